Source: an optimization exercise on an open RTL-to-GDS flow (aim: small area and a short achievable clock period). Production flows keep margins and buffers that such runs may drop.
At most, simulation tests tie the RTL to the original design; equivalence was not proved.
Runs are listed by start time; runs that overlapped did not see each other's results, and the first one shown may already differ from the original design.
The series may have gaps, and a smaller design here may also do less where the tests do not look.
No functional check of the RTL was part of run 1.
Power is estimated from default activity; no workload was simulated.

==> flow/design.v <==
module fetch_unit_with_btb (
    input clk,
    input reset,
    input stall,
    input flush,
    input branch_taken_execute,         
    input [31:0] pc_execute,            
    input [31:0] target_pc_execute,     
    output reg [31:0] pc_out,           
    output reg btb_hit,                 
    output reg [31:0] predicted_pc      
);
    localparam NUM_SETS = 16;           
    localparam NUM_WAYS = 4;            
    localparam STRONGLY_NOT_TAKEN = 2'b00;
    localparam WEAKLY_NOT_TAKEN   = 2'b01;
    localparam WEAKLY_TAKEN       = 2'b10;
    localparam STRONGLY_TAKEN     = 2'b11;
    reg [25:0] btb_tag [NUM_SETS*NUM_WAYS-1:0];              
    reg [31:0] btb_target_pc [NUM_SETS*NUM_WAYS-1:0];        
    reg [1:0] btb_predictor [NUM_SETS*NUM_WAYS-1:0];         
    reg [NUM_SETS*NUM_WAYS-1:0] btb_valid;                    
    reg [2*NUM_SETS-1:0] fifo_pointer;                        
    reg [31:0] current_pc;
    wire [3:0] set_index;               
    wire [25:0] tag_bits;               
    wire [3:0] set_index_execute;
    wire [25:0] tag_bits_execute;
    assign set_index_execute = pc_execute[5:2];  
    assign tag_bits_execute = pc_execute[31:6];  
    wire [1:0] fifo_pointer_execute = fifo_pointer[{set_index_execute, 1'b0} +: 2];
    assign set_index = current_pc[5:2];
    assign tag_bits = current_pc[31:6];
    always @(*) begin
        btb_hit = 0;
        predicted_pc = current_pc + 32'd4;  
        for (integer i = 0; i < NUM_WAYS; i = i + 1) begin
            if (btb_valid[{set_index, i[1:0]}] && btb_tag[{set_index, i[1:0]}] == tag_bits) begin
                btb_hit = 1;
                if (btb_predictor[{set_index, i[1:0]}][1])  
                    predicted_pc = btb_target_pc[{set_index, i[1:0]}];
            end
        end
    end
    always @(posedge clk or posedge reset) begin
        if (reset)
            current_pc <= 32'b0;
        else if (!stall)
            current_pc <= flush ? pc_execute : predicted_pc;
    end
    always @(*) begin
        pc_out = current_pc;
    end
    reg found_execute;
    reg [1:0] hit_way_execute;
    always @(*) begin
        found_execute = 0;
        hit_way_execute = 0;
        for (integer i = 0; i < NUM_WAYS; i = i + 1) begin
            if (btb_valid[{set_index_execute, i[1:0]}] && btb_tag[{set_index_execute, i[1:0]}] == tag_bits_execute) begin
                found_execute = 1;
                hit_way_execute = i[1:0];
            end
        end
    end
    always @(posedge clk or posedge reset) begin
        if (reset) begin
            btb_valid <= 0;
            fifo_pointer <= 0;
        end else if (branch_taken_execute || flush) begin   
            if (!found_execute) begin
                btb_valid[{set_index_execute, fifo_pointer_execute}] <= 1;
                fifo_pointer[{set_index_execute, 1'b0} +: 2] <= fifo_pointer_execute + 2'd1;
            end
        end
    end
    always @(posedge clk) begin
        if (!reset && (branch_taken_execute || flush)) begin
            if (found_execute) begin
                if ((btb_predictor[{set_index_execute, hit_way_execute}] == WEAKLY_TAKEN && !branch_taken_execute) ||
                    (btb_predictor[{set_index_execute, hit_way_execute}] == WEAKLY_NOT_TAKEN && branch_taken_execute)) begin
                    btb_target_pc[{set_index_execute, hit_way_execute}] <= target_pc_execute;
                end
                if (branch_taken_execute) begin
                    btb_predictor[{set_index_execute, hit_way_execute}] <= (btb_predictor[{set_index_execute, hit_way_execute}] == STRONGLY_TAKEN) ? STRONGLY_TAKEN :
                                                   (btb_predictor[{set_index_execute, hit_way_execute}] + 2'd1);
                end else begin
                    btb_predictor[{set_index_execute, hit_way_execute}] <= (btb_predictor[{set_index_execute, hit_way_execute}] == STRONGLY_NOT_TAKEN) ? STRONGLY_NOT_TAKEN :
                                                   (btb_predictor[{set_index_execute, hit_way_execute}] - 2'd1);
                end
            end else begin
                btb_tag[{set_index_execute, fifo_pointer_execute}] <= tag_bits_execute;
                btb_target_pc[{set_index_execute, fifo_pointer_execute}] <= target_pc_execute;
                btb_predictor[{set_index_execute, fifo_pointer_execute}] <= branch_taken_execute ? WEAKLY_TAKEN : WEAKLY_NOT_TAKEN;
            end
        end
    end
endmodule
==> flow/run.sh <==
#!/bin/bash
# synth_recipe.tcl (not shown) runs the flow's synth.tcl, then flattens the netlist and writes it again
# the make line also repeats each setting of config.mk as NAME=value (left out here)
make -C /OpenROAD-flow-scripts/flow DESIGN_CONFIG=/design/flow/config.mk WORK_HOME=/design/flow/orfs CLKGATE_MAP_FILE= SYNTH_SCRIPT=/design/flow/synth_recipe.tcl finish
==> flow/config.mk <==
export PLATFORM = sky130hd
export DESIGN_NAME = fetch_unit_with_btb
export DESIGN_NICKNAME = fetch_unit_with_btb
export VERILOG_FILES = /design/flow/design.v
export SDC_FILE = /design/flow/constraint.sdc
export NUM_CORES = 8
export LEC_CHECK = 0
export CAP_MARGIN = 20
export CORE_MARGIN = 2
export CORE_UTILIZATION = 40
export SETUP_SLACK_MARGIN = 2.0
export SLEW_MARGIN = 20
==> flow/constraint.sdc <==
create_clock -name core_clock -period 9.5 [get_ports {clk}]
set_input_delay 1.9000 -clock core_clock [delete_from_list [all_inputs] [get_ports {clk}]]
set_output_delay 1.9000 -clock core_clock [all_outputs]
set_load 0.01 [all_outputs]
==> results of run 1 <==
[worst max path at each step]
stage	to	depth (start not counted)
6_report	predicted_pc[27]	21
5_1_grt	predicted_pc[30]	21
4_1_cts	predicted_pc[27]	19
3_5_place_dp	btb_target_pc[33][11]	22
3_3_place_gp	btb_target_pc[3][7]	19
2_1_floorplan	btb_target_pc[3][0]	22
[worst max-delay path, cell delays in order (launching register included)]
cell and delay (ns):
dfrtp_4 0.57, buf_12 0.17, buf_16 0.14, buf_12 0.14
buf_6 0.11, mux4_2 0.41, mux4_2 0.56, xnor2_4 0.26
nand4_1 0.15, nor3_2 0.25, buf_4 0.22, and3_4 0.28
buf_8 0.15, buf_16 0.13, buf_4 0.12, buf_12 0.09
mux2i_4 0.26, nor2_1 0.08, a21oi_2 0.19, a21oi_4 0.12
mux2_4 0.36, buf_6 0.15
[what timing repair did]
item                                    4_1_cts  5_1_grt
gates resized for setup                     438      103
endpoints found under the setup margin     1275     1119
pin swaps                                    52       49
hold buffers                                  0        0
buffers inserted                            134       44
endpoints found under the hold margin         0        0
cloned                                       26        7
[layout by cell type (no fill, tap or decap), types with 65 or more instances in the layout]
master	count
buf_12	117
buf_4	560
clkbuf_1	92
clkbuf_16	421
clkinv_1	84
clkinv_2	79
dfrtp_1	122
edfxtp_1	3840
mux2i_1	572
mux4_2	1405
nand2_1	145
nor2_1	182
nor2_4	76
nor3_4	65
o21bai_1	67
o22ai_1	237
xnor2_1	141
[flip-flops by register name, summed over array words and instances (netlist names)]
register / count
fifo_pointer: 32
btb_tag: 1664
current_pc: 32
btb_predictor: 128
btb_target_pc: 2048
btb_valid: 64
[layer usage]
metal  GRT usage, %  part of all wire, %  up-vias
met4           10.8                  4.9        8
met3           3.87                  9.0      947
met5              0                0.015        -
met2           41.0                   49     5430
li1               -                    -    36528
met1           33.4                   37    50415
[through the flow]
step           cells  util, %  hold WS [ns]  power, uW
2_1_floorplan   8275        -         0.453      24000
3_3_place_gp   14005     42.9         0.470      26900
3_5_place_dp   14022     43.0         0.483      27000
4_1_cts        14929     46.9         0.495      43200
5_1_grt        14984     47.1         0.517      44200
6_report       14995     47.1         0.495      43200
[kinds of logic (layout without fill, tap and decap cells)]
family / after synthesis / count (layout) / synth area share, %
simple gates: 795 / 803 / 2.34
mux: 2081 / 2081 / 22.7
xor+xnor: 220 / 220 / 1.13
buf+inv: 617 / 1650 / 1.77
flops: 3968 / 3968 / 69.8
fa+ha+maj: 4 / 4 / 0.0295
other cells: 0 / 15 / 0
compound gates: 590 / 591 / 2.27
[final cells by class]
type | instances | share of cell area [%]
flip-flops and latches | 3968 | 59.4
multi-input cells | 3699 | 25.7
clock buffers | 515 | 5.44
repair buffers | 875 | 4.63
well taps | 5663 | 3.55
clock inverters | 232 | 1.14
inverters | 27 | 0.0665
diodes | 15 | 0.0188
repair inverters | 1 | 0.00439
[power breakdown]
part / switching [uW] / leakage [uW] / total [uW] / internal, uW
registers: 274 / 0.0361 / 19800 / 19600
logic: 4290 / 0.0216 / 7360 / 3070
clock network: 6870 / 0.00641 / 16000 / 9100
==> results_dict.tcl, run 1 <==
set metrics [dict create \
    outcome "timing/DRC/antenna clean" \
    drive_above_1_share_pct 35.1 \
    clkSinkCount 3968 \
    antenna_found_initial 33 \
    cp-end-kind "output port" \
    core_sq_um 423000 \
    nets 9051 \
    finalClockSkew_ns 0.0780 \
    grt.overflow.total 0 \
    fin_setup_tns_ns 0 \
    wire_per_inst_um 36.7 \
    cts-root-buf "clkbuf_16" \
    synth_area_leaders "edfxtp_1, mux4_2, mux2i_1" \
    cp-startpoint "current_pc[2]" \
    final_area_sq_um 199000 \
    die_w_um 656 \
    gp_congestion 0.897 \
    r2r_setup_slack_ns 3.05 \
    dieArea_sq_um 430000 \
    worstHoldPathCells 1 \
    synthFlopType "edfxtp_1" \
    p_per_area_nw_per_um2 217 \
    crit_fanout 8 \
    grt_use_total_pct 25.1 \
    holdCritStartpoint "btb_valid[58]" \
    clock_latency_ns 1.02 \
    worstRegToRegCells 20 \
    finalSetupViolCount 0 \
    synth_commonest_cells "edfxtp_1, mux4_2, mux2i_1" \
    wirelength_mm 550 \
    slew_viol_final 0 \
    min_period_over_period_pct 82.6 \
    tightest_slew_ns 1.14 \
    synth_most_common_cell "edfxtp_1" \
    synth_seq_area_share_pct 69.8 \
    cts_tree "built" \
    synth.distinct_cells 76 \
    regArea_sq_um 119000 \
    viasPerCell 6.22 \
    synth_area_sq_um 170000 \
    die_h_um 656 \
    setup_ws_ns 1.65 \
    relSlewSlack_pct 23.8 \
    hpwl_mm 340 \
    multi_input_area_sq_um 51300 \
    place_area_sq_um 182000 \
    vdd_drop_max_uv 191 \
    avgSynthCellArea_sq_um 20.5 \
    startpoint_type "register" \
    areaGrowthSynthToFinish_pct 17.4 \
    num_vias 93328 \
    drc 0 \
    worstSetupPathType "register to output port" \
    antenna_left 0 \
    cp.arrival_ns 5.95 \
    drtIter0Drc 13007 \
    synth-seq-cells 3968 \
    yosysWarnings 1 \
    grt_pass1_vias 93401 \
    syn-instance-count 8275 \
    hold_viol 0 \
    max_freq_mhz 127 \
    cts_made_buffers 406 \
    timing.rr.end "btb_target_pc[63][4]" \
    place_ws_ns 0.489 \
    num_rows 239 \
    grt_max_degree 121 \
    io_buffers 133 \
    clkSlewWorstSetupHoldPaths_ns 0.06 \
    initial_core_util_pct 40.1 \
    synth_top_cell_by_area "edfxtp_1" \
    whs_endpoint "btb_valid[58]" \
    period_minus_slack_ns 7.85 \
    r2r_start "btb_tag[46][23]" \
    nFillCells 34563 \
    synth_edf_count 3840 \
    cp_data_required_time_ns 7.60 \
    rsz0062_at_grt "yes" \
    synth_top_area_share_pct 67.9 \
    io_pins 134 \
    htree_levels 5 \
    grt_pass1_wl_mm 760 \
    synth_fp_nets 8348 \
    async_reset_ff_share_pct 3.23 \
    leakagePower_uw 0.0641 \
    hold_path.class "register to register" \
    dr.pass1.iters 7 \
    cts_max_path_buffers 4 \
    drv_cap 0 \
]
==> inputs of run 2 (changes only) <==
==> flow/design.v (replaced) <==
module fetch_unit_with_btb (
    input clk,
    input reset,
    input stall,
    input flush,
    input branch_taken_execute,
    input [31:0] pc_execute,
    input [31:0] target_pc_execute,
    output [31:0] pc_out,
    output btb_hit,
    output [31:0] predicted_pc
);
    reg [64*26-1:0] tag_q;
    reg [64*32-1:0] tgt_q;
    reg [64*2-1:0]  prd_q;
    reg [2*16-1:0]  ptr_q;
    reg [15:0]      full_q;
    reg [31:0] pc_q;
    reg        hit_q;       
    reg [31:0] pred_q;      
    reg [1:0]  hway_q;      
    reg [15:0] dsa;         
    assign pc_out = pc_q;
    assign btb_hit = hit_q;
    assign predicted_pc = pred_q;
    function [29:0] inc30(input [29:0] v);
        integer i;
        begin
            for (i = 0; i < 30; i = i + 1)
                inc30[i] = v[i] ^ ((v & ((30'd1 << i) - 30'd1)) == ((30'd1 << i) - 30'd1));
        end
    endfunction
    wire        T  = branch_taken_execute;
    wire        en = branch_taken_execute | flush;
    wire [3:0]  sx = pc_execute[5:2];
    wire [25:0] tx = pc_execute[31:6];
    wire [3:0]  sa = pred_q[5:2];
    wire [25:0] ta = pred_q[31:6];
    wire [15:0] dsx, dst;
    genvar g, h;
    generate
        for (g = 0; g < 16; g = g + 1) begin : dec
            assign dsx[g] = (sx == g);
            assign dst[g] = flush ? dsx[g] : dsa[g];
        end
    endgenerate
    wire [103:0] xtag, atag;
    wire [7:0]   xprd;
    wire [3:0]   aprd1;
    wire [1:0]   xptr, aptr;
    wire         xfull, afull;
    wire [127:0] trow;
    generate
        for (g = 0; g < 104; g = g + 1) begin : rtag
            wire [15:0] col;
            for (h = 0; h < 16; h = h + 1) begin : c
                assign col[h] = tag_q[h*104 + g];
            end
            btb_sel16 ux (.s(dsx), .d(col), .y(xtag[g]));
            btb_sel16 ua (.s(dsa), .d(col), .y(atag[g]));
        end
        for (g = 0; g < 8; g = g + 1) begin : rprd
            wire [15:0] col;
            for (h = 0; h < 16; h = h + 1) begin : c
                assign col[h] = prd_q[h*8 + g];
            end
            btb_sel16 ux (.s(dsx), .d(col), .y(xprd[g]));
            if (g % 2 == 1) begin : a
                btb_sel16 ua (.s(dsa), .d(col), .y(aprd1[g/2]));
            end
        end
        for (g = 0; g < 3; g = g + 1) begin : rptr
            wire [15:0] col;
            for (h = 0; h < 16; h = h + 1) begin : c
                assign col[h] = (g == 2) ? full_q[h] : ptr_q[h*2 + g];
            end
            wire yx, ya;
            btb_sel16 ux (.s(dsx), .d(col), .y(yx));
            btb_sel16 ua (.s(dsa), .d(col), .y(ya));
            if (g == 2) begin : f
                assign xfull = yx;
                assign afull = ya;
            end else begin : p
                assign xptr[g] = yx;
                assign aptr[g] = ya;
            end
        end
        for (g = 0; g < 128; g = g + 1) begin : rtgt
            wire [15:0] col;
            for (h = 0; h < 16; h = h + 1) begin : c
                assign col[h] = tgt_q[h*128 + g];
            end
            btb_sel16 ut (.s(dst), .d(col), .y(trow[g]));
        end
    endgenerate
    wire [3:0] xv = {xfull, xfull | (xptr == 2'd3), xfull | xptr[1], xfull | (xptr != 2'd0)};
    wire [3:0] av = {afull, afull | (aptr == 2'd3), afull | aptr[1], afull | (aptr != 2'd0)};
    wire [3:0] em;
    wire [3:0] am;
    generate
        for (g = 0; g < 4; g = g + 1) begin : cmp
            btb_cmp26 ux (.a(xtag[g*26 +: 26]), .b(tx), .v(xv[g]), .y(em[g]));
            btb_cmp26 ua (.a(atag[g*26 +: 26]), .b(ta), .v(av[g]), .y(am[g]));
        end
    endgenerate
    wire       found = |em;
    wire [1:0] hw = {em[3] | em[2], em[3] | em[1]};
    wire [1:0] op = ({2{em[0]}} & xprd[1:0]) | ({2{em[1]}} & xprd[3:2]) |
                    ({2{em[2]}} & xprd[5:4]) | ({2{em[3]}} & xprd[7:6]);
    wire cond = (op == 2'b10 & ~T) | (op == 2'b01 & T);    
    wire np1  = found ? (T ? (op != 2'b00) : (op == 2'b11)) : T;
    wire keep_t = found & ~cond;                            
    wire [3:0] fpdec = {xptr == 2'd3, xptr == 2'd2, xptr == 2'd1, xptr == 2'd0};
    wire [3:0] wsel = found ? em : fpdec;      
    wire [3:0] wtag = found ? 4'd0 : fpdec;    
    wire [3:0] wtgt = found ? (em & {4{cond}}) : fpdec;    
    wire [1:0] p_new = ~found ? {T, ~T} :
                       T ? ((op == 2'b11) ? 2'b11 : op + 2'd1)
                         : ((op == 2'b00) ? 2'b00 : op - 2'd1);
    wire [1:0] uway = found ? hw : xptr;
    wire [1:0] aw = {am[3] | am[2], am[3] | am[1]};
    wire [29:0] x_inc = inc30(pc_execute[31:2]);
    wire [29:0] q_inc = inc30(stall ? pc_q[31:2] : pred_q[31:2]);    
    wire sameN = en & (pred_q[31:2] == pc_execute[31:2]);
    wire sameS = en & (pc_q[31:2] == pc_execute[31:2]);
    wire uX = flush | sameN;    
    wire [3:0] np1w, condw;
    generate
        for (g = 0; g < 4; g = g + 1) begin : pw
            wire [1:0] o = xprd[g*2 +: 2];
            assign condw[g] = (o == 2'b10 & ~T) | (o == 2'b01 & T);
            assign np1w[g] = T ? (o != 2'b00) : (o == 2'b11);
        end
    endgenerate
    wire [3:0] evA = {4{en & (sa == sx)}} & fpdec;
    wire [3:0] cX = {4{uX}} & np1w & ~condw;         
    wire [3:0] cA = {4{~uX}} & aprd1 & ~evA;         
    wire [3:0] cF = {4{~uX}} & aprd1;
    wire [3:0] st = (cX & em) | (am & (cA | (cF & {4{found}})));    
    wire [3:0] amk = am & ~(evA & {4{~found}});
    wire anyT = |st;
    wire anyI = (|(em & {4{uX}} & np1w & condw)) | (uX & T & ~found);
    wire kS = |(em & np1w & ~condw);                  
    wire iS = (|(em & np1w & condw)) | (~found & T);   
    wire evictS = en & ~found & (pc_q[5:2] == sx) & hit_q & (hway_q == xptr);
    wire [3:0] selT = st & {4{~stall}};
    wire selI = stall ? (sameS & ~kS & iS) : (~anyT & anyI);
    wire selX = stall ? (sameS & ~kS & ~iS) : (~anyT & ~anyI & uX);
    wire selQ = stall ? (~sameS & evictS) : (~anyT & ~anyI & ~uX);
    wire selP = stall & (sameS ? kS : ~evictS);
    wire [1:0] lo_q = stall ? pc_q[1:0] : pred_q[1:0];
    wire [31:0] d_x = {x_inc, flush & ~stall ? pc_execute[1:0] : lo_q};
    wire [31:0] d_q = {q_inc, lo_q};
    wire [31:0] pred_n;
    generate
        for (g = 0; g < 32; g = g + 1) begin : pk
            btb_pick8 u (.s({selP, selQ, selX, selI, selT}),
                         .d({pred_q[g], d_q[g], d_x[g], target_pc_execute[g],
                             trow[96+g], trow[64+g], trow[32+g], trow[g]}),
                         .y(pred_n[g]));
        end
    endgenerate
    wire [31:0] pc_n = stall ? pc_q : flush ? pc_execute : pred_q;
    wire        hit_n = stall ? (sameS | (hit_q & ~evictS)) : (uX | (|amk));
    wire [1:0]  hway_n = stall ? (sameS ? uway : hway_q) : (uX ? uway : aw);
    wire [15:0] dsa_n;
    generate
        for (g = 0; g < 16; g = g + 1) begin : dn
            assign dsa_n[g] = (pred_n[5:2] == g);
        end
    endgenerate
    always @(posedge clk or posedge reset) begin
        if (reset) begin
            pc_q <= 32'd0;
            hit_q <= 1'b0;
            pred_q <= 32'd4;
            dsa <= 16'd2;
        end else begin
            pc_q <= pc_n;
            hit_q <= hit_n;
            pred_q <= pred_n;
            dsa <= dsa_n;
        end
    end
    always @(posedge clk)
        hway_q <= hway_n;
    wire [64*26-1:0] tag_d;
    wire [64*32-1:0] tgt_d;
    wire [64*2-1:0]  prd_d;
    generate
        for (g = 0; g < 16; g = g + 1) begin : set
            wire upd = en & dsx[g];
            always @(posedge clk or posedge reset) begin
                if (reset) begin
                    ptr_q[g*2 +: 2] <= 2'd0;
                    full_q[g] <= 1'b0;
                end else if (upd & ~found) begin
                    ptr_q[g*2 +: 2] <= ptr_q[g*2 +: 2] + 2'd1;
                    full_q[g] <= full_q[g] | (ptr_q[g*2 +: 2] == 2'd3);
                end
            end
            for (h = 0; h < 4; h = h + 1) begin : way
                localparam integer E = g*4 + h;
                wire we_tag = upd & wtag[h];
                wire we_tgt = upd & wtgt[h];
                wire we_prd = upd & wsel[h];
                genvar b;
                for (b = 0; b < 26; b = b + 1) begin : tb
                    btb_hold u (.q(tag_q[E*26 + b]), .wd(tx[b]), .we(we_tag), .hold(~we_tag),
                                .d(tag_d[E*26 + b]));
                end
                for (b = 0; b < 32; b = b + 1) begin : gb
                    btb_hold u (.q(tgt_q[E*32 + b]), .wd(target_pc_execute[b]), .we(we_tgt),
                                .hold(~we_tgt), .d(tgt_d[E*32 + b]));
                end
                for (b = 0; b < 2; b = b + 1) begin : pb
                    btb_hold u (.q(prd_q[E*2 + b]), .wd(p_new[b]), .we(we_prd), .hold(~we_prd),
                                .d(prd_d[E*2 + b]));
                end
            end
        end
    endgenerate
    always @(posedge clk) begin
        tag_q <= tag_d;
        tgt_q <= tgt_d;
        prd_q <= prd_d;
    end
endmodule
module btb_aoi222 (
    input a0, input b0, input a1, input b1, input a2, input b2,
    output y
);
    assign y = ~((a0 & b0) | (a1 & b1) | (a2 & b2));
endmodule
module btb_sel16 (
    input [15:0] s,
    input [15:0] d,
    output y
);
    wire [5:0] n;
    genvar k;
    generate
        for (k = 0; k < 5; k = k + 1) begin : g
            btb_aoi222 u (.a0(s[3*k]), .b0(d[3*k]), .a1(s[3*k+1]), .b1(d[3*k+1]),
                          .a2(s[3*k+2]), .b2(d[3*k+2]), .y(n[k]));
        end
    endgenerate
    assign n[5] = ~(s[15] & d[15]);
    assign y = ~(n[0] & n[1] & n[2]) | ~(n[3] & n[4] & n[5]);
endmodule
module btb_hold (
    input q, input wd, input we, input hold,
    output d
);
    assign d = (q & hold) | (wd & we);
endmodule
module btb_cmp26 (
    input [25:0] a,
    input [25:0] b,
    input v,
    output y
);
    wire [26:0] x = {1'b0, a ^ b};            
    wire [8:0] n;                             
    wire [2:0] m;                             
    genvar k;
    generate
        for (k = 0; k < 9; k = k + 1) begin : g3
            btb_nor3 u (.a(x[3*k]), .b(x[3*k+1]), .c(x[3*k+2]), .y(n[k]));
        end
        for (k = 0; k < 3; k = k + 1) begin : g9
            btb_nand3 u (.a(n[3*k]), .b(n[3*k+1]), .c(n[3*k+2]), .y(m[k]));
        end
    endgenerate
    btb_nor4 u (.a(m[0]), .b(m[1]), .c(m[2]), .d(~v), .y(y));
endmodule
module btb_nor3 (input a, input b, input c, output y);
    assign y = ~(a | b | c);
endmodule
module btb_nand3 (input a, input b, input c, output y);
    assign y = ~(a & b & c);
endmodule
module btb_nor4 (input a, input b, input c, input d, output y);
    assign y = ~(a | b | c | d);
endmodule
module btb_aoi22 (
    input a0, input b0, input a1, input b1,
    output y
);
    assign y = ~((a0 & b0) | (a1 & b1));
endmodule
module btb_pick8 (
    input [7:0] s,
    input [7:0] d,
    output y
);
    wire [2:0] n;
    btb_aoi222 u0 (.a0(s[0]), .b0(d[0]), .a1(s[1]), .b1(d[1]), .a2(s[2]), .b2(d[2]), .y(n[0]));
    btb_aoi222 u1 (.a0(s[3]), .b0(d[3]), .a1(s[4]), .b1(d[4]), .a2(s[5]), .b2(d[5]), .y(n[1]));
    btb_aoi22  u2 (.a0(s[6]), .b0(d[6]), .a1(s[7]), .b1(d[7]), .y(n[2]));
    btb_nand3  u3 (.a(n[0]), .b(n[1]), .c(n[2]), .y(y));
endmodule
==> flow/flow/run.sh (new file) <==
#!/bin/bash
set -o pipefail
bash standard.sh \
    MATCH_CELL_FOOTPRINT=0 \
    "BUFFER_PORTS_ARGS=-buffer_cell sky130_fd_sc_hd__buf_4" \
    "CTS_ARGS=-sink_clustering_enable -repair_clock_nets -dont_use_dummy_load" \
    finish > flow.log 2>&1
==> flow/standard.sh (new file) <==
#!/bin/bash
# synth_recipe.tcl (not shown) runs the flow's synth.tcl, then flattens the netlist and writes it again
# the make line also repeats each setting of config.mk as NAME=value (left out here)
make -C /OpenROAD-flow-scripts/flow DESIGN_CONFIG=/design/flow/config.mk WORK_HOME=/design/flow/orfs CLKGATE_MAP_FILE= SYNTH_SCRIPT=/design/flow/synth_recipe.tcl "${@:-finish}"
--- a/flow/config.mk
+++ b/flow/config.mk
@@ -7,6 +7,8 @@
 export LEC_CHECK = 0
 export CAP_MARGIN = 20
 export CORE_MARGIN = 2
-export CORE_UTILIZATION = 40
-export SETUP_SLACK_MARGIN = 2.0
+export CORE_UTILIZATION = 55
+export SETUP_SLACK_MARGIN = 5.0
 export SLEW_MARGIN = 20
+export SYNTH_HIERARCHICAL = 1
+export TNS_END_PERCENT = 0
removed: flow/run.sh
==> results_dict.tcl, run 2 <==
set metrics [dict create \
    outcome "timing/DRC/antenna clean" \
    viasPerCell 8.43 \
    synth_seq_area_share_pct 54.2 \
    cp_cell_sequence "buf_12 -> clkinvlp_4 -> ha_4 -> and3_4 -> buf_8 -> a222oi_1 -> and3_1 -> nand4_1 -> buf_4 -> inv_1 -> nor4_4 -> buf_6 -> nor3_4 -> and3_4 -> a21oi_2 -> mux2i_4 -> nor2_4 -> a222oi_1 -> nand3_2 -> nand2b_4 -> nor2_1" \
    tightest_slew_ns 1.31 \
    synth_area_sq_um 148000 \
    die_h_um 523 \
    drv_cap 0 \
    synth-seq-cells 3971 \
    synth_edf_count 2 \
    drc 0 \
    io_pins 134 \
    gp_congestion 0.954 \
    num_vias 143297 \
    grt_max_degree 110 \
    dr.pass1.iters 20 \
    cts_max_path_buffers 4 \
    cp-end-kind "register" \
    cp.arrival_ns 7.48 \
    areaGrowthSynthToFinish_pct 15.8 \
    htree_levels 5 \
    hold_viol 0 \
    clkSlewWorstSetupHoldPaths_ns 0.06 \
    hold_buffers 0 \
    antenna_left 0 \
    synth_top_area_share_pct 52.0 \
    synth_area_leaders "dfxtp_1, a22o_1, a222oi_1" \
    synth.distinct_cells 67 \
    yosys-mux-area-fraction_pct 0.518 \
    leakagePower_uw 0.0651 \
    initial_core_util_pct 55.3 \
    io_buffers 133 \
    slowest_delay_ns 0.97 \
    cts_tree "built" \
    p_per_area_nw_per_um2 328 \
    holdWs_ns 0.481 \
    wire_per_inst_um 42.0 \
    clkSinkCount 3971 \
    die_w_um 523 \
    synth-xor-area-share_pct 2.02 \
    grt_pass1_wl_mm 991 \
    cp_data_required_time_ns 10.36 \
    core_sq_um 268000 \
    cts_made_buffers 406 \
    clock_latency_ns 0.99 \
    nets 13523 \
    hpwl_mm 399 \
    synth_commonest_cells "a22o_1, dfxtp_1, a222oi_1" \
    drive_above_1_share_pct 12.0 \
    top_register "tgt_q" \
    finalSetupViolCount 0 \
    largest_registers "tgt_q x2048, tag_q x1664, prd_q x128" \
    crit_slowest_cell "a222oi_1" \
    fin_setup_tns_ns 0 \
    synth_top_family_by_area "compound AO/OA/AOI/OAI gates" \
    startpoint_type "primary input" \
    hold_path.class "register to register" \
    syn-instance-count 12281 \
    num_rows 190 \
    rsz0062_at_grt "yes" \
    dieArea_sq_um 273000 \
    wirelength_mm 715 \
    avgSynthCellArea_sq_um 12.0 \
    final_common_cell "a22o_1" \
    synthFlopType "dfxtp_1" \
    drtIter0Drc 34908 \
    fin_util_pct 64.0 \
    synth_top_cell_by_area "dfxtp_1" \
    slew_viol_final 0 \
    finalClockSkew_ns 0.0954 \
    grt_use_total_pct 49.3 \
    antenna_found_initial 36 \
    period_minus_slack_ns 6.62 \
    relSlewSlack_pct 12.3 \
    vdd_drop_max_uv 214 \
    min_period_over_period_pct 69.7 \
    max_freq_mhz 151 \
    grt_pass1_vias 134948 \
    synth_most_common_cell "a22o_1" \
    async_reset_ff_share_pct 3.25 \
    worstSetupPathType "primary input to register" \
    grt.overflow.total 0 \
    synth_fp_nets 12379 \
    cts-root-buf "clkbuf_16" \
    synth-simple-area-share_pct 6.42 \
    synthAdderAreaFrac_pct 0.245 \
    final_cell_mix "a22o_1, dfxtp_1, a222oi_1" \
    largest_reg_flops 2048 \
    crit_fanout 7 \
    synth_compound_area_share_pct 35.9 \
    yosysWarnings 7 \
]
run 2: changes by cell type after synthesis, moves of 235 or more:
cell / previous run / this run
and3_1: 20 / 383
o22ai_1: 237 / 2
a22o_1: 8 / 3842
nand2_1: 146 / 658
mux2i_1: 598 / 45
nand4_1: 64 / 379
mux4_2: 1405 / 0
dfxtp_1: 0 / 3840
edfxtp_1: 3840 / 2
a222oi_1: 0 / 1834
run 2: area by class of cell:
class	instances	area, sq um
inverters	156	632
clock buffers	406	10200
multi-input cells	8110	68600
well taps	3552	4440
repair buffers	776	7210
repair inverters	4	30.0
flip-flops and latches	3971	80200
fillers	20849	96300
diodes	30	75.1
run 2: final timing paths:
kind	cells after the start	slack, ns	start	endpoint
worst max-delay path	21	2.88	pc_execute[2]	dsa[13]
worst min-delay path	1	0.48	full_q[7]	full_q[7]
worst max register to register	18	3.23	dsa[11]	dsa[13]
worst min register to register	1	0.48	full_q[7]	full_q[7]
max in group asynchronous	3	6.95	reset	dsa[12]
min in group asynchronous	2	1.06	reset	pc_q[10]
run 2: kinds of logic after synthesis:
kind of cell             Yosys count
XOR/XNOR                         342
AND/OR/NAND/NOR                 1784
adder cells (fa/ha/maj)           29
other                              8
flip-flops                      3971
multiplexers                      73
buffers and inverters            252
AO/OA/AOI/OAI                   5822
run 2: power breakdown:
| part | internal (uW) | switching [uW] | total, uW | leakage (uW) |
|---|---|---|---|---|
| registers | 23800 | 4930 | 28700 | 0.0333 |
| logic | 7480 | 6210 | 13700 | 0.0268 |
| clock network | 7440 | 6290 | 13700 | 0.00500 |
| total | 38700 | 17400 | 56200 | 0.0651 |
run 2: metal layers:
layer  vias up  GRT usage, %  wire length, um
met5         -         0.140               70
met4        10          42.8            72800
met3      3213          16.6           106000
met2     13559          68.8           289000
met1     70436          60.5           247000
li1      56079             -                -
run 2: repair_timing:
action                     in CTS  in global routing
resized for setup             213                 14
cloned                         62                  4
setup buffers                 113                 10
hold endpoints to repair        0                  0
setup endpoints to repair    3939               3939
pin swaps                     138                 17
run 2: stage by stage:
| step | cells | total power, uW | worst slack, ns | cell area, sq um |
|---|---|---|---|---|
| after floorplan | 12281 | 36600 | 2.95 | 148000 |
| after global placement | 16367 | 40600 | 0.921 | 158000 |
| after detailed placement | 16378 | 41500 | 0.923 | 158000 |
| after CTS | 16959 | 55100 | 3.35 | 171000 |
| after global routing | 16982 | 57700 | 3.06 | 171000 |
| final | 17005 | 56200 | 2.88 | 171000 |
run 2: Yosys stat by module, one instance, submodules excluded, excerpt:
module,cells,flops+latches,cell area (sq um)
btb_nand3,1,0,5.00
btb_hold,1,0,8.76
btb_cmp26,28,0,235
btb_aoi22,1,0,12.5
btb_nor4,1,0,12.5
btb_nor3,1,0,10.0
btb_sel16,3,0,16.3
run 2: worst max-delay path: cells and delay by family:
kind | cells | cell delay [ns]
adder cells (fa/ha/maj) | 1 | 0.26
buffers and inverters | 6 | 1.16
AND/OR/NAND/NOR | 10 | 2.34
AO/OA/AOI/OAI | 3 | 1.52
multiplexers | 1 | 0.24
==> inputs of run 3 (changes only) <==
--- a/flow/design.v
+++ b/flow/design.v
@@ -19,7 +19,14 @@
     reg        hit_q;       
     reg [31:0] pred_q;      
     reg [1:0]  hway_q;      
-    reg [15:0] dsa;         
+    reg [15:0] dsa, dsa1, dsa2, dsa3;
+    reg [15:0] p_dec;       
+    reg [15:0] p_set;       
+    reg [3:0]  p_wtag, p_wtgt, p_wprd;
+    reg [3:0]  p_mt, p_mp, p_mg;    
+    reg [25:0] p_tag;
+    reg [31:0] p_tgt;
+    reg [1:0]  p_prd;
     assign pc_out = pc_q;
     assign btb_hit = hit_q;
     assign predicted_pc = pred_q;
@@ -36,14 +43,25 @@
     wire [25:0] tx = pc_execute[31:6];
     wire [3:0]  sa = pred_q[5:2];
     wire [25:0] ta = pred_q[31:6];
-    wire [15:0] dsx, dst;
+    wire [15:0] dsx, dst, dsu;
     genvar g, h;
     generate
         for (g = 0; g < 16; g = g + 1) begin : dec
             assign dsx[g] = (sx == g);
-            assign dst[g] = flush ? dsx[g] : dsa[g];
+            assign dst[g] = flush ? dsx[g] : dsa2[g];
+            assign dsu[g] = flush ? dsx[g] : dsa3[g];
         end
     endgenerate
+    wire [3:0] mt = p_mt;
+    wire [3:0] mp = p_mp;
+    wire [3:0] mg = p_mg;
+    wire bx = |(dsx & p_dec);
+    wire pm_x = (p_tag == tx);           
+    wire pm_a = (p_tag == ta);           
+    wire ba = |(dsa & p_dec);
+    wire ba1 = |(dsa1 & p_dec);
+    wire bt = |(dst & p_dec);
+    wire bu = |(dsu & p_dec);
     wire [103:0] xtag, atag;
     wire [7:0]   xprd;
     wire [3:0]   aprd1;
@@ -57,16 +75,24 @@
                 assign col[h] = tag_q[h*104 + g];
             end
             btb_sel16 ux (.s(dsx), .d(col), .y(xtag[g]));
-            btb_sel16 ua (.s(dsa), .d(col), .y(atag[g]));
+            if (g < 52) begin : lo
+                btb_sel16 ua (.s(dsa), .d(col), .y(atag[g]));
+            end else begin : hi
+                btb_sel16 ua (.s(dsa1), .d(col), .y(atag[g]));
+            end
         end
         for (g = 0; g < 8; g = g + 1) begin : rprd
             wire [15:0] col;
             for (h = 0; h < 16; h = h + 1) begin : c
                 assign col[h] = prd_q[h*8 + g];
             end
-            btb_sel16 ux (.s(dsx), .d(col), .y(xprd[g]));
+            wire rx;
+            btb_sel16 ux (.s(dsx), .d(col), .y(rx));
+            assign xprd[g] = (bx & mp[g/2]) ? p_prd[g % 2] : rx;
             if (g % 2 == 1) begin : a
-                btb_sel16 ua (.s(dsa), .d(col), .y(aprd1[g/2]));
+                wire r;
+                btb_sel16 ua (.s(dsa1), .d(col), .y(r));
+                assign aprd1[g/2] = (ba1 & mp[g/2]) ? p_prd[1] : r;
             end
         end
         for (g = 0; g < 3; g = g + 1) begin : rptr
@@ -76,7 +102,7 @@
             end
             wire yx, ya;
             btb_sel16 ux (.s(dsx), .d(col), .y(yx));
-            btb_sel16 ua (.s(dsa), .d(col), .y(ya));
+            btb_sel16 ua (.s(dsa1), .d(col), .y(ya));
             if (g == 2) begin : f
                 assign xfull = yx;
                 assign afull = ya;
@@ -90,7 +116,15 @@
             for (h = 0; h < 16; h = h + 1) begin : c
                 assign col[h] = tgt_q[h*128 + g];
             end
-            btb_sel16 ut (.s(dst), .d(col), .y(trow[g]));
+            if (g % 32 < 16) begin : lo
+                wire r;
+                btb_sel16 ut (.s(dst), .d(col), .y(r));
+                assign trow[g] = (bt & mg[g/32]) ? p_tgt[g % 32] : r;
+            end else begin : hi
+                wire r;
+                btb_sel16 ut (.s(dsu), .d(col), .y(r));
+                assign trow[g] = (bu & mg[g/32]) ? p_tgt[g % 32] : r;
+            end
         end
     endgenerate
     wire [3:0] xv = {xfull, xfull | (xptr == 2'd3), xfull | xptr[1], xfull | (xptr != 2'd0)};
@@ -99,8 +133,11 @@
     wire [3:0] am;
     generate
         for (g = 0; g < 4; g = g + 1) begin : cmp
-            btb_cmp26 ux (.a(xtag[g*26 +: 26]), .b(tx), .v(xv[g]), .y(em[g]));
-            btb_cmp26 ua (.a(atag[g*26 +: 26]), .b(ta), .v(av[g]), .y(am[g]));
+            wire ex, ea;
+            btb_cmp26 ux (.a(xtag[g*26 +: 26]), .b(tx), .v(xv[g]), .y(ex));
+            btb_cmp26 ua (.a(atag[g*26 +: 26]), .b(ta), .v(av[g]), .y(ea));
+            assign em[g] = (bx & mt[g]) ? (xv[g] & pm_x) : ex;
+            assign am[g] = ((g < 2 ? ba : ba1) & mt[g]) ? (av[g] & pm_a) : ea;
         end
     endgenerate
     wire       found = |em;
@@ -136,18 +173,13 @@
     wire [3:0] cX = {4{uX}} & np1w & ~condw;         
     wire [3:0] cA = {4{~uX}} & aprd1 & ~evA;         
     wire [3:0] cF = {4{~uX}} & aprd1;
-    wire [3:0] st = (cX & em) | (am & (cA | (cF & {4{found}})));    
-    wire [3:0] amk = am & ~(evA & {4{~found}});
-    wire anyT = |st;
-    wire anyI = (|(em & {4{uX}} & np1w & condw)) | (uX & T & ~found);
-    wire kS = |(em & np1w & ~condw);                  
-    wire iS = (|(em & np1w & condw)) | (~found & T);   
-    wire evictS = en & ~found & (pc_q[5:2] == sx) & hit_q & (hway_q == xptr);
-    wire [3:0] selT = st & {4{~stall}};
-    wire selI = stall ? (sameS & ~kS & iS) : (~anyT & anyI);
-    wire selX = stall ? (sameS & ~kS & ~iS) : (~anyT & ~anyI & uX);
-    wire selQ = stall ? (~sameS & evictS) : (~anyT & ~anyI & ~uX);
-    wire selP = stall & (sameS ? kS : ~evictS);
+    wire [3:0] selT;
+    wire selI, selX, selQ, selP, hit_n;
+    btb_ctl uctl (.em(em), .am(am), .cX(cX), .cA(cA), .cF(cF), .cI({4{uX}} & np1w & condw),
+                  .kw(np1w & ~condw), .iw(np1w & condw), .evA(evA), .uX(uX), .uXT(uX & T), .T(T),
+                  .stall(stall), .sameS(sameS),
+                  .evS(en & (pc_q[5:2] == sx) & hit_q & (hway_q == xptr)), .hit_q(hit_q),
+                  .selT(selT), .selI(selI), .selX(selX), .selQ(selQ), .selP(selP), .hit_n(hit_n));
     wire [1:0] lo_q = stall ? pc_q[1:0] : pred_q[1:0];
     wire [31:0] d_x = {x_inc, flush & ~stall ? pc_execute[1:0] : lo_q};
     wire [31:0] d_q = {q_inc, lo_q};
@@ -161,12 +193,16 @@
         end
     endgenerate
     wire [31:0] pc_n = stall ? pc_q : flush ? pc_execute : pred_q;
-    wire        hit_n = stall ? (sameS | (hit_q & ~evictS)) : (uX | (|amk));
     wire [1:0]  hway_n = stall ? (sameS ? uway : hway_q) : (uX ? uway : aw);
-    wire [15:0] dsa_n;
+    wire [15:0] dsa_n, dsa1_n, dsa2_n, dsa3_n;
     generate
         for (g = 0; g < 16; g = g + 1) begin : dn
-            assign dsa_n[g] = (pred_n[5:2] == g);
+            wire [6:0] d = {d_q[5:2] == g, d_x[5:2] == g, target_pc_execute[5:2] == g,
+                            trow[101:98] == g, trow[69:66] == g, trow[37:34] == g, trow[5:2] == g};
+            btb_pick8 u0 (.s({selP, selQ, selX, selI, selT}), .d({dsa[g], d}), .y(dsa_n[g]));
+            btb_pick8 u1 (.s({selP, selQ, selX, selI, selT}), .d({dsa1[g], d}), .y(dsa1_n[g]));
+            btb_pick8 u2 (.s({selP, selQ, selX, selI, selT}), .d({dsa2[g], d}), .y(dsa2_n[g]));
+            btb_pick8 u3 (.s({selP, selQ, selX, selI, selT}), .d({dsa3[g], d}), .y(dsa3_n[g]));
         end
     endgenerate
     always @(posedge clk or posedge reset) begin
@@ -175,15 +211,42 @@
             hit_q <= 1'b0;
             pred_q <= 32'd4;
             dsa <= 16'd2;
+            dsa1 <= 16'd2;
+            dsa2 <= 16'd2;
+            dsa3 <= 16'd2;
         end else begin
             pc_q <= pc_n;
             hit_q <= hit_n;
             pred_q <= pred_n;
             dsa <= dsa_n;
+            dsa1 <= dsa1_n;
+            dsa2 <= dsa2_n;
+            dsa3 <= dsa3_n;
         end
     end
     always @(posedge clk)
         hway_q <= hway_n;
+    always @(posedge clk or posedge reset) begin
+        if (reset) begin
+            p_mt <= 4'd0;
+            p_mg <= 4'd0;
+            p_mp <= 4'd0;
+        end else begin
+            p_mt <= wtag & {4{en}};
+            p_mg <= wtgt & {4{en}};
+            p_mp <= wsel & {4{en}};
+        end
+    end
+    always @(posedge clk) begin
+        p_dec <= dsx;
+        p_set <= dsx & {16{en}};
+        p_wtag <= wtag;
+        p_wtgt <= wtgt;
+        p_wprd <= wsel;
+        p_tag <= tx;
+        p_tgt <= target_pc_execute;
+        p_prd <= p_new;
+    end
     wire [64*26-1:0] tag_d;
     wire [64*32-1:0] tgt_d;
     wire [64*2-1:0]  prd_d;
@@ -201,20 +264,21 @@
             end
             for (h = 0; h < 4; h = h + 1) begin : way
                 localparam integer E = g*4 + h;
-                wire we_tag = upd & wtag[h];
-                wire we_tgt = upd & wtgt[h];
-                wire we_prd = upd & wsel[h];
+                wire pv = p_set[g];
+                wire we_tag = pv & p_wtag[h];
+                wire we_tgt = pv & p_wtgt[h];
+                wire we_prd = pv & p_wprd[h];
                 genvar b;
                 for (b = 0; b < 26; b = b + 1) begin : tb
-                    btb_hold u (.q(tag_q[E*26 + b]), .wd(tx[b]), .we(we_tag), .hold(~we_tag),
+                    btb_hold u (.q(tag_q[E*26 + b]), .wd(p_tag[b]), .we(we_tag), .hold(~we_tag),
                                 .d(tag_d[E*26 + b]));
                 end
                 for (b = 0; b < 32; b = b + 1) begin : gb
-                    btb_hold u (.q(tgt_q[E*32 + b]), .wd(target_pc_execute[b]), .we(we_tgt),
+                    btb_hold u (.q(tgt_q[E*32 + b]), .wd(p_tgt[b]), .we(we_tgt),
                                 .hold(~we_tgt), .d(tgt_d[E*32 + b]));
                 end
                 for (b = 0; b < 2; b = b + 1) begin : pb
-                    btb_hold u (.q(prd_q[E*2 + b]), .wd(p_new[b]), .we(we_prd), .hold(~we_prd),
+                    btb_hold u (.q(prd_q[E*2 + b]), .wd(p_prd[b]), .we(we_prd), .hold(~we_prd),
                                 .d(prd_d[E*2 + b]));
                 end
             end
@@ -283,20 +347,49 @@
 module btb_nor4 (input a, input b, input c, input d, output y);
     assign y = ~(a | b | c | d);
 endmodule
-module btb_aoi22 (
-    input a0, input b0, input a1, input b1,
-    output y
-);
-    assign y = ~((a0 & b0) | (a1 & b1));
-endmodule
 module btb_pick8 (
     input [7:0] s,
     input [7:0] d,
     output y
 );
-    wire [2:0] n;
-    btb_aoi222 u0 (.a0(s[0]), .b0(d[0]), .a1(s[1]), .b1(d[1]), .a2(s[2]), .b2(d[2]), .y(n[0]));
-    btb_aoi222 u1 (.a0(s[3]), .b0(d[3]), .a1(s[4]), .b1(d[4]), .a2(s[5]), .b2(d[5]), .y(n[1]));
-    btb_aoi22  u2 (.a0(s[6]), .b0(d[6]), .a1(s[7]), .b1(d[7]), .y(n[2]));
-    btb_nand3  u3 (.a(n[0]), .b(n[1]), .c(n[2]), .y(y));
+    assign y = |(s & d);
+endmodule
+module btb_ctl (
+    input [3:0] em,
+    input [3:0] am,
+    input [3:0] cX,
+    input [3:0] cA,
+    input [3:0] cF,
+    input [3:0] cI,
+    input [3:0] kw,
+    input [3:0] iw,
+    input [3:0] evA,
+    input uX,
+    input uXT,
+    input T,
+    input stall,
+    input sameS,
+    input evS,
+    input hit_q,
+    output [3:0] selT,
+    output selI,
+    output selX,
+    output selQ,
+    output selP,
+    output hit_n
+);
+    wire found = |em;
+    wire [3:0] st = (cX & em) | (am & (cA | (cF & {4{found}})));    
+    wire anyT = |st;
+    wire anyI = (|(em & cI)) | (uXT & ~found);
+    wire kS = |(em & kw);                     
+    wire iS = (|(em & iw)) | (~found & T);    
+    wire evictS = evS & ~found;
+    wire [3:0] amk = am & ~(evA & {4{~found}});
+    assign selT = st & {4{~stall}};
+    assign selI = stall ? (sameS & ~kS & iS) : (~anyT & anyI);
+    assign selX = stall ? (sameS & ~kS & ~iS) : (~anyT & ~anyI & uX);
+    assign selQ = stall ? (~sameS & evictS) : (~anyT & ~anyI & ~uX);
+    assign selP = stall & (sameS ? kS : ~evictS);
+    assign hit_n = stall ? (sameS | (hit_q & ~evictS)) : (uX | (|amk));
 endmodule
==> flow/flow/run.sh (replaced) <==
#!/bin/bash
set -o pipefail
bash standard.sh \
    MATCH_CELL_FOOTPRINT=0 \
    "BUFFER_PORTS_ARGS=-buffer_cell sky130_fd_sc_hd__buf_4" \
    "CTS_ARGS=-sink_clustering_enable -repair_clock_nets -dont_use_dummy_load -sink_clustering_size 24 -sink_clustering_max_diameter 80" \
    finish > flow.log 2>&1
==> results_dict.tcl, run 3 <==
set metrics [dict create \
    leakagePower_uw 0.0665 \
    num_vias 155774 \
    crit_fanout 19 \
    drive_above_1_share_pct 10.4 \
    die_w_um 540 \
    cts_made_buffers 209 \
    outcome "timing/DRC/antenna clean" \
    fin_setup_tns_ns 0 \
    synth_top_area_share_pct 50.0 \
    relSlewSlack_pct 13.8 \
    synth-seq-cells 4135 \
    crit_buf_inv 7 \
    die_h_um 540 \
    final_cell_mix "dfxtp_1, a22o_1, a222oi_1" \
    synthAdderAreaFrac_pct 0.253 \
    synth_compound_area_share_pct 35.3 \
    num_rows 196 \
    synth-xor-area-share_pct 2.16 \
    core_sq_um 285000 \
    hold_viol 0 \
    synth_top_cell_by_area "dfxtp_1" \
    synth_area_sq_um 158000 \
    grt.overflow.total 0 \
    synth_commonest_cells "dfxtp_1, a22o_1, a222oi_1" \
    top_register "tgt_q" \
    hpwl_mm 458 \
    drv_cap 0 \
    grt_pass1_vias 144516 \
    synth_top_family_by_area "compound AO/OA/AOI/OAI gates" \
    hold_path.class "register to register" \
    viasPerCell 8.66 \
    cts-root-buf "clkbuf_16" \
    timing.rr.end "pred_q[10]" \
    r2r_start "dsa[1]" \
    io_buffers 133 \
    worstRegToRegCells 19 \
    htree_levels 4 \
    clock_latency_ns 0.97 \
    initial_core_util_pct 55.4 \
    io_pins 134 \
    grt_use_total_pct 50.7 \
    antenna_left 0 \
    dr.pass1.iters 22 \
    period_minus_slack_ns 6.31 \
    dp.cells 17630 \
    antenna_found_initial 63 \
    grt_pass1_wl_mm 1090 \
    p_per_area_nw_per_um2 304 \
    yosysWarnings 7 \
    synth_seq_area_share_pct 53.0 \
    synth_fp_nets 13454 \
    cp-startpoint "pc_execute[2]" \
    worstHoldPathCells 1 \
    wirelength_mm 790 \
    max_freq_mhz 158 \
    areaGrowthSynthToFinish_pct 11.5 \
    largest_reg_flops 2048 \
    r2r_setup_slack_ns 3.36 \
    finalSetupViolCount 0 \
    grt_max_degree 121 \
    cts_max_path_buffers 4 \
    slew_viol_final 0 \
    critPathTopFamily "simple AND/OR/NAND/NOR gates" \
    synth.distinct_cells 81 \
    avgSynthCellArea_sq_um 11.8 \
    nets 14283 \
    crit_slowest_cell "nor4_4" \
    min_period_over_period_pct 66.5 \
    synth_most_common_cell "dfxtp_1" \
    clkSlewWorstSetupHoldPaths_ns 0.07 \
    startpoint_type "primary input" \
    drc 0 \
    cp-end-kind "register" \
    drtIter0Drc 41515 \
    tightest_slew_ns 1.29 \
    synth_edf_count 2 \
    vdd_drop_max_uv 236 \
    async_reset_ff_share_pct 4.57 \
    worstSetupPathType "primary input to register" \
    stdcell_count 17996 \
    synth_area_leaders "dfxtp_1, a22o_1, a222oi_1" \
    rsz0062_at_grt "yes" \
    wire_per_inst_um 43.9 \
    final_common_cell "dfxtp_1" \
    yosys-mux-area-fraction_pct 1.44 \
    gp_congestion 1.03 \
    slowest_delay_ns 0.45 \
    clkSinkCount 4135 \
    largest_registers "tgt_q x2048, tag_q x1664, prd_q x128" \
    finalClockSkew_ns 0.0871 \
    whs_endpoint "prd_q[120]" \
    cp.arrival_ns 7.13 \
    cts_tree "built" \
    holdCritStartpoint "prd_q[120]" \
    syn-instance-count 13353 \
    synth-simple-area-share_pct 6.77 \
    dieArea_sq_um 292000 \
    cp_data_required_time_ns 10.32 \
    synthFlopType "dfxtp_1" \
    cp_cell_sequence "buf_12 -> inv_6 -> ha_4 -> nand3_4 -> clkinv_8 -> buf_16 -> a222oi_1 -> and3_4 -> nand4_1 -> xor2_1 -> nor3_2 -> nand3_2 -> nor4_4 -> o21ai_2 -> and2_4 -> inv_6 -> or4_4 -> o211ai_4 -> or3_4 -> o22ai_4 -> clkbuf_16 -> clkbuf_16 -> a22oi_1 -> nand4_1" \
]
run 3: cell count changes after synthesis, sizes merged, moves of 61 or more:
| cell | previous run | this run |
|---|---|---|
| a22oi | 33 | 416 |
| mux2 | 28 | 146 |
| nand4 | 380 | 484 |
| nor4 | 15 | 88 |
| inv | 156 | 289 |
| a222oi | 1834 | 1773 |
| dfxtp | 3840 | 3944 |
run 3: how the worst max path moves through the flow:
stage | to | slack, ns | cells past startpoint
final | dsa2[3] | 3.19 | 24
after global routing | pred_q[9] | 3.30 | 24
after CTS | dsa2[3] | 3.58 | 24
after detailed placement | dsa2[2] | 1.20 | 21
after global placement | dsa[2] | 1.34 | 21
after floorplan | dsa1[1] | 1.23 | 20
run 3: area by class of cell:
cell class	count	area, sq um
Inverter	295	1390
Multi-Input combinational cell	8788	73700
Timing Repair Buffer	739	6870
Timing Repair inverter	14	140
Sequential cell	4135	84000
Antenna cell	54	135
Fill cell	22927	109000
Clock buffer	209	5230
Tap cell	3762	4710
run 3: logic make-up after synthesis:
family	after synthesis
AO/OA/AOI/OAI	6219
flip-flops	4135
AND/OR/NAND/NOR	1931
buffers and inverters	430
XOR/XNOR	389
multiplexers	209
adder cells (fa/ha/maj)	32
other	8
run 3: worst register-to-register path: stages, from the launching register on:
cell       delay [ns]
dfstp_2          0.55
buf_4            0.55
buf_4            0.64
a222oi_1         0.18
and3_1           0.25
nand4_1          0.22
xor2_1           0.12
nor3_2           0.43
nand3_1          0.34
nor4_4           0.70
o21ai_0          0.17
o21ai_0          0.28
a22oi_1          0.27
nand4_1          0.17
or2_4            0.19
o22ai_4          0.13
buf_12           0.19
clkbuf_16        0.22
a22oi_1          0.25
nand4_1          0.12
run 3: Yosys stat by module (local to each module, per instance):
module	cells	cell area [sq um]	times used
btb_aoi222	1	10.0	1770
btb_cmp26	28	235	8
btb_ctl	52	327	1
btb_hold	1	8.76	3840
btb_nand3	1	5.00	24
btb_nor3	1	10.0	72
btb_nor4	1	12.5	8
btb_pick8	5	36.3	96
btb_sel16	3	16.3	354
fetch_unit_with_btb	5821	94300	1
run 3: metrics by stage:
stage               power (uW)  hold slack [ns]  setup WS (ns)  util, %  cell area [sq um]
floorplan                37600            0.447           1.23        -             158000
global placement         42000            0.464           1.34     58.9             168000
detailed placement       42800            0.469           1.20     59.0             168000
CTS                      52200            0.485           3.58     61.5             175000
global route             54900            0.499           3.30     61.7             176000
finish                   53600            0.489           3.19     61.7             176000
run 3: power by group:
group | switching, uW | total (uW) | internal [uW] | leakage [uW]
logic | 6600 | 14100 | 7510 | 0.0290
clock network | 5770 | 9690 | 3920 | 0.00258
registers | 5470 | 29800 | 24300 | 0.0350
total | 17800 | 53600 | 35800 | 0.0665
run 3: per-layer routing:
metal	track usage, %	wire, um	up-vias
met1	64.6	281000	76205
met4	36.1	65900	38
met5	2.55	861	-
met2	67.4	305000	16163
met3	22.5	138000	3773
li1	-	-	59595
run 3: timing repair:
| item | 4_1_cts | 5_1_grt |
|---|---|---|
| hold endpoints to repair | 0 | 0 |
| gates cloned | 38 | 5 |
| setup endpoints to repair | 173 | 173 |
| pin swaps | 62 | 36 |
| hold buffers | 0 | 0 |
| resized for setup | 201 | 51 |
| setup buffers | 42 | 11 |
==> inputs of run 4 (changes only) <==
--- a/flow/design.v
+++ b/flow/design.v
@@ -44,10 +44,10 @@
     wire [3:0]  sa = pred_q[5:2];
     wire [25:0] ta = pred_q[31:6];
     wire [15:0] dsx, dst, dsu;
+    btb_dec16 udx (.a(sx), .y(dsx));
     genvar g, h;
     generate
         for (g = 0; g < 16; g = g + 1) begin : dec
-            assign dsx[g] = (sx == g);
             assign dst[g] = flush ? dsx[g] : dsa2[g];
             assign dsu[g] = flush ? dsx[g] : dsa3[g];
         end
@@ -324,7 +324,7 @@
     input v,
     output y
 );
-    wire [26:0] x = {1'b0, a ^ b};            
+    wire [26:0] x = {~v, a ^ b};              
     wire [8:0] n;                             
     wire [2:0] m;                             
     genvar k;
@@ -336,7 +336,7 @@
             btb_nand3 u (.a(n[3*k]), .b(n[3*k+1]), .c(n[3*k+2]), .y(m[k]));
         end
     endgenerate
-    btb_nor4 u (.a(m[0]), .b(m[1]), .c(m[2]), .d(~v), .y(y));
+    btb_nor3 u (.a(m[0]), .b(m[1]), .c(m[2]), .y(y));
 endmodule
 module btb_nor3 (input a, input b, input c, output y);
     assign y = ~(a | b | c);
@@ -344,9 +344,6 @@
 module btb_nand3 (input a, input b, input c, output y);
     assign y = ~(a & b & c);
 endmodule
-module btb_nor4 (input a, input b, input c, input d, output y);
-    assign y = ~(a | b | c | d);
-endmodule
 module btb_pick8 (
     input [7:0] s,
     input [7:0] d,
@@ -393,3 +390,14 @@
     assign selP = stall & (sameS ? kS : ~evictS);
     assign hit_n = stall ? (sameS | (hit_q & ~evictS)) : (uX | (|amk));
 endmodule
+module btb_dec16 (
+    input [3:0] a,
+    output [15:0] y
+);
+    genvar k;
+    generate
+        for (k = 0; k < 16; k = k + 1) begin : d
+            assign y[k] = (a == k);
+        end
+    endgenerate
+endmodule
==> results_dict.tcl, run 4 <==
set metrics [dict create \
    drc 0 \
    drive_above_1_share_pct 10.7 \
    place_ws_ns 1.50 \
    grt_pass1_wl_mm 1090 \
    gp_congestion 1.00 \
    wl_met2_mm 305 \
    synth_top_area_share_pct 50.0 \
    cts_made_buffers 205 \
    wire_per_inst_um 44.5 \
    synth_commonest_cells "dfxtp_1, a22o_1, a222oi_1" \
    crit_fanout 38 \
    num_vias 156819 \
    avgSynthCellArea_sq_um 11.9 \
    yosysWarnings 7 \
    drv_cap 0 \
    syn-instance-count 13298 \
    outcome "timing/DRC/antenna clean" \
    synth_area_leaders "dfxtp_1, a22o_1, a222oi_1" \
    drtIter0Drc 43196 \
    cp-end-kind "register" \
    top_register "tgt_q" \
    synth_edf_count 2 \
    synth.distinct_cells 82 \
    dr.pass1.iters 15 \
    largest_reg_flops 2048 \
    dieArea_sq_um 292000 \
    dp.cells 17585 \
    synthFlopType "dfxtp_1" \
    vdd_drop_max_uv 209 \
    regArea_sq_um 84000 \
    grt.overflow.total 0 \
    stdcell_count 18034 \
    period_minus_slack_ns 6.14 \
    wirelength_mm 803 \
    io_buffers 133 \
    initial_core_util_pct 55.4 \
    synth_top_cell_by_area "dfxtp_1" \
    finalClockSkew_ns 0.126 \
    clkSinkCount 4135 \
    p_total_uw 53600 \
    cts_max_path_buffers 4 \
    relSlewSlack_pct 11.0 \
    die_h_um 540 \
    clkSlewWorstSetupHoldPaths_ns 0.10 \
    synth_fp_nets 13399 \
    grt_use_total_pct 51.2 \
    core_sq_um 285000 \
    synth_seq_area_share_pct 53.0 \
    nFillCells 22825 \
    io_pins 134 \
    worstSetupPathType "primary input to register" \
    async_reset_ff_share_pct 4.57 \
    cp_data_required_time_ns 10.35 \
    nets 14291 \
    top_layer "met5" \
    final_cell_mix "dfxtp_1, a22o_1, a222oi_1" \
    fin_setup_tns_ns 0 \
    slew_viol_final 0 \
    setup_ws_ns 3.36 \
    hold_path.class "register to register" \
    hold_viol 0 \
    cts_tree "built" \
    fin_util_pct 61.7 \
    max_freq_mhz 163 \
    num_rows 196 \
    synth_most_common_cell "dfxtp_1" \
    viasPerCell 8.70 \
    synth_area_sq_um 158000 \
    multi_input_area_sq_um 73600 \
    grt_pass1_vias 144731 \
    p_per_area_nw_per_um2 305 \
    antenna_left 0 \
    largest_registers "tgt_q x2048, tag_q x1664, prd_q x128" \
    areaGrowthSynthToFinish_pct 11.4 \
    rsz0062_at_grt "yes" \
    htree_levels 4 \
    final_common_cell "dfxtp_1" \
    synth-seq-cells 4135 \
    wl_met3_mm 148 \
    hpwl_mm 462 \
    cp.arrival_ns 7.00 \
    finalSetupViolCount 0 \
    drt-met1-wl_mm 282 \
    tightest_slew_ns 1.34 \
    startpoint_type "primary input" \
    grt_max_degree 121 \
    cts-root-buf "clkbuf_16" \
    leakagePower_uw 0.0669 \
    die_w_um 540 \
    min_period_over_period_pct 64.7 \
    clock_latency_ns 1.00 \
    antenna_found_initial 83 \
]
-- run 4: cell families (layout without fill, tap and decap cells) --
kind of cell / count (synthesis) / after routing / synth area share [%]
AOI/OAI and AO/OA: 6202 / 6202 / 35.2
xor gates and xnor gates: 383 / 383 / 2.13
adders and majority gates: 32 / 32 / 0.253
buffers and inverters: 364 / 1242 / 0.957
DFF: 4135 / 4135 / 53.0
muxes: 234 / 234 / 1.62
other: 0 / 84 / 0
and+or+nand+nor: 1948 / 1960 / 6.82
-- run 4: worst max-delay path, stage by stage --
cell and delay (ns):
clkbuf_16 0.17, and4bb_4 0.84, mux2_4 0.83, buf_4 0.72, a222oi_1 0.25, and3_1 0.37, nand4_1 0.36, mux2_2 0.43
nand2_1 0.31, nor2_1 0.42, a22oi_1 0.16, nand4_1 0.15
-- run 4: final timing paths --
path,from,end,slack (ns),depth (start not counted)
max,pc_execute[2],dsa1[7],3.36,12
min,p_tgt[19],tgt_q[1939],0.47,1
max reg2reg,dsa1[2],pred_q[12],3.59,20
min reg2reg,p_tgt[19],tgt_q[1939],0.47,1
max in group asynchronous,reset,dsa1[13],7.02,3
min in group asynchronous,reset,p_mt[1],1.06,2
-- run 4: layer usage --
metal	global-route usage [%]	vias to the layer above
li1	-	59634
met1	63.9	76846
met2	66.7	16385
met3	26.2	3888
met4	37.1	66
met5	2.32	-
-- run 4: final cells by class --
| class | count | area share, % |
|---|---|---|
| timing repair buffer | 792 | 4.23 |
| multi-input combinational | 8811 | 41.8 |
| sequential | 4135 | 47.7 |
| inverter | 244 | 0.541 |
| tap | 3762 | 2.67 |
| antenna | 84 | 0.119 |
| timing repair inverter | 1 | 0.00284 |
| clock buffer | 205 | 2.91 |
-- run 4: modules after synthesis, one instance, submodules excluded, a selection --
| module | cell area, sq um | cells inside |
|---|---|---|
| fetch_unit_with_btb | 94100 | 5754 |
| btb_ctl | 327 | 52 |
| btb_dec16 | 277 | 20 |
| btb_cmp26 | 231 | 27 |
| btb_pick8 | 36.3 | 5 |
| btb_aoi222 | 10.0 | 1 |
| btb_hold | 8.76 | 1 |
-- run 4: metrics by stage --
step / instance area, sq um / hold WS (ns)
2_1_floorplan: 158000 / 0.455
3_3_place_gp: 168000 / 0.459
3_5_place_dp: 168000 / 0.467
4_1_cts: 174000 / 0.462
5_1_grt: 176000 / 0.477
6_report: 176000 / 0.467
-- run 4: timing repair --
action | in CTS | in global routing
cloned | 22 | 23
gates resized for setup | 84 | 106
hold buffers | 0 | 0
endpoints found under the setup margin | 174 | 174
buffers inserted | 53 | 61
pin swaps | 36 | 70
-- run 4: power breakdown --
part | internal, uW | switching, uW
combinational | 7530 | 6740
clock | 3850 | 5780
sequential | 24300 | 5400
==> inputs of run 5 (changes only) <==
--- a/flow/design.v
+++ b/flow/design.v
@@ -19,7 +19,9 @@
     reg        hit_q;       
     reg [31:0] pred_q;      
     reg [1:0]  hway_q;      
-    reg [15:0] dsa, dsa1, dsa2, dsa3;
+    reg [15:0] dsa, dsa1n, dsa2, dsa3n;
+    wire [15:0] dsa1 = ~dsa1n;
+    wire [15:0] dsa3 = ~dsa3n;
     reg [15:0] p_dec;       
     reg [15:0] p_set;       
     reg [3:0]  p_wtag, p_wtgt, p_wprd;
@@ -194,15 +196,13 @@
     endgenerate
     wire [31:0] pc_n = stall ? pc_q : flush ? pc_execute : pred_q;
     wire [1:0]  hway_n = stall ? (sameS ? uway : hway_q) : (uX ? uway : aw);
-    wire [15:0] dsa_n, dsa1_n, dsa2_n, dsa3_n;
+    wire [15:0] dsa_n, dsa2_n;
     generate
         for (g = 0; g < 16; g = g + 1) begin : dn
             wire [6:0] d = {d_q[5:2] == g, d_x[5:2] == g, target_pc_execute[5:2] == g,
                             trow[101:98] == g, trow[69:66] == g, trow[37:34] == g, trow[5:2] == g};
             btb_pick8 u0 (.s({selP, selQ, selX, selI, selT}), .d({dsa[g], d}), .y(dsa_n[g]));
-            btb_pick8 u1 (.s({selP, selQ, selX, selI, selT}), .d({dsa1[g], d}), .y(dsa1_n[g]));
             btb_pick8 u2 (.s({selP, selQ, selX, selI, selT}), .d({dsa2[g], d}), .y(dsa2_n[g]));
-            btb_pick8 u3 (.s({selP, selQ, selX, selI, selT}), .d({dsa3[g], d}), .y(dsa3_n[g]));
         end
     endgenerate
     always @(posedge clk or posedge reset) begin
@@ -211,17 +211,17 @@
             hit_q <= 1'b0;
             pred_q <= 32'd4;
             dsa <= 16'd2;
-            dsa1 <= 16'd2;
+            dsa1n <= ~16'd2;
             dsa2 <= 16'd2;
-            dsa3 <= 16'd2;
+            dsa3n <= ~16'd2;
         end else begin
             pc_q <= pc_n;
             hit_q <= hit_n;
             pred_q <= pred_n;
             dsa <= dsa_n;
-            dsa1 <= dsa1_n;
+            dsa1n <= ~dsa_n;
             dsa2 <= dsa2_n;
-            dsa3 <= dsa3_n;
+            dsa3n <= ~dsa2_n;
         end
     end
     always @(posedge clk)
@@ -394,10 +394,15 @@
     input [3:0] a,
     output [15:0] y
 );
+    wire [3:0] lo = {a[1] & a[0], a[1] & ~a[0], ~a[1] & a[0], ~a[1] & ~a[0]};
+    wire [3:0] hi = {a[3] & a[2], a[3] & ~a[2], ~a[3] & a[2], ~a[3] & ~a[2]};
     genvar k;
     generate
         for (k = 0; k < 16; k = k + 1) begin : d
-            assign y[k] = (a == k);
+            btb_and2 u (.a(lo[k % 4]), .b(hi[k / 4]), .y(y[k]));
         end
     endgenerate
 endmodule
+module btb_and2 (input a, input b, output y);
+    assign y = a & b;
+endmodule
==> results_dict.tcl, run 5 <==
set metrics [dict create \
    worstSetupPathType "primary input to register" \
    initial_core_util_pct 55.2 \
    synth_commonest_cells "dfxtp_1, a22o_1, a222oi_1" \
    tightest_slew_ns 1.32 \
    slowest_delay_ns 0.51 \
    gp_congestion 1.01 \
    grt.overflow.total 0 \
    wirelength_mm 799 \
    htree_levels 4 \
    holdWs_ns 0.490 \
    cp_common_cell "buf_12" \
    cts_max_path_buffers 4 \
    p_per_area_nw_per_um2 307 \
    r2r_start "dsa1n[1]" \
    power_frac_clock_pct 18.0 \
    drtIter0Drc 42062 \
    synth_area_leaders "dfxtp_1, a22o_1, a222oi_1" \
    hpwl_mm 456 \
    dieArea_sq_um 290000 \
    outcome "timing/DRC/antenna clean" \
    antenna_left 0 \
    worstHoldPathCells 1 \
    timing.rr.end "dsa[6]" \
    finalClockSkew_ns 0.114 \
    viasPerCell 8.61 \
    drv_cap 0 \
    largest_reg_flops 2048 \
    critPathTopFamily "simple AND/OR/NAND/NOR gates" \
    drc 0 \
    grt_use_total_pct 51.8 \
    synth_area_sq_um 157000 \
    fin_setup_tns_ns 0 \
    synth_top_area_share_pct 50.3 \
    synth_most_common_cell "dfxtp_1" \
    hold_path.class "register to register" \
    crit_buf_inv 7 \
    cts-root-buf "clkbuf_16" \
    max_freq_mhz 165 \
    final_area_sq_um 175000 \
    num_rows 196 \
    yosysWarnings 7 \
    slew_viol_final 0 \
    p_int_uw 35800 \
    vdd_drop_max_uv 247 \
    rsz0062_at_grt "yes" \
    synthFlopType "dfxtp_1" \
    crit_slowest_cell "and2_4" \
    drive_above_1_share_pct 11.1 \
    async_reset_ff_share_pct 4.57 \
    num_vias 154069 \
    synth_top_cell_by_area "dfxtp_1" \
    final_cell_mix "dfxtp_1, a22o_1, a222oi_1" \
    startpoint_type "primary input" \
    p_sw_uw 17900 \
    cp_cell_sequence "buf_12 -> nor2_4 -> and2_4 -> buf_12 -> a222oi_1 -> nand4_1 -> xor2_1 -> nor3_2 -> nand3_2 -> nor3_4 -> a21boi_4 -> nor2_4 -> inv_2 -> buf_6 -> buf_4 -> a222oi_1 -> and3_4 -> nand3_1 -> o21ai_4 -> buf_12 -> clkbuf_16 -> a22oi_1 -> nand4_1" \
    synth-seq-cells 4135 \
    syn-instance-count 13214 \
    place_area_sq_um 167000 \
    areaGrowthSynthToFinish_pct 11.4 \
    core_sq_um 285000 \
    holdCritStartpoint "tgt_q[1772]" \
    io_buffers 133 \
    antenna_found_initial 77 \
    clock_latency_ns 0.99 \
    grt_max_degree 123 \
    relSlewSlack_pct 12.0 \
    p_sw_share_pct 33.4 \
    synth.distinct_cells 81 \
    grt_pass1_vias 143132 \
    power_frac_seq_pct 55.6 \
    top_register "tgt_q" \
    synth_fp_nets 13315 \
    final_common_cell "dfxtp_1" \
    cp_data_required_time_ns 10.26 \
    cp.arrival_ns 6.81 \
    min_period_over_period_pct 63.7 \
    hold_viol 0 \
    cts_made_buffers 207 \
    dp.cells 17478 \
    stdcell_count 17893 \
    worstRegToRegCells 22 \
    whs_endpoint "tgt_q[1772]" \
    leakagePower_uw 0.0666 \
    synth_seq_area_share_pct 53.4 \
    crit_fanout 62 \
    synth_edf_count 2 \
    clkSlewWorstSetupHoldPaths_ns 0.06 \
    clkSinkCount 4135 \
    io_pins 134 \
    dr.pass1.iters 17 \
    die_w_um 538 \
    die_h_um 538 \
    nets 14199 \
    period_minus_slack_ns 6.05 \
    cp-end-kind "register" \
    r2r_setup_slack_ns 3.46 \
    grt_pass1_wl_mm 1100 \
    pwr-share-comb_pct 26.4 \
    cts_tree "built" \
    wire_per_inst_um 44.7 \
    largest_registers "tgt_q x2048, tag_q x1664, prd_q x128" \
    avgSynthCellArea_sq_um 11.9 \
    finalSetupViolCount 0 \
]
## run 5: cells by family after synthesis
kind of cell	count (synthesis)	synth area share, %
XOR/XNOR	386	2.16
AO/OA/AOI/OAI	6074	34.9
AND/OR/NAND/NOR	1922	6.66
multiplexers	230	1.59
flip-flops	4135	53.4
buffers and inverters	435	1.12
adder cells (fa/ha/maj)	32	0.255
## run 5: final cells by class
type | instances | area (sq um)
inverters | 308 | 1170
multi-input cells | 8670 | 72500
well taps | 3762 | 4710
fillers | 22908 | 110000
flip-flops and latches | 4135 | 84000
clock buffers | 207 | 5180
repair buffers | 776 | 7260
diodes | 35 | 87.6
## run 5: worst max-delay path by stage
stage                             start        to  cells past startpoint
final                     pc_execute[2]    dsa[6]                     23
after global routing      pc_execute[2]    dsa[6]                     25
after CTS                 pc_execute[4]  dsa1n[1]                     25
after detailed placement  pc_execute[5]  dsa1n[1]                     22
after global placement    pc_execute[3]  dsa1n[1]                     22
after floorplan           pc_execute[2]  dsa1n[1]                     22
## run 5: stage by stage
stage / total power, uW / utilization (%) / setup slack, ns
after detailed placement: 42900 / 58.6 / 1.42
after global routing: 54900 / 61.4 / 3.53
after CTS: 52300 / 61.2 / 3.81
final: 53700 / 61.4 / 3.45
after floorplan: 37500 / - / 2.53
after global placement: 42200 / 58.6 / 1.54
## run 5: power groups by stage
stage / sequential (uW) / combinational, uW / clock, uW
2_1_floorplan: 28100 / 9430 / 0
3_3_place_gp: 29400 / 12800 / 0
3_5_place_dp: 29700 / 13200 / 0
4_1_cts: 29400 / 13300 / 9530
5_1_grt: 30300 / 14500 / 10100
6_report: 29800 / 14200 / 9640
## run 5: what timing repair did
action                     4_1_cts  5_1_grt
buffers inserted               113        7
hold buffers                     0        0
resized for setup              172       46
cloned                          40        4
setup endpoints to repair      176      175
pin swaps                       92       56
## run 5: metal layers
metal | GRT usage (%) | routed length [um] | vias to the layer above
met5 | 0.493 | 609 | -
met4 | 37.1 | 70100 | 52
met3 | 25.5 | 147000 | 3786
met2 | 68.5 | 305000 | 15996
met1 | 64.6 | 277000 | 75374
li1 | - | - | 58861
## run 5: per-module statistics from Yosys (local to each module, per instance), a selection
module,flops+latches,cells inside
btb_nand3,0,1
fetch_unit_with_btb,4135,5826
btb_pick8,0,5
btb_sel16,0,3
btb_ctl,0,52
btb_cmp26,0,27
btb_nor3,0,1
btb_and2,0,1
btb_dec16,0,8
btb_hold,0,1
==> inputs of run 6 (changes only) <==
--- a/flow/design.v
+++ b/flow/design.v
@@ -76,11 +76,11 @@
             for (h = 0; h < 16; h = h + 1) begin : c
                 assign col[h] = tag_q[h*104 + g];
             end
-            btb_sel16 ux (.s(dsx), .d(col), .y(xtag[g]));
+            btb_sel16f ux (.s(dsx), .d(col), .y(xtag[g]));
             if (g < 52) begin : lo
-                btb_sel16 ua (.s(dsa), .d(col), .y(atag[g]));
+                btb_sel16f ua (.s(dsa), .d(col), .y(atag[g]));
             end else begin : hi
-                btb_sel16 ua (.s(dsa1), .d(col), .y(atag[g]));
+                btb_sel16f ua (.s(dsa1), .d(col), .y(atag[g]));
             end
         end
         for (g = 0; g < 8; g = g + 1) begin : rprd
@@ -406,3 +406,33 @@
 module btb_and2 (input a, input b, output y);
     assign y = a & b;
 endmodule
+module btb_sel16f (
+    input [15:0] s,
+    input [15:0] d,
+    output y
+);
+    wire [3:0] q;
+    genvar k;
+    generate
+        for (k = 0; k < 4; k = k + 1) begin : g
+            btb_sel4 u (.s(s[4*k +: 4]), .d(d[4*k +: 4]), .y(q[k]));
+        end
+    endgenerate
+    wire n0, n1;
+    btb_nor2 u0 (.a(q[0]), .b(q[1]), .y(n0));
+    btb_nor2 u1 (.a(q[2]), .b(q[3]), .y(n1));
+    btb_nand2 u2 (.a(n0), .b(n1), .y(y));
+endmodule
+module btb_nor2 (input a, input b, output y);
+    assign y = ~(a | b);
+endmodule
+module btb_nand2 (input a, input b, output y);
+    assign y = ~(a & b);
+endmodule
+module btb_sel4 (
+    input [3:0] s,
+    input [3:0] d,
+    output y
+);
+    assign y = |(s & d);
+endmodule
==> results_dict.tcl, run 6 <==
set metrics [dict create \
    outcome "timing/DRC/antenna clean" \
    worstSetupPathType "primary input to register" \
    vdd_drop_max_uv 227 \
    htree_levels 4 \
    gp_congestion 1.03 \
    finalSetupViolCount 0 \
    critPathTopFamily "simple AND/OR/NAND/NOR gates" \
    finalClockSkew_ns 0.0895 \
    tightest_slew_ns 1.32 \
    grt_max_degree 76 \
    top_register "tgt_q" \
    dr.pass1.iters 12 \
    crit_slowest_cell "mux2_4" \
    largest_registers "tgt_q x2048, tag_q x1664, prd_q x128" \
    final_common_cell "dfxtp_1" \
    holdWs_ns 0.491 \
    cts_max_path_buffers 4 \
    areaGrowthSynthToFinish_pct 11.7 \
    relSlewSlack_pct 11.2 \
    grt.overflow.total 0 \
    num_vias 156204 \
    synth_area_leaders "dfxtp_1, a22o_1, a22oi_1" \
    synth_most_common_cell "dfxtp_1" \
    synth-seq-cells 4135 \
    hpwl_mm 449 \
    synth_top_area_share_pct 49.0 \
    cts_made_buffers 206 \
    die_h_um 545 \
    worstHoldPathCells 1 \
    crit_buf_inv 5 \
    cp_cell_sequence "buf_12 -> nor2_4 -> buf_4 -> and2_4 -> clkbuf_16 -> mux2_4 -> buf_4 -> a222oi_1 -> and3_1 -> nand4_1 -> mux2_2 -> nand2b_1 -> nor2_1 -> a22oi_1 -> nand4_1 -> inv_1" \
    synthFlopType "dfxtp_1" \
    clkSlewWorstSetupHoldPaths_ns 0.09 \
    drc 0 \
    cp_num_cells 16 \
    die_w_um 545 \
    cp.arrival_ns 6.68 \
    fin_setup_tns_ns 0 \
    drtIter0Drc 31848 \
    synth_fp_nets 14771 \
    nets 15647 \
    clkSinkCount 4135 \
    synth_seq_area_share_pct 52.0 \
    io_pins 134 \
    slew_viol_final 0 \
    leakagePower_uw 0.0730 \
    viasPerCell 8.01 \
    final_cell_mix "dfxtp_1, a22o_1, a22oi_1" \
    core_sq_um 291000 \
    io_buffers 133 \
    clock_latency_ns 0.98 \
    period_minus_slack_ns 5.87 \
    antenna_found_initial 67 \
    slowest_delay_ns 0.78 \
    synth_commonest_cells "dfxtp_1, a22o_1, a22oi_1" \
    r2r_setup_slack_ns 3.91 \
    grt_use_total_pct 49.8 \
    crit_fanout 34 \
    drive_above_1_share_pct 10.5 \
    wirelength_mm 788 \
    syn-instance-count 14670 \
    cp_data_required_time_ns 10.30 \
    startpoint_type "primary input" \
    initial_core_util_pct 55.3 \
    cts-root-buf "clkbuf_16" \
    p_per_area_nw_per_um2 297 \
    drv_cap 0 \
    synth_area_sq_um 161000 \
    hold_viol 0 \
    grt_pass1_vias 145943 \
    grt_pass1_wl_mm 1090 \
    min_period_over_period_pct 61.8 \
    largest_reg_flops 2048 \
    cp-end-kind "register" \
    worstRegToRegCells 23 \
    async_reset_ff_share_pct 4.57 \
    avgSynthCellArea_sq_um 11.0 \
    yosysWarnings 7 \
    num_rows 198 \
    max_freq_mhz 170 \
    cts_tree "built" \
    hold_path.class "register to register" \
    synth_top_cell_by_area "dfxtp_1" \
    synth_edf_count 2 \
    dieArea_sq_um 297000 \
    rsz0062_at_grt "yes" \
    wire_per_inst_um 40.5 \
    synth.distinct_cells 81 \
    antenna_left 0 \
]
==> run 6: cell count changes in the layout (fill, tap and decap cells not counted), moves of 23 or more <==
cell and change:
buf_4 -32, nand4_1 -208, a222oi_1 -1040, a22oi_2 +23
nor2_1 +345, nor2_4 +29, and3_1 -195, nor2_2 +43
a22oi_1 +1641, nand2_1 +820
==> run 6: modules after synthesis, one instance, submodules excluded, a selection <==
module	times used	cells	area [sq um]
btb_sel4	832	3	18.8
btb_pick8	64	5	36.3
btb_aoi222	730	1	10.0
btb_sel16	146	3	16.3
btb_nor3	80	1	10.0
fetch_unit_with_btb	1	5826	94400
btb_cmp26	8	27	231
btb_hold	3840	1	8.76
btb_nor2	416	1	3.75
btb_and2	16	1	6.26
btb_ctl	1	52	327
==> run 6: cell families (layout without fill, tap and decap cells) <==
family / after synthesis / after routing / share of synthesized area [%]
other: 0 / 45 / 0
and+or+nand+nor: 2754 / 2779 / 7.78
buffers and inverters: 435 / 1283 / 1.09
DFF: 4135 / 4135 / 52.0
muxes: 230 / 230 / 1.55
xor gates and xnor gates: 386 / 386 / 2.10
AOI/OAI and AO/OA: 6698 / 6699 / 35.3
adders and majority gates: 32 / 32 / 0.248
==> run 6: layout make-up <==
cell class	count	area, sq um
fill	23856	111000
sequential	4135	84000
multi-input combinational	10126	77200
timing repair buffer	769	7480
clock buffer	206	5150
tap	3900	4880
inverter	308	1190
antenna	45	113
==> run 6: what timing repair did <==
item | 4_1_cts | 5_1_grt
endpoints found under the setup margin | 174 | 174
buffers inserted | 119 | 24
pin swaps | 88 | 56
cloned | 53 | 4
hold buffers | 0 | 0
resized for setup | 295 | 48
hold endpoints to repair | 0 | 0
==> run 6: final timing paths <==
path,to,start
worst min register to register,tgt_q[971],tgt_q[971]
worst max register to register,dsa3n[1],dsa1n[6]
min in group asynchronous,pc_q[29],reset
worst max-delay path,dsa3n[1],pc_execute[4]
worst min-delay path,tgt_q[971],tgt_q[971]
max in group asynchronous,dsa[5],reset
==> run 6: power by group <==
group	internal (uW)	switching (uW)	total (uW)	leakage, uW
clock network	3870	5750	9620	0.00254
registers	24300	5240	29600	0.0349
logic	7500	6780	14300	0.0355
==> run 6: through the flow <==
step	utilization, %	setup WS (ns)	total power (uW)	cell area (sq um)	std cells
final	61.8	3.63	53500	180000	19489
after floorplan	-	2.59	37700	161000	14670
after detailed placement	58.7	1.67	42800	171000	19026
after CTS	61.5	4.03	52300	179000	19404
after global routing	61.8	3.69	55000	180000	19452
after global placement	58.6	1.71	41900	171000	19019
==> run 6: routing by layer <==
metal | up-vias | GRT usage [%] | wire [um]
li1 | 61759 | - | -
met1 | 76675 | 58.9 | 272000
met2 | 14119 | 69.0 | 318000
met3 | 3574 | 20.5 | 116000
met4 | 77 | 43.8 | 81100
met5 | - | 1.51 | 1040
==> run 6: worst reg2reg max path: cells and delay by family (launching register included) <==
family / cells / cell delay [ns]
simple gates: 9 / 2.09
compound gates: 6 / 1.28
buf+inv: 8 / 1.61
flops: 1 / 0.52
==> inputs of run 7 (changes only) <==
--- a/flow/design.v
+++ b/flow/design.v
@@ -45,13 +45,14 @@
     wire [25:0] tx = pc_execute[31:6];
     wire [3:0]  sa = pred_q[5:2];
     wire [25:0] ta = pred_q[31:6];
-    wire [15:0] dsx, dst, dsu;
+    wire [15:0] dsx, dst, dsu, dsb;
     btb_dec16 udx (.a(sx), .y(dsx));
     genvar g, h;
     generate
         for (g = 0; g < 16; g = g + 1) begin : dec
             assign dst[g] = flush ? dsx[g] : dsa2[g];
             assign dsu[g] = flush ? dsx[g] : dsa3[g];
+            assign dsb[g] = flush ? dsx[g] : dsa[g];
         end
     endgenerate
     wire [3:0] mt = p_mt;
@@ -64,6 +65,7 @@
     wire ba1 = |(dsa1 & p_dec);
     wire bt = |(dst & p_dec);
     wire bu = |(dsu & p_dec);
+    wire bb = |(dsb & p_dec);
     wire [103:0] xtag, atag;
     wire [7:0]   xprd;
     wire [3:0]   aprd1;
@@ -89,11 +91,11 @@
                 assign col[h] = prd_q[h*8 + g];
             end
             wire rx;
-            btb_sel16 ux (.s(dsx), .d(col), .y(rx));
+            btb_sel16f ux (.s(dsx), .d(col), .y(rx));
             assign xprd[g] = (bx & mp[g/2]) ? p_prd[g % 2] : rx;
             if (g % 2 == 1) begin : a
                 wire r;
-                btb_sel16 ua (.s(dsa1), .d(col), .y(r));
+                btb_sel16f ua (.s(dsa1), .d(col), .y(r));
                 assign aprd1[g/2] = (ba1 & mp[g/2]) ? p_prd[1] : r;
             end
         end
@@ -103,8 +105,8 @@
                 assign col[h] = (g == 2) ? full_q[h] : ptr_q[h*2 + g];
             end
             wire yx, ya;
-            btb_sel16 ux (.s(dsx), .d(col), .y(yx));
-            btb_sel16 ua (.s(dsa1), .d(col), .y(ya));
+            btb_sel16f ux (.s(dsx), .d(col), .y(yx));
+            btb_sel16f ua (.s(dsa1), .d(col), .y(ya));
             if (g == 2) begin : f
                 assign xfull = yx;
                 assign afull = ya;
@@ -118,7 +120,11 @@
             for (h = 0; h < 16; h = h + 1) begin : c
                 assign col[h] = tgt_q[h*128 + g];
             end
-            if (g % 32 < 16) begin : lo
+            if (g % 32 >= 2 && g % 32 < 6) begin : st
+                wire r;
+                btb_sel16 ut (.s(dsb), .d(col), .y(r));
+                assign trow[g] = (bb & mg[g/32]) ? p_tgt[g % 32] : r;
+            end else if (g % 32 < 16) begin : lo
                 wire r;
                 btb_sel16 ut (.s(dst), .d(col), .y(r));
                 assign trow[g] = (bt & mg[g/32]) ? p_tgt[g % 32] : r;
@@ -324,20 +330,25 @@
     input v,
     output y
 );
-    wire [26:0] x = {~v, a ^ b};              
+    wire [25:0] x = a ^ b;                    
     wire [8:0] n;                             
     wire [2:0] m;                             
     genvar k;
     generate
-        for (k = 0; k < 9; k = k + 1) begin : g3
+        for (k = 0; k < 8; k = k + 1) begin : g3
             btb_nor3 u (.a(x[3*k]), .b(x[3*k+1]), .c(x[3*k+2]), .y(n[k]));
         end
-        for (k = 0; k < 3; k = k + 1) begin : g9
+        btb_nor2 u8 (.a(x[24]), .b(x[25]), .y(n[8]));
+        for (k = 0; k < 2; k = k + 1) begin : g9
             btb_nand3 u (.a(n[3*k]), .b(n[3*k+1]), .c(n[3*k+2]), .y(m[k]));
         end
     endgenerate
+    btb_nand4 uv (.a(n[6]), .b(n[7]), .c(n[8]), .d(v), .y(m[2]));
     btb_nor3 u (.a(m[0]), .b(m[1]), .c(m[2]), .y(y));
 endmodule
+module btb_nand4 (input a, input b, input c, input d, output y);
+    assign y = ~(a & b & c & d);
+endmodule
 module btb_nor3 (input a, input b, input c, output y);
     assign y = ~(a | b | c);
 endmodule
==> results_dict.tcl, run 7 <==
set metrics [dict create \
    wirelength_mm 806 \
    rsz0062_at_grt "yes" \
    synthFlopType "dfxtp_1" \
    areaGrowthSynthToFinish_pct 12.1 \
    crit_slowest_cell "nor3_4" \
    avgSynthCellArea_sq_um 10.9 \
    startpoint_type "primary input" \
    largest_registers "tgt_q x2048, tag_q x1664, prd_q x128" \
    syn-instance-count 14820 \
    cp_cell_sequence "buf_12 -> and2_4 -> and2_4 -> buf_12 -> buf_8 -> clkbuf_16 -> a22oi_1 -> nand2_1 -> nor2_1 -> nand2_1 -> xor2_1 -> nor2_1 -> nand4_1 -> nor3_4 -> o21ai_2 -> buf_4 -> buf_4 -> buf_4 -> buf_4 -> buf_4 -> o2bb2ai_2 -> o2111a_1 -> nor3_2 -> a311o_1" \
    dr.pass1.iters 17 \
    grt_use_total_pct 50.9 \
    synth_most_common_cell "dfxtp_1" \
    max_freq_mhz 170 \
    cp_common_cell "buf_4" \
    outcome "timing/DRC/antenna clean" \
    synth_seq_area_share_pct 51.8 \
    synth_commonest_cells "dfxtp_1, a22o_1, a22oi_1" \
    clock_latency_ns 0.97 \
    worstHoldPathCells 1 \
    finalSetupViolCount 0 \
    io_buffers 133 \
    vdd_drop_max_uv 231 \
    hold_viol 0 \
    synth_edf_count 2 \
    hpwl_mm 477 \
    cp_data_required_time_ns 10.31 \
    cp-end-kind "register" \
    final_common_cell "dfxtp_1" \
    final_area_sq_um 181000 \
    crit_fanout 11 \
    synth_top_cell_by_area "dfxtp_1" \
    antenna_left 0 \
    worstRegToRegCells 21 \
    min_period_over_period_pct 62.0 \
    largest_reg_flops 2048 \
    drive_above_1_share_pct 11.3 \
    drtIter0Drc 32599 \
    cts-root-buf "clkbuf_16" \
    cts_max_path_buffers 4 \
    period_minus_slack_ns 5.89 \
    die_w_um 546 \
    antenna_found_initial 65 \
    clkSlewWorstSetupHoldPaths_ns 0.09 \
    cp_num_cells 24 \
    worstSetupPathType "primary input to register" \
    gp_congestion 1.02 \
    hold_buffers 0 \
    grt_max_degree 143 \
    die_h_um 546 \
    slew_viol_final 0 \
    synth-seq-cells 4135 \
    finalClockSkew_ns 0.0941 \
    crit_buf_inv 9 \
    final_cell_mix "dfxtp_1, a22o_1, a22oi_1" \
    slowest_delay_ns 0.56 \
    dieArea_sq_um 299000 \
    viasPerCell 8.00 \
    leakagePower_uw 0.0738 \
    synth_area_leaders "dfxtp_1, a22o_1, a22oi_1" \
    grt.overflow.total 0 \
    synth_top_area_share_pct 48.8 \
    io_pins 134 \
    core_sq_um 293000 \
    grt_pass1_wl_mm 1110 \
    drv_cap 0 \
    cp.arrival_ns 6.70 \
    critPathTopFamily "simple AND/OR/NAND/NOR gates" \
    tightest_slew_ns 1.32 \
    drc 0 \
    htree_levels 4 \
    hold_path.class "register to register" \
    p_per_area_nw_per_um2 296 \
    yosysWarnings 7 \
    wire_per_inst_um 40.9 \
    top_register "tgt_q" \
    relSlewSlack_pct 11.1 \
    cts_made_buffers 207 \
    fin_setup_tns_ns 0 \
    synth_fp_nets 14921 \
    nets 15852 \
    clkSinkCount 4135 \
    num_vias 157597 \
    synth.distinct_cells 86 \
    initial_core_util_pct 55.2 \
    synth_area_sq_um 162000 \
    r2r_setup_slack_ns 3.79 \
    place_area_sq_um 172000 \
    num_rows 199 \
    grt_pass1_vias 147137 \
    async_reset_ff_share_pct 4.57 \
    cts_tree "built" \
]
[run 7: layer usage]
metal  track usage (%)  part of all wire, %
met3              21.1                   16
met1              61.5                   35
met5             0.176                0.067
met4              43.1                   10
met2              69.7                   40
[run 7: worst reg2reg max path: stages (launching register included)]
cell and delay, ns:
dfrtp_1 0.43, inv_2 0.60, buf_4 0.78, a22oi_1 0.20, nand2_1 0.11, nor2_1 0.09, nand2_1 0.15, xor2_1 0.10
nor3_2 0.20, nand3_1 0.27, nor3_2 0.50, nand2_1 0.09, o21ai_1 0.47, a22oi_1 0.24, a21oi_1 0.21, or2_4 0.22
o22ai_4 0.10, buf_12 0.17, clkbuf_16 0.17, clkbuf_16 0.16, a22oi_1 0.20, nand4_1 0.13
[run 7: final cells by class]
cell class                      instances  area, sq um
Multi-Input combinational cell      10303        78300
Clock buffer                          207         5180
Antenna cell                           41          103
Fill cell                           24008       112000
Timing Repair Buffer                  807         7740
Sequential cell                      4135        84000
Tap cell                             3919         4900
Inverter                              297         1130
[run 7: per-stage QoR]
stage / utilization [%] / hold slack [ns] / setup slack (ns) / total power, uW / instances
2_1_floorplan: - / 0.455 / 2.51 / 37700 / 14820
3_3_place_gp: 58.5 / 0.464 / 1.17 / 42100 / 19225
3_5_place_dp: 58.6 / 0.469 / 1.12 / 43000 / 19231
4_1_cts: 61.5 / 0.486 / 3.92 / 52500 / 19645
5_1_grt: 61.8 / 0.501 / 3.68 / 55200 / 19674
6_report: 61.8 / 0.492 / 3.61 / 53800 / 19709
[run 7: logic make-up (layout without fill, tap and decap cells)]
family / Yosys count / after routing / share of synthesized area, %
AO/OA/AOI/OAI: 6752 / 6755 / 35.2
XOR/XNOR: 392 / 392 / 2.12
adder cells (fa/ha/maj): 32 / 32 / 0.247
buffers and inverters: 425 / 1311 / 1.04
flip-flops: 4135 / 4135 / 51.8
multiplexers: 251 / 251 / 1.69
other: 0 / 41 / 0
AND/OR/NAND/NOR: 2833 / 2873 / 7.90
[run 7: report_power, final]
part | internal (uW) | switching [uW]
clock | 3880 | 5730
combinational | 7500 | 6890
sequential | 24300 | 5440
[run 7: final timing paths]
path                                     to          start
worst max-delay path                p_mg[2]  pc_execute[4]
worst min-delay path            tgt_q[1979]    tgt_q[1979]
worst max register to register   pred_q[16]       dsa1n[1]
worst min register to register  tgt_q[1979]    tgt_q[1979]
max in group asynchronous          pc_q[10]          reset
min in group asynchronous           pc_q[9]          reset
[run 7: what timing repair did]
action                                 CTS  global route
pin swaps                              130            56
endpoints found under the hold margin    0             0
cloned                                  62             4
gates resized for setup                367           110
buffers inserted                       145             7
setup endpoints to repair              173           173
[run 7: per-module statistics from Yosys, one instance, submodules excluded, excerpt]
module	copies in the design	flops+latches	cells inside	cell area, sq um
btb_hold	3840	0	1	8.76
btb_dec16	1	0	8	57.6
btb_ctl	1	0	52	327
btb_aoi222	640	0	1	10.0
fetch_unit_with_btb	1	4135	5858	94700
btb_cmp26	8	0	26	228
btb_sel4	904	0	3	18.8
btb_and2	16	0	1	6.26
btb_nor3	72	0	1	10.0
==> inputs of run 8 (changes only) <==
--- a/flow/design.v
+++ b/flow/design.v
@@ -22,7 +22,6 @@
     reg [15:0] dsa, dsa1n, dsa2, dsa3n;
     wire [15:0] dsa1 = ~dsa1n;
     wire [15:0] dsa3 = ~dsa3n;
-    reg [15:0] p_dec;       
     reg [15:0] p_set;       
     reg [3:0]  p_wtag, p_wtgt, p_wprd;
     reg [3:0]  p_mt, p_mp, p_mg;    
@@ -45,27 +44,25 @@
     wire [25:0] tx = pc_execute[31:6];
     wire [3:0]  sa = pred_q[5:2];
     wire [25:0] ta = pred_q[31:6];
-    wire [15:0] dsx, dst, dsu, dsb;
+    wire [15:0] dsx, dst, dsu;
     btb_dec16 udx (.a(sx), .y(dsx));
     genvar g, h;
     generate
         for (g = 0; g < 16; g = g + 1) begin : dec
             assign dst[g] = flush ? dsx[g] : dsa2[g];
             assign dsu[g] = flush ? dsx[g] : dsa3[g];
-            assign dsb[g] = flush ? dsx[g] : dsa[g];
         end
     endgenerate
     wire [3:0] mt = p_mt;
     wire [3:0] mp = p_mp;
     wire [3:0] mg = p_mg;
-    wire bx = |(dsx & p_dec);
+    wire bx = |(dsx & p_set);
     wire pm_x = (p_tag == tx);           
     wire pm_a = (p_tag == ta);           
-    wire ba = |(dsa & p_dec);
-    wire ba1 = |(dsa1 & p_dec);
-    wire bt = |(dst & p_dec);
-    wire bu = |(dsu & p_dec);
-    wire bb = |(dsb & p_dec);
+    wire ba = |(dsa & p_set);
+    wire ba1 = |(dsa1 & p_set);
+    wire bt = |(dst & p_set);
+    wire bu = |(dsu & p_set);
     wire [103:0] xtag, atag;
     wire [7:0]   xprd;
     wire [3:0]   aprd1;
@@ -91,11 +88,11 @@
                 assign col[h] = prd_q[h*8 + g];
             end
             wire rx;
-            btb_sel16f ux (.s(dsx), .d(col), .y(rx));
+            btb_sel16 ux (.s(dsx), .d(col), .y(rx));
             assign xprd[g] = (bx & mp[g/2]) ? p_prd[g % 2] : rx;
             if (g % 2 == 1) begin : a
                 wire r;
-                btb_sel16f ua (.s(dsa1), .d(col), .y(r));
+                btb_sel16 ua (.s(dsa1), .d(col), .y(r));
                 assign aprd1[g/2] = (ba1 & mp[g/2]) ? p_prd[1] : r;
             end
         end
@@ -105,8 +102,8 @@
                 assign col[h] = (g == 2) ? full_q[h] : ptr_q[h*2 + g];
             end
             wire yx, ya;
-            btb_sel16f ux (.s(dsx), .d(col), .y(yx));
-            btb_sel16f ua (.s(dsa1), .d(col), .y(ya));
+            btb_sel16 ux (.s(dsx), .d(col), .y(yx));
+            btb_sel16 ua (.s(dsa1), .d(col), .y(ya));
             if (g == 2) begin : f
                 assign xfull = yx;
                 assign afull = ya;
@@ -120,11 +117,7 @@
             for (h = 0; h < 16; h = h + 1) begin : c
                 assign col[h] = tgt_q[h*128 + g];
             end
-            if (g % 32 >= 2 && g % 32 < 6) begin : st
-                wire r;
-                btb_sel16 ut (.s(dsb), .d(col), .y(r));
-                assign trow[g] = (bb & mg[g/32]) ? p_tgt[g % 32] : r;
-            end else if (g % 32 < 16) begin : lo
+            if (g % 32 < 16) begin : lo
                 wire r;
                 btb_sel16 ut (.s(dst), .d(col), .y(r));
                 assign trow[g] = (bt & mg[g/32]) ? p_tgt[g % 32] : r;
@@ -150,6 +143,14 @@
     endgenerate
     wire       found = |em;
     wire [1:0] hw = {em[3] | em[2], em[3] | em[1]};
+    wire [3:0] np1w, condw;
+    generate
+        for (g = 0; g < 4; g = g + 1) begin : pw
+            wire [1:0] o = xprd[g*2 +: 2];
+            assign condw[g] = (o == 2'b10 & ~T) | (o == 2'b01 & T);
+            assign np1w[g] = T ? (o != 2'b00) : (o == 2'b11);
+        end
+    endgenerate
     wire [1:0] op = ({2{em[0]}} & xprd[1:0]) | ({2{em[1]}} & xprd[3:2]) |
                     ({2{em[2]}} & xprd[5:4]) | ({2{em[3]}} & xprd[7:6]);
     wire cond = (op == 2'b10 & ~T) | (op == 2'b01 & T);    
@@ -158,10 +159,18 @@
     wire [3:0] fpdec = {xptr == 2'd3, xptr == 2'd2, xptr == 2'd1, xptr == 2'd0};
     wire [3:0] wsel = found ? em : fpdec;      
     wire [3:0] wtag = found ? 4'd0 : fpdec;    
-    wire [3:0] wtgt = found ? (em & {4{cond}}) : fpdec;    
-    wire [1:0] p_new = ~found ? {T, ~T} :
-                       T ? ((op == 2'b11) ? 2'b11 : op + 2'd1)
-                         : ((op == 2'b00) ? 2'b00 : op - 2'd1);
+    wire [3:0] wtgt = (em & condw) | ({4{~found}} & fpdec);    
+    wire [7:0] pnw;                  
+    generate
+        for (g = 0; g < 4; g = g + 1) begin : pn
+            wire [1:0] o = xprd[g*2 +: 2];
+            assign pnw[g*2 +: 2] = T ? ((o == 2'b11) ? 2'b11 : o + 2'd1)
+                                     : ((o == 2'b00) ? 2'b00 : o - 2'd1);
+        end
+    endgenerate
+    wire [1:0] p_new = ({2{em[0]}} & pnw[1:0]) | ({2{em[1]}} & pnw[3:2]) |
+                       ({2{em[2]}} & pnw[5:4]) | ({2{em[3]}} & pnw[7:6]) |
+                       ({2{~found}} & {T, ~T});
     wire [1:0] uway = found ? hw : xptr;
     wire [1:0] aw = {am[3] | am[2], am[3] | am[1]};
     wire [29:0] x_inc = inc30(pc_execute[31:2]);
@@ -169,14 +178,6 @@
     wire sameN = en & (pred_q[31:2] == pc_execute[31:2]);
     wire sameS = en & (pc_q[31:2] == pc_execute[31:2]);
     wire uX = flush | sameN;    
-    wire [3:0] np1w, condw;
-    generate
-        for (g = 0; g < 4; g = g + 1) begin : pw
-            wire [1:0] o = xprd[g*2 +: 2];
-            assign condw[g] = (o == 2'b10 & ~T) | (o == 2'b01 & T);
-            assign np1w[g] = T ? (o != 2'b00) : (o == 2'b11);
-        end
-    endgenerate
     wire [3:0] evA = {4{en & (sa == sx)}} & fpdec;
     wire [3:0] cX = {4{uX}} & np1w & ~condw;         
     wire [3:0] cA = {4{~uX}} & aprd1 & ~evA;         
@@ -244,7 +245,6 @@
         end
     end
     always @(posedge clk) begin
-        p_dec <= dsx;
         p_set <= dsx & {16{en}};
         p_wtag <= wtag;
         p_wtgt <= wtgt;
@@ -330,25 +330,20 @@
     input v,
     output y
 );
-    wire [25:0] x = a ^ b;                    
+    wire [26:0] x = {~v, a ^ b};              
     wire [8:0] n;                             
     wire [2:0] m;                             
     genvar k;
     generate
-        for (k = 0; k < 8; k = k + 1) begin : g3
+        for (k = 0; k < 9; k = k + 1) begin : g3
             btb_nor3 u (.a(x[3*k]), .b(x[3*k+1]), .c(x[3*k+2]), .y(n[k]));
         end
-        btb_nor2 u8 (.a(x[24]), .b(x[25]), .y(n[8]));
-        for (k = 0; k < 2; k = k + 1) begin : g9
+        for (k = 0; k < 3; k = k + 1) begin : g9
             btb_nand3 u (.a(n[3*k]), .b(n[3*k+1]), .c(n[3*k+2]), .y(m[k]));
         end
     endgenerate
-    btb_nand4 uv (.a(n[6]), .b(n[7]), .c(n[8]), .d(v), .y(m[2]));
     btb_nor3 u (.a(m[0]), .b(m[1]), .c(m[2]), .y(y));
 endmodule
-module btb_nand4 (input a, input b, input c, input d, output y);
-    assign y = ~(a & b & c & d);
-endmodule
 module btb_nor3 (input a, input b, input c, output y);
     assign y = ~(a | b | c);
 endmodule
--- a/flow/config.mk
+++ b/flow/config.mk
@@ -11,4 +11,4 @@
 export SETUP_SLACK_MARGIN = 5.0
 export SLEW_MARGIN = 20
 export SYNTH_HIERARCHICAL = 1
-export TNS_END_PERCENT = 0
+export TNS_END_PERCENT = 100
==> results_dict.tcl, run 8 <==
set metrics [dict create \
    hold_viol 0 \
    cp-end-kind "register" \
    largest_registers "tgt_q x2048, tag_q x1664, prd_q x128" \
    final_common_cell "dfxtp_1" \
    synth.distinct_cells 83 \
    grt_use_total_pct 50.2 \
    max_freq_mhz 167 \
    leakagePower_uw 0.0739 \
    grt_max_degree 134 \
    crit_fanout 10 \
    synth_area_leaders "dfxtp_1, a22o_1, a22oi_1" \
    holdCritStartpoint "tgt_q[1344]" \
    holdWs_ns 0.490 \
    hpwl_mm 461 \
    synthFlopType "dfxtp_1" \
    hold_path.class "register to register" \
    areaGrowthSynthToFinish_pct 13.0 \
    nets 15758 \
    gp_congestion 1.04 \
    io_pins 134 \
    top_register "tgt_q" \
    outcome "timing/DRC/antenna clean" \
    avgSynthCellArea_sq_um 11.0 \
    grt.overflow.total 0 \
    drc 0 \
    rsz0062_at_grt "yes" \
    drive_above_1_share_pct 11.9 \
    yosysWarnings 7 \
    clkSinkCount 4119 \
    worstHoldPathCells 1 \
    synth-seq-cells 4119 \
    io_buffers 133 \
    die_h_um 546 \
    synth_most_common_cell "dfxtp_1" \
    synth_top_cell_by_area "dfxtp_1" \
    slew_viol_final 0 \
    slowest_delay_ns 0.51 \
    num_vias 157889 \
    largest_reg_flops 2048 \
    cts-root-buf "clkbuf_16" \
    synth_top_area_share_pct 48.7 \
    clkSlewWorstSetupHoldPaths_ns 0.08 \
    fin_setup_tns_ns 0 \
    synth_commonest_cells "dfxtp_1, a22o_1, a22oi_1" \
    whs_endpoint "tgt_q[1344]" \
    core_sq_um 292000 \
    cp-startpoint "pc_execute[2]" \
    r2r_start "dsa1n[9]" \
    grt_pass1_wl_mm 1100 \
    dieArea_sq_um 298000 \
    tightest_slew_ns 1.28 \
    antenna_found_initial 84 \
    place_area_sq_um 171000 \
    syn-instance-count 14705 \
    crit_slowest_cell "nor3_4" \
    drtIter0Drc 33227 \
    cts_tree "built" \
    cp.arrival_ns 6.75 \
    fin_util_pct 62.6 \
    worstRegToRegCells 21 \
    period_minus_slack_ns 5.98 \
    async_reset_ff_share_pct 4.59 \
    final_area_sq_um 183000 \
    cp_data_required_time_ns 10.27 \
    die_w_um 546 \
    drv_cap 0 \
    timing.rr.end "pred_q[14]" \
    dr.pass1.iters 17 \
    synth_area_sq_um 161000 \
    htree_levels 4 \
    final_cell_mix "dfxtp_1, a22o_1, a22oi_1" \
    finalSetupViolCount 0 \
    worstSetupPathType "primary input to register" \
    cts_max_path_buffers 4 \
    clock_latency_ns 0.99 \
    wire_per_inst_um 40.6 \
    synth_fp_nets 14806 \
    crit_buf_inv 8 \
    grt_pass1_vias 146383 \
    num_rows 198 \
    r2r_setup_slack_ns 3.77 \
    hold_buffers 0 \
    initial_core_util_pct 55.4 \
    critPathTopFamily "simple AND/OR/NAND/NOR gates" \
    cp_common_cell "buf_12" \
    antenna_left 0 \
    p_per_area_nw_per_um2 296 \
    finalClockSkew_ns 0.0980 \
    vdd_drop_max_uv 252 \
    relSlewSlack_pct 14.5 \
    synth_seq_area_share_pct 51.7 \
    min_period_over_period_pct 63.0 \
    viasPerCell 8.05 \
    synth_edf_count 2 \
    startpoint_type "primary input" \
    wirelength_mm 797 \
    cts_made_buffers 210 \
]
==> run 8: per-module statistics from Yosys, one instance, submodules excluded, a selection <==
module / flip-flops and latches / area, sq um / cells inside / times used
fetch_unit_with_btb: 4119 / 94600 / 5861 / 1
btb_and2: 0 / 6.26 / 1 / 16
btb_cmp26: 0 / 231 / 27 / 8
btb_sel4: 0 / 18.8 / 3 / 832
btb_nand3: 0 / 5.00 / 1 / 24
btb_nand2: 0 / 3.75 / 1 / 208
btb_ctl: 0 / 327 / 52 / 1
==> run 8: what timing repair did <==
| action | CTS | global route |
|---|---|---|
| resized for setup | 377 | 173 |
| buffers inserted | 153 | 42 |
| pin swaps | 167 | 127 |
| setup endpoints to repair | 173 | 173 |
| gates cloned | 60 | 10 |
==> run 8: per-stage QoR <==
stage	power, uW	instances	setup slack (ns)
4_1_cts	52500	19475	3.93
3_3_place_gp	42100	19040	0.896
6_report	54000	19613	3.52
3_5_place_dp	42900	19052	0.889
2_1_floorplan	37600	14705	2.87
5_1_grt	55400	19563	3.58
==> run 8: cell families (layout without fill, tap and decap cells) <==
logic type                 count (synthesis)  in the layout  share of synthesized area [%]
AOI/OAI and AO/OA                       6687           6687                           35.2
xor gates and xnor gates                 388            388                           2.10
adders and majority gates                 35             35                          0.267
buffers and inverters                    435           1356                           1.07
DFF                                     4119           4119                           51.7
muxes                                    249            249                           1.68
other                                      0             58                              0
and+or+nand+nor                         2792           2821                           8.01
==> run 8: how the worst max path moves through the flow <==
stage / cells past startpoint / endpoint
global placement: 22 / pred_q[21]
detailed placement: 22 / pred_q[31]
CTS: 25 / dsa1n[7]
finish: 26 / pred_q[14]
global route: 27 / pred_q[14]
floorplan: 22 / dsa1n[1]
==> run 8: layer usage <==
metal	up-vias	wire length [um]	GRT usage [%]
met4	46	64800	35.4
met5	-	310	0.304
li1	62055	-	-
met1	77789	283000	62.9
met3	3224	134000	22.7
met2	14775	314000	67.8
==> run 8: where the power goes <==
| group | internal (uW) | switching, uW |
|---|---|---|
| clock | 3940 | 5760 |
| sequential | 24300 | 5370 |
| combinational | 7600 | 7030 |
==> run 8: cell type report <==
cell class,instances,area [sq um]
diodes,58,145
clock buffers,210,5260
fillers,23626,109000
inverters,293,1120
multi-input cells,10180,78600
flip-flops and latches,4119,83700
well taps,3900,4880
repair buffers,853,8810
==> run 8: worst register-to-register path: cells and delay by family, from the launching register on <==
kind / cells / cell delay (ns)
AO/OA/AOI/OAI: 6 / 1.52
XOR/XNOR: 1 / 0.21
buffers and inverters: 6 / 1.16
flip-flops: 1 / 0.60
AND/OR/NAND/NOR: 8 / 2.11

## what the ideal ports hide
In the flow no input, the clock included, has a driving cell. The finished layouts below were timed again as built, in two steps. Step 1: set_driving_cell puts a clkbuf_16 on clk and a buf_2 on each other input, an assumption about the parent block. Step 2 also shifts input and output timing later by t, the mid clock arrival at the registers, as if the neighbouring blocks saw the same clock. a / b / c = ideal ports / drivers / drivers and shift; a / b = the first two.
| run | shift t [ns] | setup WS [ns] | worst setup path at the end | slew at the worst register clock pin (ns) | worst data-port slew with drivers (ns) |
|---|---|---|---|---|---|
| run 1 | 1.083 | 1.654 / 1.547 / 0.843 | input to register | 0.07 / 0.07 | 0.29 |
| run 2 | 1.046 | 2.879 / 2.921 / 1.875 | input to register | 0.07 / 0.07 | 0.13 |
| run 3 | 1.039 | 3.187 / 3.031 / 1.992 | input to register | 0.11 / 0.11 | 0.32 |
| run 4 | 1.040 | 3.357 / 3.037 / 1.998 | input to register | 0.11 / 0.11 | 0.48 |
| run 5 | 1.042 | 3.453 / 3.333 / 2.291 | input to register | 0.11 / 0.11 | 0.33 |
| run 6 | 1.038 | 3.627 / 3.588 / 2.550 | input to register | 0.11 / 0.11 | 0.18 |
| run 7 | 1.039 | 3.612 / 3.554 / 2.515 | input to register | 0.10 / 0.10 | 0.18 |
| run 8 | 1.068 | 3.517 / 3.397 / 2.329 | input to register | 0.10 / 0.10 | 0.30 |
After both steps every run listed still meets setup and hold. For run 4, which loses most, drivers alone change the setup slack by -0.320 ns; drivers and shift together by -1.359 ns.
